From an optimization exercise on the open Yosys and OpenROAD flow, aimed at small area; shortcuts taken in it are not production practice.
At most, simulation tests tie the RTL to the original design; equivalence was not proved.
The runs stand in the order in which they began. Some may have run side by side, so a run need not build on the results above it, and the first need not be the original design.
Some runs may be left out. An edit can pass the tests and still lose a function that they never use.
Only the layout flow was run in runs 2, 3 and 8; the RTL was not checked for function there.

[config.mk]
export PLATFORM = sky130hd
export DESIGN_NAME = memory
export DESIGN_NICKNAME = memory
export VERILOG_FILES = /design/flow/design.v
export SDC_FILE = /design/flow/constraint.sdc
export NUM_CORES = 4
export LEC_CHECK = 0
export CAP_MARGIN = 20
export CORE_MARGIN = 2
export CORE_UTILIZATION = 40
export SLEW_MARGIN = 20
[run.sh]
#!/bin/bash
# synth_recipe.tcl (not shown) runs the flow's synth.tcl, then flattens the netlist and writes it again
# the make line also repeats each setting of config.mk as NAME=value (left out here)
make -C /OpenROAD-flow-scripts/flow DESIGN_CONFIG=/design/flow/config.mk WORK_HOME=/design/flow/orfs CLKGATE_MAP_FILE= SYNTH_SCRIPT=/design/flow/synth_recipe.tcl finish
[constraint.sdc]
create_clock -name core_clock -period 10.0 [get_ports {clk_100M}]
set_input_delay 2.0000 -clock core_clock [delete_from_list [all_inputs] [get_ports {clk_100M}]]
set_output_delay 2.0000 -clock core_clock [all_outputs]
set_load 0.01 [all_outputs]
[design.v]
`timescale 1ns / 10ps
module memory(
    input clk_100M,
    input reset,
    input rst,
    input str,
    input [7:0] sw,
    input debug,
    input entr,
    input bld,
    output reg [3:0] an,
    output reg [6:0] seg,
    output reg [15:0] led,
    output wire out,
    output o_shutdown_n,
    output o_gain,
    output o_connect_n
    );
    assign	o_shutdown_n = 1'b1;
    assign  o_connect_n = 1'b1;
    assign  o_gain = 1'b1;
    reg [31:0] counter;
    reg [3:0] seconds;
    wire [14:0] random;
    wire chk1, chk2, db0;
    wire rst_clean;
    wire chk3, chk4, db1;
    wire str_clean;
    wire chk5, chk6, db2;
    wire entr_clean;
    wire chk7, chk8, db3;
    wire bld_clean;
    reg [31:0] pause_counter, pause_counter2;
    reg enable;
    reg enable1, enable2, enable3, enable4, enable5;
    reg [7:0] sound_sel;
    reg [2:0] level;
    reg [7:0] sequence_1;
    reg [15:0] sequence_2;
    reg [23:0] sequence_3;
    reg [31:0] sequence_4;
    reg [39:0] sequence_5;
    reg [7:0] in_sw1;
    reg [15:0] in_sw2;
    reg [23:0] in_sw3;
    reg [31:0] in_sw4;
    reg [39:0] in_sw5;
    reg cleared1;
    reg stall;
    reg regen;
    reg [31:0] win_counter;
    reg win_enable;
    localparam [31:0] CNT_MAX = 999;
    localparam [31:0] PAUSE1 = 5994;
    localparam [31:0] PAUSE2 = 11988;
    localparam [31:0] PAUSE3 = 17982;
    localparam [31:0] PAUSE4 = 23976;
    localparam [31:0] PAUSE5 = 29970;
    localparam [31:0] WIN_TIME = 11988;
    reg [3:0] bld_cnt;
    always@(posedge clk_100M) begin
        if (reset)
            counter <= 0;
        else begin
        counter <= counter + 1;
        if (counter == CNT_MAX)
            counter <= 0;
        end
    end
    assign random = {counter[7]^counter[5], counter[6]^counter[4], counter[5]^counter[3], 
                     counter[4]^counter[2], counter[3]^counter[1], counter[2]^counter[0],
                     counter[5]^counter[3], counter[7]^counter[5], counter[6]^counter[4],
                     counter[7]^counter[4], counter[6]^counter[3], counter[5]^counter[2],
                     counter[4]^counter[1], counter[3]^counter[0], counter[2]^counter[7]};
    always @(posedge clk_100M) begin
        if (reset) begin
            sequence_1 <= 0;
            sequence_2 <= 0;
            sequence_3 <= 0;
            sequence_4 <= 0;
            sequence_5 <= 0;
        end
        else if (str_clean || rst_clean || regen) begin
            case(random[2:0])
                3'b000: sequence_1 <= 8'b00000001;
                3'b001: sequence_1 <= 8'b00000010;
                3'b010: sequence_1 <= 8'b00000100;
                3'b011: sequence_1 <= 8'b00001000;
                3'b100: sequence_1 <= 8'b00010000;
                3'b101: sequence_1 <= 8'b00100000;
                3'b110: sequence_1 <= 8'b01000000;
                3'b111: sequence_1 <= 8'b10000000;
            endcase
            case(random[5:3])
                3'b000: sequence_2 <= {sequence_1, 8'b00000001};
                3'b001: sequence_2 <= {sequence_1, 8'b00000010};
                3'b010: sequence_2 <= {sequence_1, 8'b00000100};
                3'b011: sequence_2 <= {sequence_1, 8'b00001000};
                3'b100: sequence_2 <= {sequence_1, 8'b00010000};
                3'b101: sequence_2 <= {sequence_1, 8'b00100000};
                3'b110: sequence_2 <= {sequence_1, 8'b01000000};
                3'b111: sequence_2 <= {sequence_1, 8'b10000000};
            endcase
            case(random[8:6])
                3'b000: sequence_3 <= {sequence_2, 8'b00000001};
                3'b001: sequence_3 <= {sequence_2, 8'b00000010};
                3'b010: sequence_3 <= {sequence_2, 8'b00000100};
                3'b011: sequence_3 <= {sequence_2, 8'b00001000};
                3'b100: sequence_3 <= {sequence_2, 8'b00010000};
                3'b101: sequence_3 <= {sequence_2, 8'b00100000};
                3'b110: sequence_3 <= {sequence_2, 8'b01000000};
                3'b111: sequence_3 <= {sequence_2, 8'b10000000};
            endcase
            case(random[11:9])
                3'b000: sequence_4 <= {sequence_3, 8'b00000001};
                3'b001: sequence_4 <= {sequence_3, 8'b00000010};
                3'b010: sequence_4 <= {sequence_3, 8'b00000100};
                3'b011: sequence_4 <= {sequence_3, 8'b00001000};
                3'b100: sequence_4 <= {sequence_3, 8'b00010000};
                3'b101: sequence_4 <= {sequence_3, 8'b00100000};
                3'b110: sequence_4 <= {sequence_3, 8'b01000000};
                3'b111: sequence_4 <= {sequence_3, 8'b10000000};
            endcase
            case(random[14:12])
                3'b000: sequence_5 <= {sequence_4, 8'b00000001};
                3'b001: sequence_5 <= {sequence_4, 8'b00000010};
                3'b010: sequence_5 <= {sequence_4, 8'b00000100};
                3'b011: sequence_5 <= {sequence_4, 8'b00001000};
                3'b100: sequence_5 <= {sequence_4, 8'b00010000};
                3'b101: sequence_5 <= {sequence_4, 8'b00100000};
                3'b110: sequence_5 <= {sequence_4, 8'b01000000};
                3'b111: sequence_5 <= {sequence_4, 8'b10000000};
            endcase   
        end
    end
    always @(posedge clk_100M) begin
      if (reset) begin
        level <= 1;
        seg = 7'b1001111;
        an <= 4'b1110;
        pause_counter <= 0;
        enable <= 0;
        enable1 <= 0;
        enable2 <= 0;
        enable3 <= 0;
        enable4 <= 0;
        enable5 <= 0;
        led <= 16'b0;
        sound_sel <= 0;
        win_counter <= 0;
        win_enable <= 0;
        in_sw1 <= 0;
        bld_cnt <= 0;
        regen <= 0;
        stall <= 0;
      end
      else begin
        case(level)
            3'b001: seg = 7'b1001111;  
            3'b010: seg = 7'b0010010;  
            3'b011: seg = 7'b0000110;  
            3'b100: seg = 7'b1001100;  
            3'b101: seg = 7'b0100100;  
            3'b110: seg = 7'b0100000;  
        endcase
        an <= 4'b1110;
        if (enable1 == 1) begin
            pause_counter <= pause_counter + 1;
            if (pause_counter == PAUSE1) begin
                pause_counter <= 0;
                enable <= 0;
                enable1 <= 0;
                led <= 16'b0;
            end
        end  
        if (enable2 == 1) begin
            pause_counter <= pause_counter + 1;
            if (pause_counter == PAUSE1) begin
                led <= sequence_2[7:0];
                sound_sel <= sequence_2[7:0];
                enable <= 1;
            end
            if (pause_counter == PAUSE2) begin
                pause_counter <= 0;
                enable <= 0;
                enable2 <= 0;
                led <= 16'b0;
            end
        end
        if (enable3 == 1) begin
            pause_counter <= pause_counter + 1;
            if (pause_counter == PAUSE1) begin
                led <= sequence_2[7:0];
                sound_sel <= sequence_2[7:0];
            end
            if (pause_counter == PAUSE2) begin
                led <= sequence_3[7:0];
                sound_sel <= sequence_3[7:0];
                enable <= 1;
            end
            if (pause_counter == PAUSE3) begin
                pause_counter <= 0;
                enable <= 0;
                enable3 <= 0;
                led <= 16'b0;
            end
        end
        if (enable4 == 1) begin
            pause_counter <= pause_counter + 1;
            if (pause_counter == PAUSE1) begin
                led <= sequence_2[7:0];
                sound_sel <= sequence_2[7:0];
            end
            if (pause_counter == PAUSE2) begin
                led <= sequence_3[7:0];
                sound_sel <= sequence_3[7:0];
            end
            if (pause_counter == PAUSE3) begin
                led <= sequence_4[7:0];
                sound_sel <= sequence_4[7:0];
                enable <= 1;
            end
            if (pause_counter == PAUSE4) begin
                pause_counter <= 0;
                enable <= 0;
                enable4 <= 0;
                led <= 16'b0;
            end
        end
        if (enable5 == 1) begin
            pause_counter <= pause_counter + 1;
            if (pause_counter == PAUSE1) begin
                led <= sequence_2[7:0];
                sound_sel <= sequence_2[7:0];
            end
            if (pause_counter == PAUSE2) begin
                led <= sequence_3[7:0];
                sound_sel <= sequence_3[7:0];
            end
            if (pause_counter == PAUSE3) begin
                led <= sequence_4[7:0];
                sound_sel <= sequence_4[7:0];
            end
            if (pause_counter == PAUSE4) begin
                led <= sequence_5[7:0];
                sound_sel <= sequence_5[7:0];
                enable <= 1;
            end
            if (pause_counter == PAUSE5) begin
                pause_counter <= 0;
                enable <= 0;
                enable5 <= 0;
                led <= 16'b0;
            end
        end
        if (win_enable) begin
            win_counter <= win_counter + 1;
            if (win_counter == WIN_TIME) begin
                win_counter <= 0;
                win_enable <= 0;
                led <= 16'b0;
                level <= 1;
            end
        end
        if (bld_clean) begin
            case(level)
            3'b001: in_sw1 <= sw;
            3'b010: bld_cnt <= bld_cnt + 1;
            3'b011: bld_cnt <= bld_cnt + 1;
            3'b100: bld_cnt <= bld_cnt + 1;
            3'b101: bld_cnt <= bld_cnt + 1;
            endcase
        end
        if (entr_clean || rst_clean) begin
            bld_cnt <= 1;
            case(level)
            3'b001: begin
                regen <= 0;
                if (!rst_clean) begin
                    sound_sel <= sequence_1;
                    led <= sequence_1;
                    enable <= 1;    
                    enable1 <= 1; 
                end         
                if (in_sw1 == sequence_1) begin
                    level <= level + 1;
                    stall <= 1;
                end 
                else begin
                    level <= 1;
                end
                if (rst_clean) begin
                    level <= 1;
                end
            end
            3'b010: begin
                if (!rst_clean) begin
                    sound_sel <= sequence_1;
                    led <= sequence_1;
                    enable <= 1;
                    enable2 <= 1;
                end
                if (in_sw2 == {sequence_2[7:0], sequence_1}) begin
                    level <= level + 1;
                end 
                if (rst_clean) begin
                    level <= 1;
                end
            end
            3'b011: begin
                if (!rst_clean) begin
                    sound_sel <= sequence_1;
                    led <= sequence_1;
                    enable <= 1;
                    enable3 <= 1;
                end
                if (in_sw3 == {sequence_3[7:0], sequence_2[7:0], sequence_1}) begin
                    level <= level + 1;
                end 
                if (rst_clean) begin
                    level <= 1;
                end
            end
            3'b100: begin
                if (!rst_clean) begin
                    sound_sel <= sequence_1;
                    led <= sequence_1;
                    enable <= 1;
                    enable4 <= 1;
                end
                if (in_sw4 == {sequence_4[7:0], sequence_3[7:0], sequence_2[7:0], sequence_1}) begin
                    level <= level + 1;
                end
                if (rst_clean) begin
                    level <= 1;
                end
            end
            3'b101: begin
                if (in_sw5 == {sequence_5[7:0], sequence_4[7:0], sequence_3[7:0], sequence_2[7:0], sequence_1}) begin
                    led <= 16'b1111111111111111;
                    win_enable <= 1;
                end
                else begin
                    sound_sel <= sequence_1;
                    led <= sequence_1;
                    enable <= 1;
                    enable5 <= 1;
                end
            end
            endcase
        end
      end
    end
    always@ (posedge clk_100M) begin
      if (reset) begin
        in_sw2 <= 0;
        in_sw3 <= 0;
        in_sw4 <= 0;
        in_sw5 <= 0;
      end
      else
        case (bld_cnt)
            4'b0001: begin
                in_sw2[7:0] <= sw;
                in_sw3[7:0] <= sw;
                in_sw4[7:0] <= sw;
                in_sw5[7:0] <= sw;
            end
            4'b0011: begin
                in_sw2[15:8] <= sw;
                in_sw3[15:8] <= sw;
                in_sw4[15:8] <= sw;
                in_sw5[15:8] <= sw;
            end
            4'b0101: begin 
                in_sw3[23:16] <= sw;
                in_sw4[23:16] <= sw;
                in_sw5[23:16] <= sw;
            end
            4'b0111: begin
                in_sw4[31:24] <= sw;
                in_sw5[31:24] <= sw;
            end
            4'b1001: begin
                in_sw5[39:32] <= sw;
            end
        endcase 
    end
    delay_chk d0(clk_100M, reset, counter[0], rst, db0);
    delay_chk d2(clk_100M, reset, counter[0], db0, chk1);
    delay_chk d3(clk_100M, reset, counter[0], chk1, chk2);
    assign rst_clean = chk1 & ~chk2;
    delay_chk d4(clk_100M, reset, counter[0], str, db1);
    delay_chk d5(clk_100M, reset, counter[0], db1, chk3);
    delay_chk d6(clk_100M, reset, counter[0], chk3, chk4);
    assign str_clean = chk3 & ~chk4;    
    delay_chk d7(clk_100M, reset, counter[0], entr, db2);
    delay_chk d8(clk_100M, reset, counter[0], db2, chk5);
    delay_chk d9(clk_100M, reset, counter[0], chk5, chk6);
    assign entr_clean = chk5 & ~chk6; 
    delay_chk d10(clk_100M, reset, counter[0], bld, db3);
    delay_chk d11(clk_100M, reset, counter[0], db3, chk7);
    delay_chk d12(clk_100M, reset, counter[0], chk7, chk8);
    assign bld_clean = chk7 & ~chk8; 
    fpgaudio_oscillator fo0(clk_100M, reset, sound_sel, enable , out);
endmodule
module delay_chk (input D_clock, reset, slow_clk, D, output reg Q);
    always@(posedge D_clock) begin
        if (reset)
            Q <= 0;
        else if (slow_clk == 1)
            Q <= D;
    end
endmodule
module fpgaudio_oscillator(
  input wire clk,
  input wire reset,
  input wire [7:0] sound_sel,
  input wire enable,
  output wire out
);
    reg [7:0] track;
    reg [7:0] midi;
    wire [6:0] small_midi;
    wire [31:0] cursor0;
    assign cursor0 = 32'd0;
    assign small_midi = midi[6:0];
    reg [383:0] octave;
    always@ (posedge clk) begin
      if (reset) begin
        midi <= 0;
        track <= 0;
        octave <= 0;
      end
      else begin
        midi <= {track[cursor0+7],track[cursor0+6],track[cursor0+5],track[cursor0+4],track[cursor0+3],track[cursor0+2],track[cursor0+1],track[cursor0+0]};
        case(sound_sel)
        8'b00000001: begin
            track <= 8'h40;
            octave <= 384'h000009e200000a7900000b1800000bc100000c7400000d3200000dfb00000ed000000fb1000010a00000119d000012a9;
        end
        8'b00000010: begin
            track <= 8'h42;
            octave <= 384'h000009e200000a7900000b1800000bc100000c7400000d3200000dfb00000ed000000fb1000010a00000119d000012a9;
        end   
        8'b00000100: begin
            track <= 8'h44;
            octave <= 384'h000009e200000a7900000b1800000bc100000c7400000d3200000dfb00000ed000000fb1000010a00000119d000012a9;
        end     
        8'b00001000: begin
            track <= 8'h46;
            octave <= 384'h000009e200000a7900000b1800000bc100000c7400000d3200000dfb00000ed000000fb1000010a00000119d000012a9;
        end
        8'b00010000: begin
            track <= 8'h48;
            octave <= 384'h000009e200000a7900000b1800000bc100000c7400000d3200000dfb00000ed000000fb1000010a00000119d000012a9;
        end
        8'b00100000: begin
            track <= 8'h4A;
            octave <= 384'h000009e200000a7900000b1800000bc100000c7400000d3200000dfb00000ed000000fb1000010a00000119d000012a9;
        end 
        8'b01000000: begin
            track <= 8'h4C;
            octave <= 384'h000009e200000a7900000b1800000bc100000c7400000d3200000dfb00000ed000000fb1000010a00000119d000012a9;
        end
        8'b10000000: begin
            track <= 8'h4E;
            octave <= 384'h000009e200000a7900000b1800000bc100000c7400000d3200000dfb00000ed000000fb1000010a00000119d000012a9;
        end                                       
        endcase
      end
    end
    wire [8:0] i = (small_midi % 12) << 5;
    wire [31:0] base_period = {octave[i+31],octave[i+30],octave[i+29],octave[i+28],octave[i+27],octave[i+26],octave[i+25],octave[i+24],octave[i+23],octave[i+22],octave[i+21],octave[i+20],octave[i+19],octave[i+18],octave[i+17],octave[i+16],octave[i+15],octave[i+14],octave[i+13],octave[i+12],octave[i+11],octave[i+10],octave[i+9],octave[i+8],octave[i+7],octave[i+6],octave[i+5],octave[i+4],octave[i+3],octave[i+2],octave[i+1],octave[i+0]};
    wire [31:0] period = base_period >> (small_midi / 12);
    wire [15:0] internal_out;
    fpgaudio_divider fd_midi(clk, reset, period, internal_out);
    assign out = enable ? internal_out : 1'b0;
endmodule
module fpgaudio_divider(
  input wire clk,
  input wire reset,
  input wire [31:0] period_t,
  output reg dclk
);
reg [31:0] t;
wire [31:0] t_inc = t + 1;
always @(posedge clk) begin
  if (reset) begin
    t <= 0;
    dclk <= 0;
  end
  else if (t_inc >= period_t) begin
    t <= 0;
    dclk <= ~dclk;
  end
  else
    t <= t_inc;
end
endmodule
==> impl_metrics.ini, run 1 <==
[sta]
min_period_ps = 3990
tightest_slew_ps = 1180
final.setup.tns_ps = 0
rsz0062_at_grt = false
slew_headroom_pct = 21.4
finalHoldViolCount = 0
fin_ws_ps = 6010
slew_viol_final = 0
whs_ps = 448
clock_skew_ps = 23.1
fmax_mhz = 250
period_share_pct = 39.9
setup_violations = 0

[worst_setup_path]
worstRegToRegCells = 11
cp_max_fo = 12
startpoint_type = flop
required_ps = 10480
r2r-start = level[2]
r2r_slack_ps = 6010
critPathCapture = led[14]
crit_path_end_kind = flop
criticalPathCategory = flop to flop
startpoint = level[2]
cp.arrival_ps = 4480
r2r_end = led[14]

[global_route]
first_global_vias = 12700
grt_pass1_wl_um = 67200
track_usage_pct = 20.1
antenna_found_initial = 0
grt_max_degree = 74
grt_overflow = 0

[clock_tree]
cts_tree = yes
cts_resized = 0
path_clk_slew_ps = 60
numClockSinks = 281
cts_setup_buffers = 0
cts_buffer_depth = 3
clockRootBuffer = clkbuf_16
clk_latency_ps = 580
cts_hold_buf = 0
htreeDepth = 1
numCtsBuffers = 31

[routing]
avgRoutedWirePerCell_um = 16.8
antenna_left = 0
first_pass_iters = 6
wirelength_um = 41200
via_per_inst = 5.58
drt_iter0_drc = 1115
via_count = 13600
drc_errors = 0

[synthesis]
synth_area_um2 = 15400
synthCells = 1929
synth_cell_types = 94
synthFlopType = dfxtp_1
synth_edf_count = 0
synthArstFlopShare_pct = 0
seq_area_frac_synth_pct = 36.5
yosys_register_bits = 281
synth.avg_cell_area_um2 = 7.99
yosys_warnings = 5

[placement]
port_buffers = 37
place_hpwl_um = 29400
place_congestion = 0.927
dp_worst_setup_slack_ps = 5830
place_area_um2 = 16100

[finish]
areaGrowthSynthToFinish_pct = 10.2
layout.nets = 1957
antenna_cells = 0
layout-drive-gt1-share_pct = 5.53
design_area_um2 = 17000

[die]
num_rows = 71
dieHeight_um = 200
coreArea_um2 = 37800
dieArea_um2 = 40100
die_w_um = 200
io_pins = 46
initial_core_util_pct = 40.7

[outcome]
status = no timing/DRC/antenna violations

[run]
cap_viol_max_count = 0

[min_path]
hp-class = flop to flop
-- synthesized netlist by cell type, drive strengths merged, types with 5 or more instances --
| cell | instances | area [um^2] |
|---|---|---|
| or4 | 5 | 41.3 |
| mux2i | 47 | 470 |
| a22oi | 35 | 263 |
| xor2 | 102 | 893 |
| inv | 29 | 109 |
| and3 | 33 | 206 |
| nand2b | 25 | 164 |
| nor4 | 33 | 259 |
| nand2 | 193 | 727 |
| and2 | 11 | 68.8 |
| nor3 | 32 | 171 |
| clkbuf | 79 | 297 |
| and4 | 11 | 96.3 |
| nand3 | 82 | 410 |
| nor3b | 6 | 55.1 |
| o21a | 13 | 97.6 |
| a21boi | 8 | 60.1 |
| nand4 | 47 | 300 |
| nor2b | 33 | 206 |
| a31oi | 12 | 75.1 |
| o22ai | 14 | 93.8 |
| o21ai | 87 | 435 |
| or3 | 13 | 86.3 |
| xnor2 | 72 | 631 |
| o211ai | 12 | 90.1 |
| nor4b | 6 | 58.8 |
| o32ai | 10 | 87.6 |
| or2 | 8 | 50.1 |
| dfxtp | 281 | 5630 |
| a21oi | 126 | 642 |
| nor2 | 289 | 1090 |
| a31o | 8 | 70.1 |
| ha | 29 | 363 |
| a21o | 18 | 135 |
| buf | 43 | 264 |
| a211oi | 13 | 103 |
-- cells by family (layout without fill, tap and decap cells) --
| family | Yosys count | count (layout) | synth area share, % |
|---|---|---|---|
| other cells | 2 | 26 | 0.0487 |
| simple gates | 842 | 842 | 26.9 |
| compound gates | 401 | 401 | 16.8 |
| mux | 49 | 49 | 3.22 |
| fa+ha+maj | 29 | 29 | 2.35 |
| xor+xnor | 174 | 174 | 9.89 |
| flops | 281 | 281 | 36.5 |
| buf+inv | 151 | 133 | 4.34 |
-- sequential cells by signal (all words and copies together), names as in the netlist, 3 cells and up --
name / cells
sequence_3: 8
pause_counter: 32
counter: 32
fo0.track: 4
led: 16
win_counter: 32
sound_sel: 8
in_sw1: 8
in_sw4: 8
level: 3
bld_cnt: 4
fo0.midi: 4
sequence_2: 8
in_sw2: 16
in_sw3: 8
in_sw5: 8
seg: 6
sequence_1: 8
fo0.fd_midi.t: 32
sequence_4: 8
sequence_5: 8
-- worst max-delay path: stages, from the launching register on --
cell and delay, ps:
dfxtp_1 550, inv_1 160, ha_1 350, a21o_1 260, or3_1 500, o21ai_1 630
nor2_1 160, nor2_1 380, nand4b_1 230, nor3_4 430, nand2_1 100, a21oi_1 160
-- how the worst min path moves through the flow --
stage,startpoint,cells past startpoint,endpoint,slack (ps)
detailed placement,fo0.track[2],2,fo0.track[2],450
global placement,fo0.track[2],2,fo0.track[2],440
floorplan,fo0.track[2],2,fo0.track[2],430
finish,fo0.track[2],2,fo0.track[2],450
global route,led[8],2,led[8],480
CTS,fo0.track[2],2,fo0.track[2],450
-- metrics by stage --
stage	utilization (%)	instances
after global routing	44.9	2446
after floorplan	-	1953
after detailed placement	42.4	2391
final	44.9	2446
after global placement	42.4	2391
after CTS	44.9	2446
-- placed cells by master, fill, tap and decap left out, types with 36 or more instances in the layout --
master / synthesis / routed
a21oi_1: 123 / 122
clkdlybuf4s50_1: 0 / 36
dfxtp_1: 281 / 281
mux2i_1: 47 / 47
nand2_1: 192 / 192
nand3_1: 82 / 82
nand4_1: 46 / 46
nor2_1: 287 / 287
o21ai_0: 80 / 80
xnor2_1: 72 / 72
xor2_1: 102 / 102
-- metal layers --
metal,wire (um),track usage [%],up-vias
li1,-,-,6706
met1,18900,27.3,6428
met2,18700,32.7,418
met3,2260,2.96,89
met4,1350,6.88,0
met5,0,0,-
-- layout make-up --
type,instances,area (um^2)
multi-input combinational,1521,9220
clock inverter,7,41.3
sequential,281,5630
clock buffer,48,890
timing repair buffer,49,458
tap,511,639
fill,3838,20900
inverter,29,109
Power of run 1 is not shown: the default activity estimate is doubtful for this run.
==> run 2: changes to the inputs <==
==> design.v (replaced) <==
`timescale 1ns / 10ps
module memory(
    input clk_100M,
    input reset,
    input rst,
    input str,
    input [7:0] sw,
    input debug,
    input entr,
    input bld,
    output [3:0] an,
    output reg [6:0] seg,
    output [15:0] led,
    output out,
    output o_shutdown_n,
    output o_gain,
    output o_connect_n
    );
    assign o_shutdown_n = 1'b1;
    assign o_connect_n = 1'b1;
    assign o_gain = 1'b1;
    assign an = 4'b1110;
    localparam [14:0] PAUSE1 = 15'b011100101011111;
    localparam [14:0] PAUSE2 = 15'b001001101110101;
    localparam [14:0] PAUSE3 = 15'b101111000110110;
    localparam [14:0] PAUSE4 = 15'b011010100010001;
    localparam [14:0] PAUSE5 = 15'b000011101110000;
    localparam [13:0] WIN_TIME = 14'b01011100101011;
    reg [9:0] counter;
    always @(posedge clk_100M) begin
        if (reset || (&counter[9:5] && &counter[2:0]))
            counter <= 0;
        else
            counter <= counter + 1'b1;
    end
    reg [3:0] db, c1, c2;
    always @(posedge clk_100M) begin
        if (reset) begin
            db <= 0;
            c1 <= 0;
            c2 <= 0;
        end
        else if (counter[0]) begin
            db <= {bld, entr, str, rst};
            c1 <= db;
            c2 <= c1;
        end
    end
    wire [3:0] cl = c1 & ~c2;
    wire rst_clean = cl[0];
    wire str_clean = cl[1];
    wire entr_clean = cl[2];
    wire bld_clean = cl[3];
    reg drawn;
    reg [7:0] sd;
    always @(posedge clk_100M) begin
        if (reset) begin
            drawn <= 0;
            sd <= 0;
        end
        else if (str_clean || rst_clean) begin
            drawn <= 1;
            sd <= counter[7:0];
        end
    end
    wire [2:0] ix1 = {sd[4]^sd[1], sd[3]^sd[0], sd[2]^sd[7]};
    wire [2:0] ix2 = {sd[7]^sd[4], sd[6]^sd[3], sd[5]^sd[2]};
    wire [2:0] ix3 = {sd[5]^sd[3], sd[7]^sd[5], sd[6]^sd[4]};
    wire [2:0] ix4 = {sd[4]^sd[2], sd[3]^sd[1], sd[2]^sd[0]};
    wire [2:0] ix5 = {sd[7]^sd[5], sd[6]^sd[4], sd[5]^sd[3]};
    wire sw_oh = (sw != 8'd0) && ((sw & (sw - 8'd1)) == 8'd0);
    wire [3:0] sw_code = {sw_oh, sw[7] | sw[6] | sw[5] | sw[4],
                                 sw[7] | sw[6] | sw[3] | sw[2],
                                 sw[7] | sw[5] | sw[3] | sw[1]};
    wire [3:0] q1 = {drawn, ix1};
    wire [3:0] q2 = {drawn, ix2};
    wire [3:0] q3 = {drawn, ix3};
    wire [3:0] q4 = {drawn, ix4};
    wire [3:0] q5 = {drawn, ix5};
    reg [3:0] a1;                        
    reg [3:0] b0, b1, b2, b3, b4;        
    reg [3:0] bld_cnt;
    always @(posedge clk_100M) begin
        if (reset) begin
            b0 <= 0;
            b1 <= 0;
            b2 <= 0;
            b3 <= 0;
            b4 <= 0;
        end
        else
            case (bld_cnt)
                4'd1: b0 <= sw_code;
                4'd3: b1 <= sw_code;
                4'd5: b2 <= sw_code;
                4'd7: b3 <= sw_code;
                4'd9: b4 <= sw_code;
            endcase
    end
    wire m1 = (a1 == q1);
    wire e0 = (b0 == q1);
    wire e1 = (b1 == q2);
    wire e2 = (b2 == q3);
    wire e3 = (b3 == q4);
    wire e4 = (b4 == q5);
    wire m2 = e0 & e1;
    wire m3 = m2 & e2;
    wire m4 = m3 & e3;
    wire m5 = m4 & e4;
    reg [2:0] level, seg_lvl;
    reg [14:0] pc;
    reg [13:0] wc;
    wire [14:0] pc_nx = {pc[13:0], ~(pc[14] ^ pc[13])};
    wire [13:0] wc_nx = {wc[12:0], ~(wc[13] ^ wc[4] ^ wc[2] ^ wc[0])};
    reg enable, win_enable;
    reg [5:1] en;
    reg led_on, led_win, ss_valid;
    reg [2:0] idx;
    always @(*) begin
        case (seg_lvl)
            3'b001: seg = 7'b1001111;
            3'b010: seg = 7'b0010010;
            3'b011: seg = 7'b0000110;
            3'b100: seg = 7'b1001100;
            default: seg = 7'b0100100;
        endcase
    end
    reg [7:0] led_lo;
    always @(*) begin
        led_lo = 8'd0;
        led_lo[idx] = led_on;
        led_lo = led_lo | {8{led_win}};
    end
    assign led = {{8{led_win}}, led_lo};
    always @(posedge clk_100M) begin
        if (reset) begin
            level <= 1;
            seg_lvl <= 1;
            pc <= 0;
            enable <= 0;
            en <= 0;
            led_on <= 0;
            led_win <= 0;
            ss_valid <= 0;
            idx <= 0;
            wc <= 0;
            win_enable <= 0;
            a1 <= 0;
            bld_cnt <= 0;
        end
        else begin
            seg_lvl <= level;
            if (en[1]) begin
                pc <= pc_nx;
                if (pc == PAUSE1) begin
                    pc <= 0; enable <= 0; en[1] <= 0;
                    led_on <= 0; led_win <= 0;
                end
            end
            if (en[2]) begin
                pc <= pc_nx;
                if (pc == PAUSE1) begin
                    led_on <= drawn; led_win <= 0; ss_valid <= drawn; idx <= ix2;
                    enable <= 1;
                end
                if (pc == PAUSE2) begin
                    pc <= 0; enable <= 0; en[2] <= 0;
                    led_on <= 0; led_win <= 0;
                end
            end
            if (en[3]) begin
                pc <= pc_nx;
                if (pc == PAUSE1) begin
                    led_on <= drawn; led_win <= 0; ss_valid <= drawn; idx <= ix2;
                end
                if (pc == PAUSE2) begin
                    led_on <= drawn; led_win <= 0; ss_valid <= drawn; idx <= ix3;
                    enable <= 1;
                end
                if (pc == PAUSE3) begin
                    pc <= 0; enable <= 0; en[3] <= 0;
                    led_on <= 0; led_win <= 0;
                end
            end
            if (en[4]) begin
                pc <= pc_nx;
                if (pc == PAUSE1) begin
                    led_on <= drawn; led_win <= 0; ss_valid <= drawn; idx <= ix2;
                end
                if (pc == PAUSE2) begin
                    led_on <= drawn; led_win <= 0; ss_valid <= drawn; idx <= ix3;
                end
                if (pc == PAUSE3) begin
                    led_on <= drawn; led_win <= 0; ss_valid <= drawn; idx <= ix4;
                    enable <= 1;
                end
                if (pc == PAUSE4) begin
                    pc <= 0; enable <= 0; en[4] <= 0;
                    led_on <= 0; led_win <= 0;
                end
            end
            if (en[5]) begin
                pc <= pc_nx;
                if (pc == PAUSE1) begin
                    led_on <= drawn; led_win <= 0; ss_valid <= drawn; idx <= ix2;
                end
                if (pc == PAUSE2) begin
                    led_on <= drawn; led_win <= 0; ss_valid <= drawn; idx <= ix3;
                end
                if (pc == PAUSE3) begin
                    led_on <= drawn; led_win <= 0; ss_valid <= drawn; idx <= ix4;
                end
                if (pc == PAUSE4) begin
                    led_on <= drawn; led_win <= 0; ss_valid <= drawn; idx <= ix5;
                    enable <= 1;
                end
                if (pc == PAUSE5) begin
                    pc <= 0; enable <= 0; en[5] <= 0;
                    led_on <= 0; led_win <= 0;
                end
            end
            if (win_enable) begin
                wc <= wc_nx;
                if (wc == WIN_TIME) begin
                    wc <= 0;
                    win_enable <= 0;
                    led_on <= 0; led_win <= 0;
                    level <= 1;
                end
            end
            if (bld_clean) begin
                case (level)
                    3'd1: a1 <= sw_code;
                    3'd2, 3'd3, 3'd4, 3'd5: bld_cnt <= bld_cnt + 1'b1;
                endcase
            end
            if (entr_clean || rst_clean) begin
                bld_cnt <= 1;
                case (level)
                    3'd1: begin
                        if (!rst_clean) begin
                            led_on <= drawn; led_win <= 0; ss_valid <= drawn; idx <= ix1;
                            enable <= 1; en[1] <= 1;
                        end
                        if (m1 && !rst_clean) level <= 2;
                        else level <= 1;
                    end
                    3'd2: begin
                        if (!rst_clean) begin
                            led_on <= drawn; led_win <= 0; ss_valid <= drawn; idx <= ix1;
                            enable <= 1; en[2] <= 1;
                        end
                        if (rst_clean) level <= 1;
                        else if (m2) level <= 3;
                    end
                    3'd3: begin
                        if (!rst_clean) begin
                            led_on <= drawn; led_win <= 0; ss_valid <= drawn; idx <= ix1;
                            enable <= 1; en[3] <= 1;
                        end
                        if (rst_clean) level <= 1;
                        else if (m3) level <= 4;
                    end
                    3'd4: begin
                        if (!rst_clean) begin
                            led_on <= drawn; led_win <= 0; ss_valid <= drawn; idx <= ix1;
                            enable <= 1; en[4] <= 1;
                        end
                        if (rst_clean) level <= 1;
                        else if (m4) level <= 5;
                    end
                    3'd5: begin
                        if (m5) begin
                            led_on <= 0; led_win <= 1;
                            win_enable <= 1;
                        end
                        else begin
                            led_on <= drawn; led_win <= 0; ss_valid <= drawn; idx <= ix1;
                            enable <= 1; en[5] <= 1;
                        end
                    end
                endcase
            end
        end
    end
    reg [2:0] tr_idx, mi_idx;
    reg tr_valid;
    always @(posedge clk_100M) begin
        tr_idx <= idx;
        mi_idx <= tr_idx;
        if (reset)
            tr_valid <= 0;
        else
            tr_valid <= ss_valid;
    end
    reg [6:0] tlim;      
    always @(*) begin
        case (mi_idx)
            3'd0: tlim = 7'd117;
            3'd1: tlim = 7'd104;
            3'd2: tlim = 7'd93;
            3'd3: tlim = 7'd82;
            3'd4: tlim = 7'd73;
            3'd5: tlim = 7'd65;
            3'd6: tlim = 7'd58;
            default: tlim = 7'd51;
        endcase
    end
    reg [6:0] t;
    reg dclk;
    always @(posedge clk_100M) begin
        if (reset) begin
            t <= 0;
            dclk <= 0;
        end
        else if (!tr_valid || t >= tlim) begin
            t <= 0;
            dclk <= ~dclk;
        end
        else
            t <= t + 1'b1;
    end
    assign out = enable & dclk;
endmodule
==> impl_metrics.ini, run 2 <==
[clock_tree]
cts_buffer_depth = 2
cts_hold_buf = 0
clockRootBuffer = clkbuf_16
cts_tree = yes
path_clk_slew_ps = 50
numClockSinks = 122
cts_resized = 0
htreeDepth = 4
numCtsBuffers = 17
clk_latency_ps = 420
cts_setup_buffers = 0

[global_route]
track_usage_pct = 17.8
antenna_found_initial = 0
grt_max_degree = 89
grt_pass1_wl_um = 25500
first_global_vias = 5017
grt_overflow = 0

[synthesis]
synthFlopType = dfxtp_1
seq_area_frac_synth_pct = 36.6
yosys_warnings = 1
yosys.cell_count.top_type = dfxtp_1
synth_edf_count = 0
synthArstFlopShare_pct = 0
synth.avg_cell_area_um2 = 8.36
synthCells = 797
yosys_register_bits = 122
synth_common_cells = dfxtp_1, nor2_1, nand2_1, a21oi_1, xor2_1
synth_area_um2 = 6670
synth_cell_types = 77
yosysTopAreaCell = dfxtp_1
synth_top_area_share_pct = 36.6
synth.area.top_cells = dfxtp_1, nor2_1, xor2_1

[finish]
largest_register_ffs = 15
layout-drive-gt1-share_pct = 6.62
seq_area_um2 = 2440
fin_cells = 1036
fillerInstances = 1580
multiInputGateArea_um2 = 3830
areaGrowthSynthToFinish_pct = 14.9
antenna_cells = 0
top_register = pc
final_common_cell = dfxtp_1
fin_util_pct = 46.7
layout.nets = 834
design_area_um2 = 7660
reg_top3 = pc (15), wc (14), counter (10)
final_cell_mix = dfxtp_1, nor2_1, nand2_1

[placement]
place_hpwl_um = 10700
place_area_um2 = 7070
port_buffers = 37
place_congestion = 0.936
dp.cells = 1007

[die]
die_w_um = 133
dieArea_um2 = 17700
dieHeight_um = 133
io_pins = 46
coreArea_um2 = 16400
num_rows = 47
initial_core_util_pct = 40.6

[sta]
rsz0062_at_grt = false
tightest_slew_ps = 937
fmax_mhz = 231
setup_violations = 0
min_period_ps = 4330
clock_skew_ps = 9.51
period_share_pct = 43.3
slew_viol_final = 0
finalHoldViolCount = 0
slew_headroom_pct = 37.4
final.setup.tns_ps = 0

[min_path]
whs_endpoint = mi_idx[1]
min_path_cells = 0
hp-start = tr_idx[1]
hp-class = flop to flop

[worst_setup_path]
r2r_slack_ps = 7010
cp_max_fo = 6
cp.arrival_ps = 2330
required_ps = 8000
startpoint_type = flop
r2r_end = idx[0]
r2r-start = sd[3]
crit_path_end_kind = primary output
criticalPathCategory = flop to primary output
worstRegToRegCells = 7

[routing]
wirelength_um = 15400
drc_errors = 0
first_pass_iters = 7
avgRoutedWirePerCell_um = 14.9
via_per_inst = 5.35
antenna_left = 0
via_count = 5543
drt_iter0_drc = 406

[run]
cap_viol_max_count = 0

[outcome]
status = no timing/DRC/antenna violations
run 2: changes by cell type in the layout (fill, tap and decap cells not counted), sizes merged, moves of 57 or more:
cell / previous run / this run
a21oi: 126 / 41
dfxtp: 281 / 122
nand2: 193 / 63
nor2: 289 / 107
o21ai: 87 / 21
xnor2: 72 / 15
xor2: 102 / 41
run 2: layout make-up:
type	instances	area share, %
clock inverters	8	1.57
flip-flops and latches	122	31.9
multi-input cells	592	50.0
repair buffers	43	5.39
clock buffers	21	6.14
inverters	30	1.47
well taps	220	3.59
run 2: through the flow:
stage	hold slack, ps	setup slack, ps
global route	339	5480
floorplan	310	6530
finish	329	5670
detailed placement	317	5870
CTS	331	5660
global placement	313	5890
run 2: metal layers:
layer  track usage [%]  wire, um
met1              24.6      7610
met2              27.6      6950
met3              4.00       594
met4              6.32       242
met5                 0         0
run 2: worst max-delay path by stage:
stage,from,endpoint,cells after the start
global placement,sw[1],a1[3],8
floorplan,sw[1],a1[3],8
CTS,idx[0],led[5],5
global route,idx[0],led[4],7
finish,idx[0],led[5],5
detailed placement,sw[1],a1[3],8
run 2: cell families after synthesis:
family | Yosys count | share of synthesized area, %
xor+xnor | 56 | 7.36
flops | 122 | 36.6
fa+ha+maj | 14 | 2.59
mux | 26 | 3.92
other cells | 2 | 0.113
simple gates | 325 | 25.3
compound gates | 164 | 17.8
buf+inv | 88 | 6.23
run 2: critical path, stage by stage (launching register included):
cell	delay, ps
dfxtp_1	420
inv_1	100
ha_1	370
inv_1	110
o31ai_1	320
clkdlybuf4s50_1	590
Power of run 2 is not shown: the default activity estimate is doubtful for this run.
==> run 3: changes to the inputs <==
--- a/config.mk
+++ b/config.mk
@@ -5,7 +5,8 @@
 export SDC_FILE = /design/flow/constraint.sdc
 export NUM_CORES = 4
 export LEC_CHECK = 0
+export ABC_AREA = 1
 export CAP_MARGIN = 20
 export CORE_MARGIN = 2
-export CORE_UTILIZATION = 40
+export CORE_UTILIZATION = 75
 export SLEW_MARGIN = 20
==> impl_metrics.ini, run 3 <==
[outcome]
status = no timing/DRC/antenna violations

[routing]
via_count = 6638
drc_errors = 0
drt_iter0_drc = 623
via_per_inst = 5.87
wirelength_um = 16600
antenna_left = 0
first_pass_iters = 8
avgRoutedWirePerCell_um = 14.7

[sta]
min_period_ps = 4350
fmax_mhz = 230
slew_viol_final = 0
finalHoldViolCount = 0
period_share_pct = 43.5
fin_ws_ps = 5650
rsz0062_at_grt = false
clock_skew_ps = 12.2
slew_headroom_pct = 39.4
tightest_slew_ps = 907
final.setup.tns_ps = 0
whs_ps = 336
setup_violations = 0

[finish]
final_cell_mix = nand2_1, dfxtp_1, inv_1
layout.nets = 1037
multiInputGateArea_um2 = 3530
antenna_cells = 0
layout-drive-gt1-share_pct = 7.83
seq_area_um2 = 2440
reg_top3 = pc (15), wc (14), counter (10)
top_register = pc
fillerInstances = 475
largest_register_ffs = 15
fin_cells = 1130
areaGrowthSynthToFinish_pct = 13.1
final_common_cell = nand2_1

[placement]
place_hpwl_um = 11700
port_buffers = 37
dp_worst_setup_slack_ps = 5950
dp.cells = 1098
place_congestion = 0.990

[synthesis]
synth_common_cells = nand2_1, dfxtp_1, inv_1, o21ai_0, nor2_1
seq_area_frac_synth_pct = 36.7
synthCells = 989
synthFlopType = dfxtp_1
yosys_warnings = 1
yosys_register_bits = 122
synth_cell_types = 45
synth_top_area_share_pct = 36.7
synth_area_um2 = 6660
synth.area.top_cells = dfxtp_1, nand2_1, o21ai_0
synth.avg_cell_area_um2 = 6.73
yosysTopAreaCell = dfxtp_1
synth_edf_count = 0
yosys.cell_count.top_type = nand2_1
synthArstFlopShare_pct = 0

[clock_tree]
path_clk_slew_ps = 60
cts_tree = yes
clk_latency_ps = 540
numCtsBuffers = 17
clockRootBuffer = clkbuf_8
cts_setup_buffers = 0
cts_hold_buf = 0
cts_buffer_depth = 2
numClockSinks = 122
htreeDepth = 4
cts_resized = 0

[global_route]
grt_pass1_wl_um = 28400
grt_max_degree = 51
grt_overflow = 0
antenna_found_initial = 0
track_usage_pct = 36.0
first_global_vias = 6275

[worst_setup_path]
cpMostUsedCell = inv_1
r2r_end = t[6]
cp_slowest_stage_delay_ps = 550
critPathCapture = led[0]
cp.arrival_ps = 2350
r2r-start = mi_idx[1]
required_ps = 8000
cp_slowest_cell = clkdlybuf4s50_1
r2r_slack_ps = 7760
crit_chain = inv_1 -> ha_1 -> inv_1 -> nand4_1 -> o21ai_0 -> clkdlybuf4s50_1
startpoint = idx[0]
startpoint_type = flop
cp_max_fo = 5
worstRegToRegCells = 12
criticalPathCategory = flop to primary output
crit_path_end_kind = primary output

[die]
io_pins = 46
dieHeight_um = 98.2
dieArea_um2 = 9640
die_w_um = 98.2
coreArea_um2 = 8680
num_rows = 34
initial_core_util_pct = 76.7

[run]
cap_viol_max_count = 0

[min_path]
hp-class = flop to flop
run 3: cell families after synthesis:
family          count (synthesis)  synth area share, %
other cells                     2                0.113
buf+inv                       166                 10.5
fa+ha+maj                      13                 2.44
flops                         122                 36.7
compound gates                212                 17.0
xor+xnor                       24                 3.27
simple gates                  450                 30.0
run 3: final cells by class:
type	instances	area share [%]
multi-input combinational	706	47.0
sequential	122	32.5
inverter	123	6.14
clock buffer	17	5.50
timing repair buffer	39	5.12
clock inverter	15	2.01
tap	108	1.80
run 3: worst min-delay path by stage:
stage	startpoint	to	slack, ps	cells after the start
2_1_floorplan	tr_idx[0]	mi_idx[0]	310	0
3_3_place_gp	tr_idx[1]	mi_idx[1]	320	0
3_5_place_dp	tr_idx[2]	mi_idx[2]	320	0
4_1_cts	tr_idx[2]	mi_idx[2]	330	0
5_1_grt	tr_idx[2]	mi_idx[2]	350	0
6_report	tr_idx[2]	mi_idx[2]	340	0
run 3: metal layers:
layer / track usage (%) / wire length (um) / up-vias
met5: 0 / 0 / -
met4: 16.1 / 535 / 0
met3: 8.45 / 1230 / 66
li1: - / - / 3247
met2: 62.0 / 8240 / 312
met1: 42.8 / 6640 / 3013
run 3: critical path, delay by kind of cell, from the launching register on:
kind,cells,cell delay [ps]
buffers and inverters,3,750
and+or+nand+nor,1,110
AOI/OAI and AO/OA,1,180
adders and majority gates,1,340
DFF,1,430
run 3: stage by stage:
stage / area [um^2] / util [%]
finish: 7520 / 86.7
global route: 7520 / 86.7
CTS: 7520 / 86.7
detailed placement: 6960 / 80.2
global placement: 6960 / 80.2
floorplan: 6670 / -
Power of run 3 is not shown: the default activity estimate is doubtful for this run.
==> run 4: changes to the inputs <==
==> design.v (replaced) <==
`timescale 1ns / 10ps
module memory(
    input clk_100M,
    input reset,
    input rst,
    input str,
    input [7:0] sw,
    input debug,
    input entr,
    input bld,
    output [3:0] an,
    output reg [6:0] seg,
    output [15:0] led,
    output out,
    output o_shutdown_n,
    output o_gain,
    output o_connect_n
    );
    assign o_shutdown_n = 1'b1;
    assign o_connect_n = 1'b1;
    assign o_gain = 1'b1;
    assign an = 4'b1110;
    localparam [14:0] PAUSE1 = 15'b011100101011111;
    localparam [14:0] PAUSE2 = 15'b001001101110101;
    localparam [14:0] PAUSE3 = 15'b101111000110110;
    localparam [14:0] PAUSE4 = 15'b011010100010001;
    localparam [14:0] PAUSE5 = 15'b000011101110000;
    localparam [13:0] WIN_TIME = 14'b01011100101011;
    reg [9:0] counter;
    always @(posedge clk_100M) begin
        if (reset || (&counter[9:5] && &counter[2:0]))
            counter <= 0;
        else
            counter <= counter + 1'b1;
    end
    reg [3:0] db, c1, c2;
    always @(posedge clk_100M) begin
        if (reset) begin
            db <= 0;
            c1 <= 0;
            c2 <= 0;
        end
        else if (counter[0]) begin
            db <= {bld, entr, str, rst};
            c1 <= db;
            c2 <= c1;
        end
    end
    wire [3:0] cl = c1 & ~c2;
    wire rst_clean = cl[0];
    wire str_clean = cl[1];
    wire entr_clean = cl[2];
    wire bld_clean = cl[3];
    reg drawn;
    reg [7:0] sd;
    always @(posedge clk_100M) begin
        if (reset) begin
            drawn <= 0;
            sd <= 0;
        end
        else if (str_clean || rst_clean) begin
            drawn <= 1;
            sd <= counter[7:0];
        end
    end
    wire [2:0] ix1 = {sd[4]^sd[1], sd[3]^sd[0], sd[2]^sd[7]};
    wire [2:0] ix2 = {sd[7]^sd[4], sd[6]^sd[3], sd[5]^sd[2]};
    wire [2:0] ix3 = {sd[5]^sd[3], sd[7]^sd[5], sd[6]^sd[4]};
    wire [2:0] ix4 = {sd[4]^sd[2], sd[3]^sd[1], sd[2]^sd[0]};
    wire [2:0] ix5 = {sd[7]^sd[5], sd[6]^sd[4], sd[5]^sd[3]};
    wire sw_oh = (sw != 8'd0) && ((sw & (sw - 8'd1)) == 8'd0);
    wire [3:0] sw_code = {sw_oh, sw[7] | sw[6] | sw[5] | sw[4],
                                 sw[7] | sw[6] | sw[3] | sw[2],
                                 sw[7] | sw[5] | sw[3] | sw[1]};
    wire [3:0] q1 = {drawn, ix1};
    wire [3:0] q2 = {drawn, ix2};
    wire [3:0] q3 = {drawn, ix3};
    wire [3:0] q4 = {drawn, ix4};
    wire [3:0] q5 = {drawn, ix5};
    reg [3:0] a1;                        
    reg [3:0] b0, b1, b2, b3, b4;        
    reg [3:0] bld_cnt;
    always @(posedge clk_100M) begin
        if (reset) begin
            b0 <= 0;
            b1 <= 0;
            b2 <= 0;
            b3 <= 0;
            b4 <= 0;
        end
        else
            case (bld_cnt)
                4'd1: b0 <= sw_code;
                4'd3: b1 <= sw_code;
                4'd5: b2 <= sw_code;
                4'd7: b3 <= sw_code;
                4'd9: b4 <= sw_code;
            endcase
    end
    wire m1 = (a1 == q1);
    wire e0 = (b0 == q1);
    wire e1 = (b1 == q2);
    wire e2 = (b2 == q3);
    wire e3 = (b3 == q4);
    wire e4 = (b4 == q5);
    wire m2 = e0 & e1;
    wire m3 = m2 & e2;
    wire m4 = m3 & e3;
    wire m5 = m4 & e4;
    reg [2:0] level, seg_lvl;
    reg [14:0] pc;
    reg [13:0] wc;
    reg enable, win_enable;
    reg [5:1] en;
    reg led_on, led_win, ss_valid;
    reg [2:0] idx;
    wire [14:0] pc_nx = {pc[13:0], ~(pc[14] ^ pc[13])};
    wire [13:0] wc_nx = {wc[12:0], ~(wc[13] ^ wc[4] ^ wc[2] ^ wc[0])};
    always @(*) begin
        case (seg_lvl)
            3'b001: seg = 7'b1001111;
            3'b010: seg = 7'b0010010;
            3'b011: seg = 7'b0000110;
            3'b100: seg = 7'b1001100;
            default: seg = 7'b0100100;
        endcase
    end
    reg [7:0] led_lo;
    always @(*) begin
        led_lo = 8'd0;
        led_lo[idx] = led_on;
        led_lo = led_lo | {8{led_win}};
    end
    assign led = {{8{led_win}}, led_lo};
    wire [5:1] hit = {pc == PAUSE5, pc == PAUSE4, pc == PAUSE3, pc == PAUSE2, pc == PAUSE1};
    wire [4:1] hi = {en[5], |en[5:4], |en[5:3], |en[5:2]};    
    wire [5:1] sel = {hit[4:1] & hi[4:1], 1'b0};              
    wire pw = |sel;
    wire pclr = |(hit & en & ~{1'b0, hi});                    
    wire en_s = |(hit[4:1] & en[5:2]);
    wire en_c = |(hit & en & ~{1'b0, en[5:2]});
    wire we = win_enable && wc == WIN_TIME;
    wire ent = entr_clean | rst_clean;
    wire lv1 = level == 3'd1;
    wire lv5 = level == 3'd5;
    wire ew = ent & (lv5 ? ~m5 : ~rst_clean);                 
    wire wst = ent & lv5 & m5;                                
    reg mL;
    always @(*) begin
        case (level)
            3'd2: mL = m2;
            3'd3: mL = m3;
            default: mL = m4;
        endcase
    end
    always @(posedge clk_100M) begin
        if (reset) begin
            level <= 1;
            seg_lvl <= 1;
            pc <= 0;
            enable <= 0;
            en <= 0;
            led_on <= 0;
            led_win <= 0;
            ss_valid <= 0;
            idx <= 0;
            wc <= 0;
            win_enable <= 0;
            a1 <= 0;
            bld_cnt <= 0;
        end
        else begin
            seg_lvl <= level;
            pc <= (pclr || en == 5'd0) ? 15'd0 : pc_nx;
            wc <= (win_enable && !we) ? wc_nx : 14'd0;
            win_enable <= wst | (win_enable & ~we);
            en <= (en & ~hit) | ({5{ew}} & {lv5, level == 3'd4, level == 3'd3, level == 3'd2, lv1});
            ss_valid <= ss_valid | ((ew | pw) & drawn);
            if (ew | en_s)
                enable <= 1;
            else if (en_c)
                enable <= 0;
            if (ew)
                idx <= ix1;
            else if (sel[2])
                idx <= ix2;
            else if (sel[3])
                idx <= ix3;
            else if (sel[4])
                idx <= ix4;
            else if (sel[5])
                idx <= ix5;
            if (wst) begin
                led_on <= 0; led_win <= 1;
            end
            else if (ew) begin
                led_on <= drawn; led_win <= 0;
            end
            else if (we) begin
                led_on <= 0; led_win <= 0;
            end
            else if (pw) begin
                led_on <= drawn; led_win <= 0;
            end
            else if (pclr) begin
                led_on <= 0; led_win <= 0;
            end
            if (ent) begin
                if (lv1)
                    level <= (m1 && !rst_clean) ? 3'd2 : 3'd1;
                else if (!lv5 && rst_clean)
                    level <= 1;
                else if (!lv5 && mL)
                    level <= level + 1'b1;
                else if (we)
                    level <= 1;
            end
            else if (we)
                level <= 1;
            if (ent)
                bld_cnt <= 1;
            else if (bld_clean && !lv1)
                bld_cnt <= bld_cnt + 1'b1;
            if (bld_clean && lv1)
                a1 <= sw_code;
        end
    end
    reg [6:0] tlim;      
    always @(*) begin
        case (idx)
            3'd0: tlim = 7'd117;
            3'd1: tlim = 7'd104;
            3'd2: tlim = 7'd93;
            3'd3: tlim = 7'd82;
            3'd4: tlim = 7'd73;
            3'd5: tlim = 7'd65;
            3'd6: tlim = 7'd58;
            default: tlim = 7'd51;
        endcase
    end
    reg [6:0] t;
    reg tg, gb, dclk;
    always @(posedge clk_100M) begin
        if (tg)
            t <= 7'd2;
        else
            t <= t + 1'b1;
        gb <= !tg && t >= tlim;
        if (reset) begin
            tg <= 1;
            dclk <= 0;
        end
        else begin
            tg <= !ss_valid || (!tg && gb);
            if (tg)
                dclk <= ~dclk;
        end
    end
    assign out = enable & dclk;
endmodule
==> flow/run.sh (new file) <==
#!/bin/bash
# Layout flow: the standard flow (standard.sh) with two changes:
#  - synthesis maps with an area-oriented ABC script (abc_area.script here)
#    in place of ORFS's; everything else in synthesis is the standard flow's script
#  - port buffers are sky130_fd_sc_hd__buf_1
# Each tool's output goes to a log file of its own in the work folder.
set -euo pipefail
cd "$(dirname "$0")/.."
W=$(pwd)
{
  echo 'proc abc {args} {'
  echo '  set i [lsearch -exact $args -script]'
  echo "  if {\$i >= 0} { lset args [expr {\$i + 1}] $W/flow/abc_area.script }"
  echo '  yosys abc {*}$args'
  echo '}'
  cat "$W/synth_recipe.tcl"
} > "$W/synth_area.tcl"
VARS=("SYNTH_SCRIPT=$W/synth_area.tcl" "BUFFER_PORTS_ARGS=-buffer_cell sky130_fd_sc_hd__buf_1")
bash standard.sh "${VARS[@]}" synth > "$W/log_synth.txt" 2>&1
bash standard.sh "${VARS[@]}" finish > "$W/log_layout.txt" 2>&1
==> flow/abc_area.script (new file) <==
strash
&get -n
&deepsyn -T 60
&put
dch -f
map -a
topo
==> standard.sh (new file) <==
#!/bin/bash
# synth_recipe.tcl (not shown) runs the flow's synth.tcl, then flattens the netlist and writes it again
# the make line also repeats each setting of config.mk as NAME=value (left out here)
make -C /OpenROAD-flow-scripts/flow DESIGN_CONFIG=/design/flow/config.mk WORK_HOME=/design/flow/orfs CLKGATE_MAP_FILE= SYNTH_SCRIPT=/design/flow/synth_recipe.tcl "${@:-finish}"
--- a/config.mk
+++ b/config.mk
@@ -5,8 +5,7 @@
 export SDC_FILE = /design/flow/constraint.sdc
 export NUM_CORES = 4
 export LEC_CHECK = 0
-export ABC_AREA = 1
 export CAP_MARGIN = 20
 export CORE_MARGIN = 2
-export CORE_UTILIZATION = 75
+export CORE_UTILIZATION = 40
 export SLEW_MARGIN = 20
removed: run.sh
==> impl_metrics.ini, run 4 <==
[finish]
antenna_cells = 0
design_area_um2 = 6280
layout.nets = 785
largest_register_ffs = 15
areaGrowthSynthToFinish_pct = 16.2
top_register = pc
final_cell_mix = clkinv_1, dfxtp_1, nor2_1
reg_top3 = pc (15), wc (14), counter (10)
layout-drive-gt1-share_pct = 5.65

[synthesis]
synthArstFlopShare_pct = 0
synth.avg_cell_area_um2 = 7.73
synth_cell_types = 34
seq_area_frac_synth_pct = 43.4
synth.area.top_cells = dfxtp_1, clkinv_1, nor2_1
synth_edf_count = 0
synth_common_cells = clkinv_1, dfxtp_1, nor2_1, nand2_1, o21ai_0
synthFlopType = dfxtp_1
synthCells = 699
synth_area_um2 = 5400
yosysTopAreaCell = dfxtp_1
synth_top_area_share_pct = 43.4
yosys_register_bits = 117
yosys_warnings = 1

[clock_tree]
cts_resized = 0
htreeDepth = 4
cts_hold_buf = 0
numCtsBuffers = 17
numClockSinks = 117
cts_setup_buffers = 0
cts_tree = yes
clockRootBuffer = clkbuf_16
path_clk_slew_ps = 50
clk_latency_ps = 400
cts_buffer_depth = 2

[die]
dieArea_um2 = 14500
dieHeight_um = 120
die_w_um = 120
initial_core_util_pct = 40.8
io_pins = 46
num_rows = 42
coreArea_um2 = 13200

[routing]
antenna_left = 0
via_per_inst = 5.10
first_pass_iters = 5
drc_errors = 0
via_count = 4781
avgRoutedWirePerCell_um = 12.9
wirelength_um = 12100
drt_iter0_drc = 283

[sta]
setup_violations = 0
slew_viol_final = 0
min_period_ps = 4330
finalHoldViolCount = 0
slew_headroom_pct = 37.2
clock_skew_ps = 7.34
rsz0062_at_grt = false
whs_ps = 411
fin_ws_ps = 5670
final.setup.tns_ps = 0
fmax_mhz = 231
tightest_slew_ps = 932
period_share_pct = 43.3

[min_path]
hp-class = flop to flop

[global_route]
track_usage_pct = 18.1
grt_pass1_wl_um = 21000
grt_overflow = 0
grt_max_degree = 48
antenna_found_initial = 0
first_global_vias = 4615

[worst_setup_path]
cp_slowest_cell = dfxtp_1
required_ps = 8000
r2r_end = gb
cp_slowest_stage_delay_ps = 440
criticalPathCategory = flop to primary output
startpoint = idx[0]
crit_chain = clkinv_1 -> ha_1 -> ha_1 -> or2_2 -> o21ai_0 -> buf_1
cpMostUsedCell = ha_1
startpoint_type = flop
r2r_slack_ps = 6450
crit_path_end_kind = primary output
critPathCapture = led[6]
r2r-start = idx[0]
cp.arrival_ps = 2330
cp_max_fo = 6
worstRegToRegCells = 17

[placement]
dp_worst_setup_slack_ps = 5860
place_congestion = 0.890
place_hpwl_um = 9100
place_area_um2 = 5680
port_buffers = 37

[run]
cap_viol_max_count = 0

[outcome]
status = no timing/DRC/antenna violations
run 4: cells by family (layout without fill, tap and decap cells):
| kind of cell | count (synthesis) | after routing | synth area share [%] |
|---|---|---|---|
| xor gates and xnor gates | 21 | 21 | 3.40 |
| adders and majority gates | 22 | 22 | 5.09 |
| buffers and inverters | 133 | 190 | 10.4 |
| DFF | 117 | 117 | 43.4 |
| other | 2 | 7 | 0.139 |
| AOI/OAI and AO/OA | 150 | 150 | 16.6 |
| and+or+nand+nor | 254 | 254 | 21.1 |
run 4: worst min path at each step:
stage	startpoint	end	slack (ps)	depth (start not counted)
floorplan	ss_valid	tg	390	1
global placement	ss_valid	tg	390	1
detailed placement	ss_valid	tg	400	1
CTS	ss_valid	tg	420	1
global route	ss_valid	tg	420	1
finish	ss_valid	tg	410	1
run 4: critical path, delay by kind of cell, from the launching register on:
family / cells / cell delay (ps)
adders and majority gates: 2 / 630
DFF: 1 / 440
buffers and inverters: 2 / 380
and+or+nand+nor: 1 / 330
AOI/OAI and AO/OA: 1 / 160
run 4: metrics by stage:
stage	utilization, %	std cells
2_1_floorplan	-	704
3_3_place_gp	42.9	904
3_5_place_dp	42.9	904
4_1_cts	47.4	936
5_1_grt	47.4	937
6_report	47.4	937
run 4: per-layer routing:
metal	track usage [%]	part of all wire [%]
met2	30.3	48
met1	22.7	47
met3	5.05	4.3
met5	0	0
met4	5.74	1.2
run 4: cell type report:
cell class | instances | area (um^2)
fillers | 1338 | 6970
multi-input cells | 454 | 2520
flip-flops and latches | 117 | 2340
clock buffers | 23 | 488
inverters | 117 | 439
well taps | 176 | 220
repair buffers | 41 | 166
clock inverters | 9 | 100
Power of run 4 is not shown: the default activity estimate is doubtful for this run.
==> run 5: changes to the inputs <==
--- a/config.mk
+++ b/config.mk
@@ -8,4 +8,7 @@
 export CAP_MARGIN = 20
 export CORE_MARGIN = 2
 export CORE_UTILIZATION = 40
+export CTS_BUF_LIST = sky130_fd_sc_hd__clkbuf_4 sky130_fd_sc_hd__clkbuf_8
+export CTS_CLUSTER_DIAMETER = 200
+export CTS_CLUSTER_SIZE = 40
 export SLEW_MARGIN = 20
==> impl_metrics.ini, run 5 <==
[clock_tree]
clockRootBuffer = clkbuf_8
numClockSinks = 117
cts_hold_buf = 0
cts_setup_buffers = 0
cts_tree = yes
clk_latency_ps = 430
numCtsBuffers = 17
cts_buffer_depth = 2
path_clk_slew_ps = 70
htreeDepth = 4
cts_resized = 0

[routing]
drc_errors = 0
drt_iter0_drc = 257
via_per_inst = 5.15
wirelength_um = 12200
via_count = 4826
first_pass_iters = 5
antenna_left = 0
avgRoutedWirePerCell_um = 13.0

[min_path]
min_path_cells = 1
hp-class = flop to flop

[worst_setup_path]
startpoint_type = flop
r2r_end = gb
r2r-start = idx[0]
cp.arrival_ps = 2350
r2r_slack_ps = 6460
worstRegToRegCells = 17
crit_path_end_kind = primary output
critPathCapture = led[6]
cp_max_fo = 6
criticalPathCategory = flop to primary output
required_ps = 8000
startpoint = idx[0]

[global_route]
track_usage_pct = 18.2
grt_pass1_wl_um = 21000
grt_overflow = 0
first_global_vias = 4598
antenna_found_initial = 0
grt_max_degree = 48

[die]
dieArea_um2 = 14500
die_w_um = 120
io_pins = 46
dieHeight_um = 120
coreArea_um2 = 13200
initial_core_util_pct = 40.8
num_rows = 42

[sta]
clock_skew_ps = 10.5
slew_headroom_pct = 34.8
period_share_pct = 43.5
setup_violations = 0
slew_viol_final = 0
finalHoldViolCount = 0
rsz0062_at_grt = false
tightest_slew_ps = 967
fmax_mhz = 230
final.setup.tns_ps = 0
min_period_ps = 4350

[finish]
design_area_um2 = 6090
layout.nets = 785
fin_util_pct = 46.0
antenna_cells = 0
reg_top3 = pc (15), wc (14), counter (10)
layout-drive-gt1-share_pct = 5.91
final_cell_mix = clkinv_1, dfxtp_1, nor2_1
top_register = pc
areaGrowthSynthToFinish_pct = 12.8
fillerInstances = 1367
largest_register_ffs = 15

[placement]
place_area_um2 = 5680
place_congestion = 0.890
port_buffers = 37
place_hpwl_um = 9100

[synthesis]
synthCells = 699
synth_compound_area_share_pct = 16.6
yosysTopAreaCell = dfxtp_1
yosys_warnings = 1
synthFlopType = dfxtp_1
seq_area_frac_synth_pct = 43.4
synth_common_cells = clkinv_1, dfxtp_1, nor2_1, nand2_1, o21ai_0
synth-xor-area-share_pct = 3.40
synth.avg_cell_area_um2 = 7.73
synth_top_area_share_pct = 43.4
synth-simple-area-share_pct = 21.1
synthMuxAreaShare_pct = 0
synth_top_family_by_area = simple AND/OR/NAND/NOR gates
synth_area_um2 = 5400
synth_edf_count = 0
synthArstFlopShare_pct = 0
synth_cell_types = 34
synth_adder_area_share_pct = 5.09
synth.area.top_cells = dfxtp_1, clkinv_1, nor2_1
yosys_register_bits = 117

[run]
cap_viol_max_count = 0

[outcome]
status = no timing/DRC/antenna violations
[run 5: worst min-delay path by stage]
stage | start | end | slack [ps]
after floorplan | ss_valid | tg | 390
after global placement | ss_valid | tg | 390
after detailed placement | ss_valid | tg | 400
after CTS | ss_valid | tg | 420
after global routing | ss_valid | tg | 430
final | ss_valid | tg | 420
[run 5: through the flow]
step | instances | worst slack, ps | hold slack, ps
3_3_place_gp | 904 | 5890 | 392
2_1_floorplan | 704 | 6260 | 385
5_1_grt | 937 | 5500 | 428
4_1_cts | 936 | 5620 | 420
3_5_place_dp | 904 | 5860 | 398
6_report | 937 | 5650 | 417
[run 5: kinds of logic (layout without fill, tap and decap cells)]
family                     count (synthesis)  in the layout
and+or+nand+nor                          254            254
AOI/OAI and AO/OA                        150            150
buffers and inverters                    133            190
DFF                                      117            117
adders and majority gates                 22             22
xor gates and xnor gates                  21             21
other                                      2              7
[run 5: final cells by class]
class / instances / area (um^2) / share of cell area, %
inverters: 117 / 439 / 7.21
repair buffers: 41 / 166 / 2.73
well taps: 176 / 220 / 3.61
clock buffers: 23 / 304 / 4.99
multi-input cells: 454 / 2520 / 41.4
flip-flops and latches: 117 / 2340 / 38.4
clock inverters: 9 / 100 / 1.64
[run 5: critical path, cell delays in order (launching register included)]
cell      delay (ps)
dfxtp_1          440
clkinv_1         210
ha_1             290
ha_1             340
or2_2            330
o21ai_0          160
buf_1            170
[run 5: metal layers]
layer,wire (um),track usage (%)
met2,5750,30.2
met1,5720,22.8
met4,180,6.10
met5,0,0
met3,543,5.14
Power of run 5 is not shown: the default activity estimate is doubtful for this run.
==> run 6: changes to the inputs <==
==> flow/run.sh (replaced) <==
#!/bin/bash
# Layout flow: the standard flow (standard.sh) with these changes:
#  - synthesis: ABC maps with the area-oriented script abc_area.script (in
#    this folder) in place of ORFS's, and ORFS's adder extraction is off
#    (ADDER_MAP_FILE empty); everything else is the standard flow's synthesis script
#  - port buffers are sky130_fd_sc_hd__buf_1
#  - clock tree: larger sink clusters (CTS_ARGS below)
# Each tool's output goes to a log file of its own in the work folder.
set -euo pipefail
cd "$(dirname "$0")/.."
W=$(pwd)
{
  echo 'proc abc {args} {'
  echo '  set i [lsearch -exact $args -script]'
  echo "  if {\$i >= 0} { lset args [expr {\$i + 1}] $W/flow/abc_area.script }"
  echo '  yosys abc {*}$args'
  echo '}'
  cat "$W/synth_recipe.tcl"
} > "$W/synth_area.tcl"
VARS=("SYNTH_SCRIPT=$W/synth_area.tcl" "ADDER_MAP_FILE="
      "BUFFER_PORTS_ARGS=-buffer_cell sky130_fd_sc_hd__buf_1"
      "CTS_ARGS=-sink_clustering_enable -repair_clock_nets -sink_clustering_size 30 -sink_clustering_max_diameter 150 -sink_buffer_max_cap_derate 1.0 -buf_list sky130_fd_sc_hd__clkbuf_8")
bash standard.sh "${VARS[@]}" synth > "$W/log_synth.txt" 2>&1
bash standard.sh "${VARS[@]}" finish > "$W/log_layout.txt" 2>&1
==> flow/abc_area.script (replaced) <==
strash
&get -n
&deepsyn -T 60
&put
dch -f
amap
topo
--- a/config.mk
+++ b/config.mk
@@ -8,7 +8,5 @@
 export CAP_MARGIN = 20
 export CORE_MARGIN = 2
 export CORE_UTILIZATION = 40
-export CTS_BUF_LIST = sky130_fd_sc_hd__clkbuf_4 sky130_fd_sc_hd__clkbuf_8
-export CTS_CLUSTER_DIAMETER = 200
-export CTS_CLUSTER_SIZE = 40
+export GPL_TIMING_DRIVEN = 0
 export SLEW_MARGIN = 20
==> impl_metrics.ini, run 6 <==
[global_route]
grt_pass1_wl_um = 18400
grt_max_degree = 22
antenna_found_initial = 0
grt_overflow = 0
first_global_vias = 4006
track_usage_pct = 17.9

[synthesis]
synthMuxAreaShare_pct = 0
synth_adder_area_share_pct = 0
yosys.cell_count.top_type = dfxtp_1
synth.area.top_cells = dfxtp_1, clkinv_1, o22ai_1
synth_edf_count = 0
yosys_warnings = 1
yosys_register_bits = 117
synth-xor-area-share_pct = 0
synth-simple-area-share_pct = 18.0
synthArstFlopShare_pct = 0
synthFlopType = dfxtp_1
synth_compound_area_share_pct = 22.6
synth_top_area_share_pct = 48.0
synth_top_family_by_area = compound AO/OA/AOI/OAI gates
synth_common_cells = dfxtp_1, clkinv_1, nor2_1, o22ai_1, nand2_1
seq_area_frac_synth_pct = 48.0
synth_cell_types = 41
synthCells = 609
yosysTopAreaCell = dfxtp_1
synth_area_um2 = 4880
synth.avg_cell_area_um2 = 8.01

[routing]
first_pass_iters = 8
antenna_left = 0
wirelength_um = 11300
via_per_inst = 5.36
drt_iter0_drc = 341
drc_errors = 0
via_count = 4445
avgRoutedWirePerCell_um = 13.6

[finish]
reg_top3 = pc (15), wc (14), counter (10)
fillerInstances = 1182
design_area_um2 = 5660
layout-drive-gt1-share_pct = 6.73
final_common_cell = dfxtp_1
fin_util_pct = 47.3
multiInputGateArea_um2 = 2020
seq_area_um2 = 2340
largest_register_ffs = 15
antenna_cells = 0
layout.nets = 685
final_cell_mix = dfxtp_1, clkinv_1, nor2_1
areaGrowthSynthToFinish_pct = 15.9
top_register = pc

[die]
io_pins = 46
coreArea_um2 = 12000
dieArea_um2 = 13100
num_rows = 40
dieHeight_um = 114
initial_core_util_pct = 40.8
die_w_um = 114

[clock_tree]
clockRootBuffer = clkbuf_8
numCtsBuffers = 17
cts_resized = 0
cts_hold_buf = 0
path_clk_slew_ps = 70
cts_buffer_depth = 2
cts_setup_buffers = 0
clk_latency_ps = 440
htreeDepth = 4
cts_tree = yes
numClockSinks = 117

[worst_setup_path]
required_ps = 10280
crit_path_end_kind = flop
cp_max_fo = 21
startpoint_type = input pin
cp.arrival_ps = 4420
startpoint = reset
r2r-start = drawn
criticalPathCategory = input pin to flop

[sta]
finalHoldViolCount = 0
tightest_slew_ps = 1020
slew_headroom_pct = 31.3
clock_skew_ps = 12.4
final.setup.tns_ps = 0
slew_viol_final = 0
fmax_mhz = 242
period_share_pct = 41.4
min_period_ps = 4140
whs_ps = 419
rsz0062_at_grt = false
setup_violations = 0

[outcome]
status = no timing/DRC/antenna violations

[placement]
port_buffers = 37
place_hpwl_um = 8330
place_area_um2 = 5230
place_congestion = 0.884

[min_path]
hp-class = flop to flop
hp-start = pc[7]

[run]
cap_viol_max_count = 0
==> run 6: changes by cell type in the layout (fill, tap and decap cells not counted), sizes merged, moves of 9 or more <==
cell	change
nor2b	+12
nand2	-15
xnor2	-18
buf	+12
o21ai	-33
ha	-22
nor2	-9
a211oi	+11
a21oi	-10
nand3	-31
o22ai	+32
==> run 6: critical path, cell delays in order <==
cell,delay (ps)
buf_1,700
clkinv_1,840
o21ai_0,670
o22ai_1,210
==> run 6: logic make-up (layout without fill, tap and decap cells) <==
group | Yosys count | in the layout
AOI/OAI and AO/OA | 164 | 164
buffers and inverters | 130 | 199
DFF | 117 | 117
other | 2 | 7
and+or+nand+nor | 196 | 196
==> run 6: routing by layer <==
metal  wire (um)  track usage, %  up-vias
li1            -               -     2270
met1        5150            22.2     2037
met2        5300            28.9      117
met3         628            5.45       21
met4         204            7.15        0
met5           0               0        -
==> run 6: worst paths after layout <==
path,cells past startpoint,slack [ps],to
max,4,5860,b2[2]
min,2,420,pc[8]
max reg2reg,12,6000,led_on
min reg2reg,2,420,pc[8]
==> run 6: final cells by class <==
class                           instances  share of cell area, %
Multi-Input combinational cell        367                   35.7
Clock buffer                           19                   4.62
Clock inverter                         13                   2.90
Inverter                              114                   7.57
Sequential cell                       117                   41.4
Tap cell                              147                   3.25
Timing Repair Buffer                   37                   2.46
Buffer                                 16                   2.12
==> run 6: metrics by stage <==
stage	worst slack [ps]	std cells
after floorplan	6570	614
after global placement	5370	798
after detailed placement	5400	798
after CTS	5860	830
after global routing	5590	830
final	5860	830
Power of run 6 is not shown: the default activity estimate is doubtful for this run.
==> run 7: changes to the inputs <==
--- a/flow/run.sh
+++ b/flow/run.sh
@@ -4,7 +4,7 @@
 #    this folder) in place of ORFS's, and ORFS's adder extraction is off
 #    (ADDER_MAP_FILE empty); everything else is the standard flow's synthesis script
 #  - port buffers are sky130_fd_sc_hd__buf_1
-#  - clock tree: larger sink clusters (CTS_ARGS below)
+#  - clock tree: sky130_fd_sc_hd__clkbuf_4 buffers and no dummy clock loads
 # Each tool's output goes to a log file of its own in the work folder.
 set -euo pipefail
 cd "$(dirname "$0")/.."
@@ -19,6 +19,7 @@
 } > "$W/synth_area.tcl"
 VARS=("SYNTH_SCRIPT=$W/synth_area.tcl" "ADDER_MAP_FILE="
       "BUFFER_PORTS_ARGS=-buffer_cell sky130_fd_sc_hd__buf_1"
-      "CTS_ARGS=-sink_clustering_enable -repair_clock_nets -sink_clustering_size 30 -sink_clustering_max_diameter 150 -sink_buffer_max_cap_derate 1.0 -buf_list sky130_fd_sc_hd__clkbuf_8")
+      "REMOVE_ABC_BUFFERS=1" "SKIP_REPAIR_TIE_FANOUT=1"
+      "CTS_ARGS=-sink_clustering_enable -repair_clock_nets -dont_use_dummy_load -buf_list sky130_fd_sc_hd__clkbuf_4")
 bash standard.sh "${VARS[@]}" synth > "$W/log_synth.txt" 2>&1
 bash standard.sh "${VARS[@]}" finish > "$W/log_layout.txt" 2>&1
==> impl_metrics.ini, run 7 <==
[outcome]
status = no timing/DRC/antenna violations

[synthesis]
yosysTopAreaCell = dfxtp_1
synth.avg_cell_area_um2 = 8.01
synthFlopType = dfxtp_1
synth.area.top_cells = dfxtp_1, clkinv_1, o22ai_1
synth_edf_count = 0
yosys_warnings = 1
synth_cell_types = 41
synthArstFlopShare_pct = 0
synth_top_area_share_pct = 48.0
synthCells = 609
yosys_register_bits = 117
synth_area_um2 = 4880
synth_common_cells = dfxtp_1, clkinv_1, nor2_1, o22ai_1, nand2_1
yosys.cell_count.top_type = dfxtp_1
seq_area_frac_synth_pct = 48.0

[global_route]
grt_pass1_wl_um = 18200
antenna_found_initial = 0
first_global_vias = 3867
grt_max_degree = 22
grt_overflow = 0
track_usage_pct = 17.8

[sta]
setup_violations = 0
fmax_mhz = 243
rsz0062_at_grt = false
final.setup.tns_ps = 0
min_period_ps = 4120
tightest_slew_ps = 1050
period_share_pct = 41.2
finalHoldViolCount = 0
clock_skew_ps = 26.7
slew_headroom_pct = 29.6
slew_viol_final = 0

[finish]
final_common_cell = dfxtp_1
areaGrowthSynthToFinish_pct = 6.92
multiInputGateArea_um2 = 2000
largest_register_ffs = 15
final_cell_mix = dfxtp_1, clkinv_1, nor2_1
layout.nets = 664
antenna_cells = 0
top_register = pc
seq_area_um2 = 2340
fillerInstances = 1214
reg_top3 = pc (15), wc (14), counter (10)
layout-drive-gt1-share_pct = 2.78

[die]
io_pins = 46
num_rows = 40
die_w_um = 114
initial_core_util_pct = 40.8
dieArea_um2 = 13100
coreArea_um2 = 12000
dieHeight_um = 114

[worst_setup_path]
startpoint_type = input pin
cp_max_fo = 21
cp_slowest_cell = clkinv_1
critPathTopFamily = buffers and inverters
worstRegToRegCells = 12
cp_slowest_stage_delay_ps = 850
required_ps = 10340
crit_path_end_kind = flop
path_buf_inv = 2
cp_num_cells = 4
crit_chain = buf_1 -> clkinv_1 -> o21ai_0 -> o22ai_1
criticalPathCategory = input pin to flop
cp.arrival_ps = 4450

[clock_tree]
numClockSinks = 117
path_clk_slew_ps = 90
clk_latency_ps = 520
cts_hold_buf = 0
htreeDepth = 4
numCtsBuffers = 17
cts_buffer_depth = 2
cts_resized = 0
cts_tree = yes
clockRootBuffer = clkbuf_4
cts_setup_buffers = 0

[placement]
place_congestion = 0.885
place_hpwl_um = 8140
port_buffers = 37

[routing]
drt_iter0_drc = 361
via_count = 4341
wirelength_um = 10900
via_per_inst = 5.47
drc_errors = 0
first_pass_iters = 6
antenna_left = 0
avgRoutedWirePerCell_um = 13.7

[run]
cap_viol_max_count = 0

[min_path]
min_path_cells = 2
hp-class = flop to flop
[run 7: cell counts after synthesis]
No cell type changed its count.
[run 7: cells by family after synthesis]
| kind of cell | after synthesis | share of synthesized area (%) |
|---|---|---|
| compound gates | 164 | 22.6 |
| buf+inv | 130 | 11.2 |
| flops | 117 | 48.0 |
| other cells | 2 | 0.154 |
| simple gates | 196 | 18.0 |
[run 7: final timing paths]
check             start  endpoint  slack (ps)
hold / removal    wc[9]    wc[10]         420
setup / recovery  reset     b2[3]        5880
hold reg to reg   wc[9]    wc[10]         420
setup reg to reg  drawn    led_on        6080
[run 7: stage by stage]
step / hold slack, ps / cell area (um^2) / worst slack [ps] / util (%) / instances
finish: 416 / 5220 / 5880 / 43.6 / 794
global route: 423 / 5220 / 5610 / 43.6 / 794
CTS: 413 / 5220 / 5870 / 43.6 / 794
detailed placement: 415 / 5090 / 5310 / 42.6 / 777
global placement: 403 / 5080 / 5370 / 42.5 / 777
floorplan: 398 / 4760 / 6570 / - / 593
[run 7: tightest hold or removal path, stage by stage (launching register included)]
cell,delay [ps]
dfxtp_1,310
clkinv_1,40
nor2_1,30
[run 7: cell type report]
type | count | share of cell area [%]
clock buffer | 17 | 2.45
inverter | 114 | 8.20
multi-input combinational | 362 | 38.3
sequential | 117 | 44.9
tap | 147 | 3.52
timing repair buffer | 37 | 2.66
[run 7: layer usage]
| metal | track usage (%) | wire (um) |
|---|---|---|
| met5 | 0 | 0 |
| met4 | 6.26 | 133 |
| met3 | 5.66 | 615 |
| met2 | 28.6 | 5080 |
| met1 | 22.4 | 5030 |
Power of run 7 is not shown: the default activity estimate is doubtful for this run.
==> run 8: changes to the inputs <==
--- a/design.v
+++ b/design.v
@@ -33,20 +33,19 @@
         else
             counter <= counter + 1'b1;
     end
-    reg [3:0] db, c1, c2;
+    reg [3:0] db, c1, cl;
     always @(posedge clk_100M) begin
         if (reset) begin
             db <= 0;
             c1 <= 0;
-            c2 <= 0;
+            cl <= 0;
         end
         else if (counter[0]) begin
             db <= {bld, entr, str, rst};
             c1 <= db;
-            c2 <= c1;
-        end
-    end
-    wire [3:0] cl = c1 & ~c2;
+            cl <= db & ~c1;
+        end
+    end
     wire rst_clean = cl[0];
     wire str_clean = cl[1];
     wire entr_clean = cl[2];
==> impl_metrics.ini, run 8 <==
[finish]
multiInputGateArea_um2 = 2050
largest_register_ffs = 15
final_common_cell = dfxtp_1
layout.nets = 670
layout-drive-gt1-share_pct = 3.06
final_cell_mix = dfxtp_1, clkinv_1, nor2_1
areaGrowthSynthToFinish_pct = 6.98
seq_area_um2 = 2340
reg_top3 = pc (15), wc (14), counter (10)
antenna_cells = 0
fillerInstances = 1244
top_register = pc
fin_util_pct = 43.9

[routing]
drc_errors = 0
top_layer_used = met4
wirelength_um = 11500
wl_met1_um = 5150
first_pass_iters = 6
avgRoutedWirePerCell_um = 14.3
dr_wl_met3_um = 696
via_per_inst = 5.52
antenna_left = 0
wl_met2_um = 5420
via_count = 4419
drt_iter0_drc = 299

[clock_tree]
cts_setup_buffers = 0
path_clk_slew_ps = 80
numCtsBuffers = 17
clk_latency_ps = 530
numClockSinks = 117
htreeDepth = 4
clockRootBuffer = clkbuf_4
cts_tree = yes
cts_resized = 0
cts_buffer_depth = 2
cts_hold_buf = 0

[synthesis]
synthMuxAreaShare_pct = 0
synth_top_family_by_area = compound AO/OA/AOI/OAI gates
synthFlopType = dfxtp_1
synth_top_area_share_pct = 47.5
yosysTopAreaCell = dfxtp_1
seq_area_frac_synth_pct = 47.5
yosys_register_bits = 117
synth-simple-area-share_pct = 18.0
yosys.cell_count.top_type = dfxtp_1
synth_edf_count = 0
synth_compound_area_share_pct = 23.3
synth_adder_area_share_pct = 0
synth.area.top_cells = dfxtp_1, clkinv_1, o22ai_1
synth_common_cells = dfxtp_1, clkinv_1, nor2_1, o22ai_1, nand2_1
yosys_warnings = 1
synthArstFlopShare_pct = 0
synth-xor-area-share_pct = 0
synth_cell_types = 42
synthCells = 614
synth_area_um2 = 4930
synth.avg_cell_area_um2 = 8.02

[die]
io_pins = 46
coreArea_um2 = 12000
die_w_um = 115
initial_core_util_pct = 41.0
dieHeight_um = 115
num_rows = 40
dieArea_um2 = 13200

[placement]
place_congestion = 0.880
port_buffers = 37
place_hpwl_um = 8390

[worst_setup_path]
startpoint = reset
cp.arrival_ps = 5270
criticalPathCategory = input pin to flop
r2r_slack_ps = 5770
required_ps = 10440
r2r-start = sd[5]
cp_max_fo = 28
startpoint_type = input pin
crit_path_end_kind = flop

[global_route]
first_global_vias = 4248
grt_overflow = 0
antenna_found_initial = 0
track_usage_pct = 18.6
grt_pass1_wl_um = 19300
grt_max_degree = 29

[run]
cap_viol_max_count = 0

[sta]
period_share_pct = 48.3
finalHoldViolCount = 0
slew_headroom_pct = 22.4
clock_skew_ps = 28.9
slew_viol_final = 0
tightest_slew_ps = 1150
rsz0062_at_grt = false
setup_violations = 0
fmax_mhz = 207
final.setup.tns_ps = 0
min_period_ps = 4830

[min_path]
hp-start = wc[10]
hp-class = flop to flop

[outcome]
status = no timing/DRC/antenna violations
run 8: cell count changes in the layout (fill, tap and decap cells not counted), moves of 4 or more:
cell / before / now
nand2_1: 52 / 39
o22ai_1: 58 / 52
a21oi_1: 16 / 21
nor2_1: 75 / 85
a22oi_1: 2 / 8
nor3_1: 15 / 22
a32o_1: 0 / 4
o221ai_1: 6 / 2
run 8: stage by stage:
step	setup slack, ps	instances	instance area (um^2)	hold slack [ps]
final	5170	800	5270	420
after global routing	4940	800	5270	449
after CTS	5150	799	5270	425
after detailed placement	4580	782	5140	413
after global placement	3840	782	5130	412
after floorplan	6200	598	4810	398
run 8: layout make-up:
type	instances	area share, %
flip-flops and latches	117	44.4
multi-input cells	369	38.9
clock buffers	17	2.42
well taps	147	3.49
repair buffers	38	2.75
inverters	112	7.98
run 8: worst paths after layout:
| check | end | depth (start not counted) |
|---|---|---|
| worst max register to register | led_on | 15 |
| worst min-delay path | wc[11] | 2 |
| worst min register to register | wc[11] | 2 |
| worst max-delay path | b2[3] | 7 |
run 8: metal layers:
layer	global-route usage, %	up-vias
met3	6.38	20
met4	7.71	0
met5	0	-
met2	30.5	120
met1	22.3	2036
li1	-	2243
run 8: kinds of logic (layout without fill, tap and decap cells):
| kind of cell | after synthesis | after routing |
|---|---|---|
| AOI/OAI and AO/OA | 171 | 171 |
| and+or+nand+nor | 196 | 196 |
| buffers and inverters | 128 | 167 |
| other | 2 | 2 |
| DFF | 117 | 117 |
run 8: worst max-delay path, stage by stage:
cell and delay [ps]:
buf_2 400, clkinv_1 860, o21ai_0 810, clkinv_1 170, o21a_1 220, or4_1 580
o22ai_1 200
Power of run 8 is not shown: the default activity estimate is doubtful for this run.
==> run 9: changes to the inputs <==
--- a/design.v
+++ b/design.v
@@ -25,7 +25,7 @@
     localparam [14:0] PAUSE3 = 15'b101111000110110;
     localparam [14:0] PAUSE4 = 15'b011010100010001;
     localparam [14:0] PAUSE5 = 15'b000011101110000;
-    localparam [13:0] WIN_TIME = 14'b01011100101011;
+    localparam [13:0] WIN_END = 14'b10111001010110;   
     reg [9:0] counter;
     always @(posedge clk_100M) begin
         if (reset || (&counter[9:5] && &counter[2:0]))
@@ -33,19 +33,20 @@
         else
             counter <= counter + 1'b1;
     end
-    reg [3:0] db, c1, cl;
+    reg [3:0] db, c1, c2;
     always @(posedge clk_100M) begin
         if (reset) begin
             db <= 0;
             c1 <= 0;
-            cl <= 0;
+            c2 <= 0;
         end
         else if (counter[0]) begin
             db <= {bld, entr, str, rst};
             c1 <= db;
-            cl <= db & ~c1;
-        end
-    end
+            c2 <= c1;
+        end
+    end
+    wire [3:0] cl = c1 & ~c2;
     wire rst_clean = cl[0];
     wire str_clean = cl[1];
     wire entr_clean = cl[2];
@@ -109,7 +110,7 @@
     reg [2:0] level, seg_lvl;
     reg [14:0] pc;
     reg [13:0] wc;
-    reg enable, win_enable;
+    reg enable;
     reg [5:1] en;
     reg led_on, led_win, ss_valid;
     reg [2:0] idx;
@@ -138,7 +139,8 @@
     wire pclr = |(hit & en & ~{1'b0, hi});                    
     wire en_s = |(hit[4:1] & en[5:2]);
     wire en_c = |(hit & en & ~{1'b0, en[5:2]});
-    wire we = win_enable && wc == WIN_TIME;
+    wire win_enable = wc != 14'd0;
+    wire we = wc == WIN_END;
     wire ent = entr_clean | rst_clean;
     wire lv1 = level == 3'd1;
     wire lv5 = level == 3'd5;
@@ -164,15 +166,16 @@
             ss_valid <= 0;
             idx <= 0;
             wc <= 0;
-            win_enable <= 0;
             a1 <= 0;
             bld_cnt <= 0;
         end
         else begin
             seg_lvl <= level;
             pc <= (pclr || en == 5'd0) ? 15'd0 : pc_nx;
-            wc <= (win_enable && !we) ? wc_nx : 14'd0;
-            win_enable <= wst | (win_enable & ~we);
+            if (we)
+                wc <= wst ? 14'd1 : 14'd0;
+            else if (win_enable || wst)
+                wc <= wc_nx;
             en <= (en & ~hit) | ({5{ew}} & {lv5, level == 3'd4, level == 3'd3, level == 3'd2, lv1});
             ss_valid <= ss_valid | ((ew | pw) & drawn);
             if (ew | en_s)
==> impl_metrics.ini, run 9 <==
[outcome]
status = no timing/DRC/antenna violations

[die]
num_rows = 40
die_w_um = 114
io_pins = 46
dieArea_um2 = 13000
dieHeight_um = 114
initial_core_util_pct = 40.6
coreArea_um2 = 11900

[synthesis]
synthCells = 607
synth.area.top_cells = dfxtp_1, clkinv_1, o22ai_1
synth.avg_cell_area_um2 = 7.97
synth_cell_types = 38
yosys_register_bits = 116
yosys.cell_count.top_type = dfxtp_1
synthFlopType = dfxtp_1
synth_common_cells = dfxtp_1, clkinv_1, nor2_1, o22ai_1, nand2_1
yosysTopAreaCell = dfxtp_1
synth_area_um2 = 4840
seq_area_frac_synth_pct = 48.0
synth_top_area_share_pct = 48.0
synthArstFlopShare_pct = 0
yosys_warnings = 1
synth_edf_count = 0

[worst_setup_path]
crit_path_end_kind = flop
crit_chain = clkinv_1 -> o22ai_1 -> o221ai_1 -> a2111oi_1 -> nand3b_1 -> nor3_1 -> nor2_1 -> o21ai_0 -> clkinv_1 -> nor2_1 -> nor2_1 -> a31oi_1 -> a211oi_1
cp_max_fo = 6
required_ps = 10380
cp.arrival_ps = 4390
cp_slowest_stage_delay_ps = 690
startpoint_type = flop
cpMostUsedCell = nor2_1
criticalPathCategory = flop to flop
cp_slowest_cell = a2111oi_1

[routing]
first_pass_iters = 4
drt_iter0_drc = 323
drc_errors = 0
via_count = 4344
wirelength_um = 11200
antenna_left = 0
avgRoutedWirePerCell_um = 14.1
via_per_inst = 5.48

[global_route]
antenna_found_initial = 0
grt_max_degree = 30
grt_pass1_wl_um = 18400
grt_overflow = 0
first_global_vias = 4036
track_usage_pct = 18.2

[finish]
top_register = pc
antenna_cells = 0
layout.nets = 663
areaGrowthSynthToFinish_pct = 7.19
reg_top3 = pc (15), wc (14), counter (10)
final_cell_mix = dfxtp_1, clkinv_1, nor2_1
largest_register_ffs = 15
layout-drive-gt1-share_pct = 3.10
final_common_cell = dfxtp_1

[clock_tree]
path_clk_slew_ps = 80
cts_tree = yes
cts_buffer_depth = 2
cts_resized = 0
numCtsBuffers = 17
htreeDepth = 4
clockRootBuffer = clkbuf_4
numClockSinks = 116
clk_latency_ps = 520
cts_setup_buffers = 0
cts_hold_buf = 0

[run]
cap_viol_max_count = 0

[sta]
min_period_ps = 4020
tightest_slew_ps = 1040
period_share_pct = 40.2
setup_violations = 0
finalHoldViolCount = 0
slew_viol_final = 0
clock_skew_ps = 28.2
rsz0062_at_grt = false
final.setup.tns_ps = 0
fmax_mhz = 249
slew_headroom_pct = 30.1

[placement]
place_hpwl_um = 8310
port_buffers = 37
place_congestion = 0.896

[min_path]
hp-class = flop to flop
-- run 9: cell count changes after synthesis, moves of 4 or more --
cell	before	now
o21ai_0	29	35
nor2b_1	13	9
a31oi_1	2	6
nand2_1	39	43
o31ai_1	9	4
o221ai_1	2	9
nor3_1	22	15
o22ai_1	52	61
nand3_1	10	3
a32o_1	4	0
nor4_1	5	9
a22oi_1	8	2
-- run 9: logic make-up (layout without fill, tap and decap cells) --
logic type	Yosys count	in the layout	share of synthesized area, %
AO/OA/AOI/OAI	175	175	23.4
buffers and inverters	128	167	11.2
flip-flops	116	116	48.0
other	2	2	0.155
AND/OR/NAND/NOR	186	186	17.3
-- run 9: path summary, 6_finish.rpt --
kind / start / end / slack [ps] / depth (start not counted)
worst max register to register: sd[4] / led_on / 5980 / 13
worst min-delay path: ss_valid / tg / 420 / 1
worst max-delay path: sd[4] / led_on / 5980 / 13
worst min register to register: ss_valid / tg / 420 / 1
-- run 9: layout make-up --
type                    instances  area (um^2)
fillers                      1205         6720
flip-flops and latches        116         2320
multi-input cells             363         1990
inverters                     112          420
well taps                     147          184
repair buffers                 38          148
clock buffers                  17          128
-- run 9: worst max-delay path: cells and delay by family, from the launching register on --
kind / cells / cell delay (ps)
AO/OA/AOI/OAI: 6 / 2030
AND/OR/NAND/NOR: 5 / 1020
flip-flops: 1 / 430
buffers and inverters: 2 / 400
-- run 9: routing by layer --
layer  up-vias  track usage, %  share of wire (%)
li1       2216               -                  -
met1      1992            22.2                 47
met2       102            27.9                 44
met3        34            7.33                6.1
met4         0            9.19                3.2
met5         -               0                  0
-- run 9: metrics by stage --
step	worst slack, ps	utilization [%]	area (um^2)	std cells	hold slack (ps)
after detailed placement	5770	42.5	5060	776	398
after global placement	4750	42.3	5040	775	394
after floorplan	6620	-	4720	591	385
after CTS	5910	43.5	5190	793	423
after global routing	5660	43.6	5190	793	441
final	5980	43.6	5190	793	420
Power of run 9 is not shown: the default activity estimate is doubtful for this run.
==> run 10: changes to the inputs <==
--- a/design.v
+++ b/design.v
@@ -33,20 +33,20 @@
         else
             counter <= counter + 1'b1;
     end
-    reg [3:0] db, c1, c2;
-    always @(posedge clk_100M) begin
-        if (reset) begin
-            db <= 0;
-            c1 <= 0;
+    reg [3:0] dbn, c1n, c2;
+    always @(posedge clk_100M) begin
+        if (reset) begin
+            dbn <= 4'hf;
+            c1n <= 4'hf;
             c2 <= 0;
         end
         else if (counter[0]) begin
-            db <= {bld, entr, str, rst};
-            c1 <= db;
-            c2 <= c1;
-        end
-    end
-    wire [3:0] cl = c1 & ~c2;
+            dbn <= ~{bld, entr, str, rst};
+            c1n <= dbn;
+            c2 <= ~c1n;
+        end
+    end
+    wire [3:0] cl = ~c1n & ~c2;
     wire rst_clean = cl[0];
     wire str_clean = cl[1];
     wire entr_clean = cl[2];
@@ -69,24 +69,24 @@
     wire [2:0] ix4 = {sd[4]^sd[2], sd[3]^sd[1], sd[2]^sd[0]};
     wire [2:0] ix5 = {sd[7]^sd[5], sd[6]^sd[4], sd[5]^sd[3]};
     wire sw_oh = (sw != 8'd0) && ((sw & (sw - 8'd1)) == 8'd0);
-    wire [3:0] sw_code = {sw_oh, sw[7] | sw[6] | sw[5] | sw[4],
+    wire [3:0] sw_code = {sw_oh, ~{ sw[7] | sw[6] | sw[5] | sw[4],
                                  sw[7] | sw[6] | sw[3] | sw[2],
-                                 sw[7] | sw[5] | sw[3] | sw[1]};
-    wire [3:0] q1 = {drawn, ix1};
-    wire [3:0] q2 = {drawn, ix2};
-    wire [3:0] q3 = {drawn, ix3};
-    wire [3:0] q4 = {drawn, ix4};
-    wire [3:0] q5 = {drawn, ix5};
+                                 sw[7] | sw[5] | sw[3] | sw[1]}};
+    wire [3:0] q1 = {drawn, ~ix1};
+    wire [3:0] q2 = {drawn, ~ix2};
+    wire [3:0] q3 = {drawn, ~ix3};
+    wire [3:0] q4 = {drawn, ~ix4};
+    wire [3:0] q5 = {drawn, ~ix5};
     reg [3:0] a1;                        
     reg [3:0] b0, b1, b2, b3, b4;        
     reg [3:0] bld_cnt;
     always @(posedge clk_100M) begin
         if (reset) begin
-            b0 <= 0;
-            b1 <= 0;
-            b2 <= 0;
-            b3 <= 0;
-            b4 <= 0;
+            b0 <= 4'b0111;
+            b1 <= 4'b0111;
+            b2 <= 4'b0111;
+            b3 <= 4'b0111;
+            b4 <= 4'b0111;
         end
         else
             case (bld_cnt)
@@ -166,7 +166,7 @@
             ss_valid <= 0;
             idx <= 0;
             wc <= 0;
-            a1 <= 0;
+            a1 <= 4'b0111;
             bld_cnt <= 0;
         end
         else begin
==> impl_metrics.ini, run 10 <==
[synthesis]
seq_area_frac_synth_pct = 48.2
synth_top_area_share_pct = 48.2
synthCells = 589
synth_common_cells = dfxtp_1, nor2_1, clkinv_1, nand2_1, o22ai_1
yosys.cell_count.top_type = dfxtp_1
synth_cell_types = 39
yosys_register_bits = 116
synth.avg_cell_area_um2 = 8.19
yosys_warnings = 1
synthFlopType = dfxtp_1
synth.area.top_cells = dfxtp_1, nor2_1, clkinv_1
synth_edf_count = 0
yosysTopAreaCell = dfxtp_1
synth_area_um2 = 4820
synthArstFlopShare_pct = 0

[worst_setup_path]
crit_path_end_kind = flop
cp_max_fo = 6
r2r-start = sd[4]
cpMostUsedCell = a21oi_1
crit_chain = clkinv_1 -> o22ai_1 -> nor2_1 -> a21oi_1 -> o2111ai_1 -> nor4_1 -> a21oi_1 -> or4_1 -> nor4_1 -> nor2_1 -> nor3_1 -> a21oi_1 -> a21oi_1
startpoint_type = flop
cp_slowest_cell = nor4_1
cp_slowest_stage_delay_ps = 600
r2r_end = led_on
required_ps = 10450
r2r_slack_ps = 5970
cp.arrival_ps = 4480
criticalPathCategory = flop to flop
worstRegToRegCells = 13

[clock_tree]
cts_setup_buffers = 0
cts_tree = yes
clk_latency_ps = 520
path_clk_slew_ps = 90
cts_resized = 0
numCtsBuffers = 17
cts_buffer_depth = 2
numClockSinks = 116
clockRootBuffer = clkbuf_4
cts_hold_buf = 0
htreeDepth = 4

[routing]
wirelength_um = 10900
antenna_left = 0
via_per_inst = 5.44
avgRoutedWirePerCell_um = 14.1
drc_errors = 0
drt_iter0_drc = 249
via_count = 4209
first_pass_iters = 6

[finish]
antenna_cells = 0
final_common_cell = dfxtp_1
largest_register_ffs = 15
layout.nets = 644
final_cell_mix = dfxtp_1, nor2_1, clkinv_1
areaGrowthSynthToFinish_pct = 6.88
top_register = pc
layout-drive-gt1-share_pct = 2.87
reg_top3 = pc (15), wc (14), counter (10)

[die]
initial_core_util_pct = 40.5
io_pins = 46
coreArea_um2 = 11900
dieArea_um2 = 12900
dieHeight_um = 114
die_w_um = 114
num_rows = 40

[sta]
slew_viol_final = 0
final.setup.tns_ps = 0
period_share_pct = 40.3
rsz0062_at_grt = false
min_period_ps = 4030
fmax_mhz = 248
finalHoldViolCount = 0
tightest_slew_ps = 1020
slew_headroom_pct = 31.1
setup_violations = 0
clock_skew_ps = 29.7

[min_path]
hp-class = flop to flop
hp-start = wc[6]
min_path_cells = 2
whs_endpoint = wc[7]

[placement]
port_buffers = 37
place_hpwl_um = 8080
place_congestion = 0.876

[global_route]
first_global_vias = 4017
antenna_found_initial = 0
grt_pass1_wl_um = 18900
track_usage_pct = 18.4
grt_overflow = 0
grt_max_degree = 28

[run]
cap_viol_max_count = 0

[outcome]
status = no timing/DRC/antenna violations
-- run 10: how the worst max path moves through the flow --
stage	depth (start not counted)	end	from
2_1_floorplan	7	b1[3]	sw[5]
3_3_place_gp	6	b4[3]	reset
3_5_place_dp	6	b4[3]	reset
4_1_cts	13	led_on	sd[4]
5_1_grt	13	led_on	sd[4]
6_report	13	led_on	sd[4]
-- run 10: worst max-delay path: cells and delay by family (launching register included) --
family	cells	cell delay, ps
simple gates	6	2070
compound gates	6	1240
flops	1	430
buf+inv	1	200
-- run 10: routing by layer --
layer / part of all wire, % / GRT usage, % / wire [um] / vias up
li1: - / - / - / 2172
met1: 47 / 23.2 / 5120 / 1910
met2: 46 / 28.9 / 4960 / 105
met3: 5.3 / 5.95 / 582 / 22
met4: 2.0 / 7.72 / 220 / 0
met5: 0 / 0 / 0 / -
-- run 10: through the flow --
stage | instance area (um^2) | worst slack [ps] | hold WS, ps | util [%] | cells
2_1_floorplan | 4700 | 6450 | 385 | - | 573
5_1_grt | 5150 | 5640 | 441 | 43.3 | 774
3_5_place_dp | 5030 | 5770 | 405 | 42.2 | 757
3_3_place_gp | 5020 | 4920 | 392 | 42.2 | 757
4_1_cts | 5150 | 6050 | 422 | 43.3 | 774
6_report | 5150 | 5970 | 422 | 43.3 | 774
-- run 10: logic make-up (layout without fill, tap and decap cells) --
kind of cell	count (synthesis)	count (layout)	share of synthesized area, %
other	2	2	0.156
DFF	116	116	48.2
buffers and inverters	95	133	8.64
AOI/OAI and AO/OA	158	158	22.5
xor gates and xnor gates	1	1	0.182
and+or+nand+nor	217	217	20.3
-- run 10: final cells by class --
type / instances / area (um^2)
Clock buffer: 17 / 128
Fill cell: 1199 / 6760
Inverter: 79 / 297
Multi-Input combinational cell: 378 / 2080
Sequential cell: 116 / 2320
Tap cell: 147 / 184
Timing Repair Buffer: 37 / 140
Power of run 10 is not shown: the default activity estimate is doubtful for this run.

==> re-timing with driven ports <==
No port has a modelled driver above. Below, the same layouts with a new extraction and two added sets of constraints. Step 1: set_driving_cell puts a clkbuf_16 on clk_100M and a buf_2 on each other input, an assumption about the parent block. Step 2 times the ports against the registers' clock, not the clock port: input delays grow and output delays shrink by t, the midpoint of the rising clock arrivals with the driver on. Slacks: no drivers / after step 1 / after step 2; pairs: no drivers / after step 1.
run	t, ns	slack for setup (ns)	worst setup path at the end	cell pins on the clock port's net
run 1	0.625	6.006 / 6.006 / 5.825	input to register	1
run 2	0.464	5.674 / 5.627 / 5.890	input to register	1
run 3	0.569	5.651 / 5.613 / 5.882	input to register	1
run 4	0.438	5.672 / 5.631 / 5.848	input to register	1
run 5	0.457	5.650 / 5.614 / 5.826	input to register	1
run 6	0.468	5.861 / 5.861 / 5.393	input to register	1
run 7	0.542	5.884 / 5.887 / 5.345	input to register	1
run 8	0.552	5.170 / 5.182 / 4.629	input to register	1
run 9	0.541	5.984 / 5.984 / 5.770	input to register	1
run 10	0.540	5.970 / 5.970 / 5.809	input to register	1
After both steps every run listed still meets setup and hold. For run 8, which loses most, drivers alone change the setup slack by +0.012 ns; drivers and shift together by -0.541 ns.
